This is an optimization exercise on Yosys and OpenROAD, whose aim is small area, not a production implementation. The RTL was checked by simulation tests, not by an equivalence proof against the original design. Runs are listed by start time; runs that overlapped did not see each other's results, and the first one shown may already differ from the original design. The series may have gaps, and a smaller design here may also do less where the tests do not look.

**config.mk**
```make
export PLATFORM = sky130hd
export DESIGN_NAME = MorseEncoder
export DESIGN_NICKNAME = MorseEncoder
export VERILOG_FILES = /design/flow/design.v
export SDC_FILE = /design/flow/constraint.sdc
export NUM_CORES = 4
export LEC_CHECK = 0
export CAP_MARGIN = 20
export CORE_MARGIN = 2
export CORE_UTILIZATION = 40
export SLEW_MARGIN = 20
```
**constraint.sdc**
```tcl
create_clock -name core_clock -period 10.0 [get_ports {clk}]
set_input_delay 2.0000 -clock core_clock [delete_from_list [all_inputs] [get_ports {clk}]]
set_output_delay 2.0000 -clock core_clock [all_outputs]
set_load 0.01 [all_outputs]
```
**design.v**
```verilog
module MorseEncoder(	
	input logic clk, 		
	input logic rst_n,
	input logic [4:0] address,
	output logic [7:0] read_data,
	input logic write_enable,
	input logic [7:0] write_data,
	output logic [6:0] leds
	);
	integer i;
	logic [2:0] current_state;
	logic [2:0] next_state;
	logic [2:0] IDLE, QUEUE_LOAD, QUEUE_CHECK, DOT, DASH, SHORT_DELAY, LONG_DELAY, FINISH;
	assign IDLE = 3'd0;
	assign QUEUE_LOAD = 3'd1;
	assign QUEUE_CHECK = 3'd2;
	assign DOT = 3'd3;
	assign DASH = 3'd4;
	assign SHORT_DELAY = 3'd5;
	assign LONG_DELAY = 3'd6;
	assign FINISH = 3'd7;
	logic [7:0] register [31:0];		 
	logic [4:0] index;					 
	logic [2:0] queue [0:5];			 
	logic [31:0] counter1;	 
	logic [31:0] counter2; 	 
	logic [31:0] counter3; 	 
	logic [31:0] counter4;	 
	always_ff @ (negedge rst_n or posedge clk) begin
		if (!rst_n) begin 
			current_state <= IDLE;
			index <= 5'd1;
			for (i=0; i<32; i=i+1) register[i] <= 8'd0;
			for (i=0; i<6; i=i+1) queue[i] <= 3'd0;
			counter1 <= 0;
			counter2 <= 0;
			counter3 <= 0;
			counter4 <= 0;
		end
		else begin 
			current_state <= next_state;
			case (current_state) 
				IDLE:
					begin
						index <= 5'd1;				 
						if (write_enable) begin						 
							register[address] <= write_data;
						end
						else begin 
							for (i=0; i<32; i=i+1) register[i] <= register[i];
						end
						for (i=0; i<6; i=i+1) queue[i] <= queue[i];
						counter1 <= 0;
						counter2 <= 0;
						counter3 <= 0;
						counter4 <= 0;
					end
				QUEUE_LOAD:
					begin
						index <= index;
						for (i=0; i<32; i=i+1) register[i] <= register[i];
						case (register[index])
							"0": {queue[0],queue[1],queue[2],queue[3],queue[4],queue[5]} <= {DASH,DASH,DASH,DASH,DASH,LONG_DELAY}; 	
							"1": {queue[0],queue[1],queue[2],queue[3],queue[4],queue[5]} <= {DOT,DASH,DASH,DASH,DASH,LONG_DELAY}; 		
							"2": {queue[0],queue[1],queue[2],queue[3],queue[4],queue[5]} <= {DOT,DOT,DASH,DASH,DASH,LONG_DELAY}; 		
							"3": {queue[0],queue[1],queue[2],queue[3],queue[4],queue[5]} <= {DOT,DOT,DOT,DASH,DASH,LONG_DELAY}; 		
							"4": {queue[0],queue[1],queue[2],queue[3],queue[4],queue[5]} <= {DOT,DOT,DOT,DOT,DASH,LONG_DELAY}; 		
							"5": {queue[0],queue[1],queue[2],queue[3],queue[4],queue[5]} <= {DOT,DOT,DOT,DOT,DOT,LONG_DELAY}; 			
							"6": {queue[0],queue[1],queue[2],queue[3],queue[4],queue[5]} <= {DASH,DOT,DOT,DOT,DOT,LONG_DELAY}; 		
							"7": {queue[0],queue[1],queue[2],queue[3],queue[4],queue[5]} <= {DASH,DASH,DOT,DOT,DOT,LONG_DELAY}; 		
							"8": {queue[0],queue[1],queue[2],queue[3],queue[4],queue[5]} <= {DASH,DASH,DASH,DOT,DOT,LONG_DELAY}; 		
							"9": {queue[0],queue[1],queue[2],queue[3],queue[4],queue[5]} <= {DASH,DASH,DASH,DASH,DOT,LONG_DELAY}; 		
							"E": {queue[0],queue[1],queue[2],queue[3],queue[4],queue[5]} <= {DOT,LONG_DELAY,3'd0,3'd0,3'd0,3'd0};								
							"T": {queue[0],queue[1],queue[2],queue[3],queue[4],queue[5]} <= {DASH,LONG_DELAY,3'd0,3'd0,3'd0,3'd0};								
							"A": {queue[0],queue[1],queue[2],queue[3],queue[4],queue[5]} <= {DOT,DASH,LONG_DELAY,3'd0,3'd0,3'd0};							
							"I": {queue[0],queue[1],queue[2],queue[3],queue[4],queue[5]} <= {DOT,DOT,LONG_DELAY,3'd0,3'd0,3'd0};							
							"M": {queue[0],queue[1],queue[2],queue[3],queue[4],queue[5]} <= {DASH,DASH,LONG_DELAY,3'd0,3'd0,3'd0};						
							"N": {queue[0],queue[1],queue[2],queue[3],queue[4],queue[5]} <= {DASH,DOT,LONG_DELAY,3'd0,3'd0,3'd0};							
							"D": {queue[0],queue[1],queue[2],queue[3],queue[4],queue[5]} <= {DASH,DOT,DOT,LONG_DELAY,3'd0,3'd0};					
							"G": {queue[0],queue[1],queue[2],queue[3],queue[4],queue[5]} <= {DASH,DASH,DOT,LONG_DELAY,3'd0,3'd0};					
							"K": {queue[0],queue[1],queue[2],queue[3],queue[4],queue[5]} <= {DASH,DOT,DASH,LONG_DELAY,3'd0,3'd0};					
							"O": {queue[0],queue[1],queue[2],queue[3],queue[4],queue[5]} <= {DASH,DASH,DASH,LONG_DELAY,3'd0,3'd0};					
							"R": {queue[0],queue[1],queue[2],queue[3],queue[4],queue[5]} <= {DOT,DASH,DOT,LONG_DELAY,3'd0,3'd0};					
							"S": {queue[0],queue[1],queue[2],queue[3],queue[4],queue[5]} <= {DOT,DOT,DOT,LONG_DELAY,3'd0,3'd0};						
							"U": {queue[0],queue[1],queue[2],queue[3],queue[4],queue[5]} <= {DOT,DOT,DASH,LONG_DELAY,3'd0,3'd0};					
							"W": {queue[0],queue[1],queue[2],queue[3],queue[4],queue[5]} <= {DOT,DASH,DASH,LONG_DELAY,3'd0,3'd0};					
							"B": {queue[0],queue[1],queue[2],queue[3],queue[4],queue[5]} <= {DASH,DOT,DOT,DOT,LONG_DELAY,3'd0};				
							"C": {queue[0],queue[1],queue[2],queue[3],queue[4],queue[5]} <= {DASH,DOT,DASH,DOT,LONG_DELAY,3'd0};				
							"F": {queue[0],queue[1],queue[2],queue[3],queue[4],queue[5]} <= {DOT,DOT,DASH,DOT,LONG_DELAY,3'd0};				
							"H": {queue[0],queue[1],queue[2],queue[3],queue[4],queue[5]} <= {DOT,DOT,DOT,DOT,LONG_DELAY,3'd0}; 				
							"J": {queue[0],queue[1],queue[2],queue[3],queue[4],queue[5]} <= {DOT,DASH,DASH,DASH,LONG_DELAY,3'd0}; 			
							"L": {queue[0],queue[1],queue[2],queue[3],queue[4],queue[5]} <= {DOT,DASH,DOT,DOT,LONG_DELAY,3'd0};				
							"P": {queue[0],queue[1],queue[2],queue[3],queue[4],queue[5]} <= {DOT,DASH,DASH,DOT,LONG_DELAY,3'd0};				
							"Q": {queue[0],queue[1],queue[2],queue[3],queue[4],queue[5]} <= {DASH,DASH,DOT,DASH,LONG_DELAY,3'd0};			
							"V": {queue[0],queue[1],queue[2],queue[3],queue[4],queue[5]} <= {DOT,DOT,DOT,DASH,LONG_DELAY,3'd0};				
							"X": {queue[0],queue[1],queue[2],queue[3],queue[4],queue[5]} <= {DASH,DOT,DOT,DASH,LONG_DELAY,3'd0};				
							"Y": {queue[0],queue[1],queue[2],queue[3],queue[4],queue[5]} <= {DASH,DOT,DASH,DASH,LONG_DELAY,3'd0};			
							"Z": {queue[0],queue[1],queue[2],queue[3],queue[4],queue[5]} <= {DASH,DASH,DOT,DOT,LONG_DELAY,3'd0};
							default: {queue[0],queue[1],queue[2],queue[3],queue[4],queue[5]} <= {FINISH,3'd0,3'd0,3'd0,3'd0,3'd0};
						endcase
						counter1 <= counter1;
						counter2 <= counter2;
						counter3 <= counter3;
						counter4 <= counter4;
					end
				QUEUE_CHECK:
					begin
						index <= index;
						for (i=0; i<32; i=i+1) register[i] <= register[i];
						for (i=0; i<6; i=i+1) queue[i] <= queue[i];
						counter1 <= 0;
						counter2 <= 0;
						counter3 <= 0;
						counter4 <= 0;
					end
				DOT:
					begin
						index <= index;
						for (i=0; i<32; i=i+1) register[i] <= register[i];
						for (i=0; i<6; i=i+1) queue[i] <= queue[i];
						counter1 <= counter1 + 1;
						counter2 <= counter2;
						counter3 <= counter3;
						counter4 <= counter4;
					end
				DASH:
					begin
						index <= index;
						for (i=0; i<32; i=i+1) register[i] <= register[i];
						for (i=0; i<6; i=i+1) queue[i] <= queue[i];
						counter1 <= counter1;
						counter2 <= counter2 + 1;
						counter3 <= counter3;
						counter4 <= counter4;
					end
				SHORT_DELAY:
					begin
						index <= index;
						for (i=0; i<32; i=i+1) register[i] <= register[i];
						if (counter3 == 0) begin 
							{queue[0],queue[1],queue[2],queue[3],queue[4],queue[5]} <= {queue[1],queue[2],queue[3],queue[4],queue[5],3'd0};
						end
						else begin 
							{queue[0],queue[1],queue[2],queue[3],queue[4],queue[5]} <= {queue[0],queue[1],queue[2],queue[3],queue[4],queue[5]};
						end					
						counter1 <= counter1;
						counter2 <= counter2;
						counter3 <= counter3 + 1;
						counter4 <= counter4;
					end
				LONG_DELAY:
					begin
						if(counter4 == 0) begin
							index <= index + 5'd1;		 
						end
						else begin 
							index <= index;
						end
						for (i=0; i<32; i=i+1) register[i] <= register[i];
						for (i=0; i<6; i=i+1) queue[i] <= queue[i];
						counter1 <= counter1;
						counter2 <= counter2;
						counter3 <= counter3;
						counter4 <= counter4 + 1;
					end
				FINISH:
					begin
						index <= 5'd1;
						for (i=0; i<32; i=i+1) register[i] <= 8'd0;				 
						for (i=0; i<6; i=i+1) queue[i] <= 3'd0;					 
						counter1 <= 0;
						counter2 <= 0;
						counter3 <= 0;
						counter4 <= 0;
					end
				default:
					begin
						index <= 5'd1;
						for (i=0; i<32; i=i+1) register[i] <= 8'd0;				
						for (i=0; i<6; i=i+1) queue[i] <= 3'd0;					 
						counter1 <= 0;
						counter2 <= 0;
						counter3 <= 0;
						counter4 <= 0;
					end
			endcase
		end	 
	end	 
	assign read_data = register[address];
	always_comb begin 
		case (current_state)
			IDLE:
				begin
					if (register[0] == 8'd1) begin			 
						next_state = QUEUE_LOAD;
					end
					else begin
						next_state = IDLE;
					end
					leds = 7'b0000000;
				end
			QUEUE_LOAD:
				begin
					if (index == 5'd0)	begin						 
						next_state = FINISH;
					end
					else begin 
						next_state = QUEUE_CHECK;
					end
					leds = 7'b0000000;
				end
			QUEUE_CHECK:
				begin
					case (queue[0]) 
						DOT: next_state = DOT;
						DASH: next_state = DASH;
						LONG_DELAY: next_state = LONG_DELAY;
						FINISH: next_state = FINISH;
						default: next_state = FINISH;
					endcase
					leds = 7'b0000000;
				end
			DOT:
				begin
					if(counter1 < 125) begin 
						next_state = DOT;
					end
					else begin
						next_state = SHORT_DELAY;
					end
					leds = 7'b1111111;
				end
			DASH:
				begin
					if(counter2 < 375) begin			 
						next_state = DASH;
					end
					else begin
						next_state = SHORT_DELAY;
					end
					leds = 7'b1111111;
				end
			SHORT_DELAY:
				begin
					if(counter3 < 125) begin 		 
						next_state = SHORT_DELAY;
					end
					else begin
						next_state = QUEUE_CHECK;
					end
					leds = 7'b0000000;
				end
			LONG_DELAY:
				begin
					if(counter4 < 250) begin 		 
						next_state = LONG_DELAY;
					end
					else begin
						next_state = QUEUE_LOAD;
					end
					leds = 7'b0000000;
				end
			FINISH:
				begin
					next_state = IDLE;
					leds = 7'b0000000;
				end
			default:
				begin
					next_state = FINISH;
					leds = 7'b0000000;
				end
		endcase
	end
endmodule
```
**run.sh**
```bash
#!/bin/bash
# synth_recipe.tcl (not shown) runs the flow's synth.tcl, then flattens the netlist and writes it again
# the make line also repeats each setting of config.mk as NAME=value (left out here)
make -C /OpenROAD-flow-scripts/flow DESIGN_CONFIG=/design/flow/config.mk WORK_HOME=/design/flow/orfs CLKGATE_MAP_FILE= SYNTH_SCRIPT=/design/flow/synth_recipe.tcl finish
```
==> results of run 1 <==
==> final timing paths <==
| path | from | to | slack, ns | cells past startpoint |
|---|---|---|---|---|
| worst max-delay path | address[2] | read_data[4] | 2.41 | 9 |
| worst min-delay path | queue[5][1] | queue[5][1] | 0.47 | 2 |
| worst max register to register | index[4] | queue[3][2] | 4.25 | 12 |
| worst min register to register | queue[5][1] | queue[5][1] | 0.47 | 2 |
| max in group asynchronous | rst_n | register[19][5] | 6.55 | 3 |
| min in group asynchronous | rst_n | counter3[22] | 1.38 | 1 |
==> metal layers <==
layer / vias up / GRT usage, % / share of wire, %
li1: 9409 / - / -
met1: 10500 / 42.4 / 40
met2: 1114 / 53.1 / 44
met3: 391 / 7.38 / 7.8
met4: 0 / 25.0 / 8.3
met5: - / 0 / 0
==> worst max-delay path: stages <==
cell and delay (ns):
clkdlybuf4s50_1 0.64, or3b_2 0.55, nor2_1 0.93, a22o_1 0.28, a221oi_1 0.05, nand4_1 0.17
nor3_1 0.08, a21oi_1 0.26, clkdlybuf4s50_1 0.62
==> stage by stage <==
step,util [%],hold WS [ns],setup WS (ns),instances,area (um2)
after floorplan,-,0.439,4.30,2573,22400
after global placement,42.2,0.463,2.56,3229,23300
after detailed placement,42.3,0.460,2.57,3231,23400
after CTS,45.0,0.478,2.54,3312,24800
after global routing,45.1,0.510,2.41,3313,24900
final,45.1,0.473,2.41,3317,24900
==> area by class of cell <==
cell class / count / area, um2 / share of cell area [%]
multi-input combinational: 1952 / 11400 / 45.8
tap: 748 / 936 / 3.76
sequential: 408 / 10200 / 41.0
inverter: 32 / 120 / 0.482
timing repair buffer: 92 / 785 / 3.15
antenna: 4 / 10.0 / 0.0402
clock inverter: 12 / 101 / 0.407
clock buffer: 69 / 1340 / 5.38
==> cells in the final DEF, fill, tap and decap left out, types with 57 or more instances in the layout <==
cell and count:
a21oi_1 70, a22o_1 57, a22oi_1 81, buf_4 59
dfrtp_1 404, nand2_1 417, nand3_1 75, nand4_1 58
nor2_1 161, o21ai_0 432
==> state kept, by name (all words and copies together), names as in the netlist <==
name,cells
register,256
counter1,32
counter2,32
counter3,32
counter4,32
queue,16
index,5
current_state,3
==> cell families (layout without fill, tap and decap cells) <==
group	count (synthesis)	count (layout)	synth area share, %
buf+inv	213	205	4.28
simple gates	954	954	20.0
fa+ha+maj	15	15	0.828
other cells	0	4	0
xor+xnor	37	37	1.45
flops	408	408	45.7
mux	50	50	2.56
compound gates	896	896	25.2
==> metrics.md, run 1 <==
| Metric | Value |
|---|---|
| Gr ovfl total | `0` |
| Status | `timing/DRC/antenna clean` |
| Mapped Cells | `2,573` |
| Final Cycle Share | `75.9%` |
| CTS Sinks | `408` |
| Tmin final | `7.59 ns` |
| Async SR Flop Fraction | `100%` |
| Max Root-Sink Buffers | `3` |
| Final ANT Viol Nets | `0` |
| Synth top area cells | `dfrtp_1, o21ai_0, nand2_1` |
| First-pass GRT wire length | `142,000 um` |
| CTS Buf Count | `47` |
| Final Hold Viols | `0` |
| Max Cap Viol | `0` |
| CTS root buffer | `clkbuf_16` |
| I/O pin count | `31` |
| Worst Path Arrival | `5.59 ns` |
| Slew @ Worst Pin | `1.37 ns` |
| Hold-fix buffer count after cts | `0` |
| Row count | `86` |
| Fmax achieved | `132 MHz` |
| CTS tree | `yes` |
| Mapped Area | `22,400 um2` |
| Die W | `240 um` |
| Drt total wl | `99,400 um` |
| Vias in the first global route | `20,000` |
| Gr usage total | `34.3%` |
| Worst-Skew Late Latency | `0.61 ns` |
| Initial antenna violation count | `3` |
| Synth cell types | `90` |
| Initial DRC count | `2,476` |
| Worst relative slew slack | `8.52%` |
| Drt wl/cell | `30.0 um` |
| CP Class | `in -> out` |
| GP Congestion | `1.05` |
| Primary FF master, synth | `dfrtp_1` |
| Critical Path RT | `8.00 ns` |
| Top-count cell post-synth | `o21ai_0` |
| Sequential fraction of the synthesis area | `45.7%` |
| DR pass1 iterations | `8` |
| IO Port Bufs | `30` |
| Synthesis warning total | `3` |
| Initial Util | `40.5%` |
| Final Slew Violations | `0` |
| Final setup viols | `0` |
| Die area | `57,800 um2` |
| Dpl hpwl | `69,400 um` |
| Core Area | `55,200 um2` |
| Hold Crit Class | `reg -> reg` |
| Leading area contributor after synthesis | `dfrtp_1` |
| Post-CTS setup buffer count | `0` |
| Unrepaired setup endpoints after global routing | `no` |
| Vias/cell | `6.46` |
| CP Launch Type | `input port` |
| Fraction of layout cells with a size suffix above 1 | `8.81%` |
| Die Span Y | `240 um` |
| DR DRC count | `0` |
| Number of synthesized flops with an enable pin | `0` |
| Area delta synth->final | `11.4%` |
| Clock Skew | `0.0176 ns` |
| Worst setup EP type | `output pin` |
| Final nets | `2,563` |
| # fillers | `5,367` |
| Syn nets | `2,603` |
| Post-CTS sizing | `0` |
| Top post-synthesis cells by count | `o21ai_0, nand2_1, dfrtp_1` |
| Syn Area/Cell | `8.69 um2` |
| Fin Setup TNS | `0 ns` |
| Via count | `21,400` |
| Synth top area share | `45.6%` |
| Largest net degree at the start of global routing | `146` |
| H-tree Lvls | `2` |
| Clock Pin Slew Worst Setup and Hold Paths | `0.05 ns` |
| Flops & latches, synth | `408` |
| Crit-path max FO | `9` |
Power of run 1 is not shown: the default activity estimate is doubtful for this run.
==> inputs of run 2 (changes only) <==
==> design.v (replaced) <==
module MorseEncoder(
	input  logic       clk,
	input  logic       rst_n,
	input  logic [4:0] address,
	output logic [7:0] read_data,
	input  logic       write_enable,
	input  logic [7:0] write_data,
	output logic [6:0] leds
	);
	localparam logic [2:0] S_IDLE  = 3'd0;
	localparam logic [2:0] S_LOAD  = 3'd1;
	localparam logic [2:0] S_CHECK = 3'd2;
	localparam logic [2:0] S_ON    = 3'd3;
	localparam logic [2:0] S_SHORT = 3'd5;
	localparam logic [2:0] S_LONG  = 3'd6;
	localparam logic [2:0] S_FIN   = 3'd7;
	logic [7:0]  data [0:31];
	logic [31:0] valid;
	logic [2:0] state;
	logic [4:0] index;    
	logic [2:0] elem;     
	logic [8:0] tmr;      
	logic idle, wr;
	assign idle = (state == S_IDLE);
	assign wr = idle && write_enable;
	always_ff @(posedge clk) begin
		if (wr) data[address] <= write_data;
	end
	always_ff @(negedge rst_n or posedge clk) begin
		if (!rst_n) valid <= 32'd0;
		else if (state == S_FIN) valid <= 32'd0;
		else if (wr) valid[address] <= 1'b1;
	end
	logic [31:0] asel, isel;
	logic [7:0] ch;
	assign asel[0] = valid[0] && address == 5'd0;
	assign isel[0] = valid[0] && index == 5'd0;
	assign asel[1] = valid[1] && address == 5'd1;
	assign isel[1] = valid[1] && index == 5'd1;
	assign asel[2] = valid[2] && address == 5'd2;
	assign isel[2] = valid[2] && index == 5'd2;
	assign asel[3] = valid[3] && address == 5'd3;
	assign isel[3] = valid[3] && index == 5'd4;
	assign asel[4] = valid[4] && address == 5'd4;
	assign isel[4] = valid[4] && index == 5'd9;
	assign asel[5] = valid[5] && address == 5'd5;
	assign isel[5] = valid[5] && index == 5'd18;
	assign asel[6] = valid[6] && address == 5'd6;
	assign isel[6] = valid[6] && index == 5'd5;
	assign asel[7] = valid[7] && address == 5'd7;
	assign isel[7] = valid[7] && index == 5'd11;
	assign asel[8] = valid[8] && address == 5'd8;
	assign isel[8] = valid[8] && index == 5'd22;
	assign asel[9] = valid[9] && address == 5'd9;
	assign isel[9] = valid[9] && index == 5'd12;
	assign asel[10] = valid[10] && address == 5'd10;
	assign isel[10] = valid[10] && index == 5'd25;
	assign asel[11] = valid[11] && address == 5'd11;
	assign isel[11] = valid[11] && index == 5'd19;
	assign asel[12] = valid[12] && address == 5'd12;
	assign isel[12] = valid[12] && index == 5'd7;
	assign asel[13] = valid[13] && address == 5'd13;
	assign isel[13] = valid[13] && index == 5'd15;
	assign asel[14] = valid[14] && address == 5'd14;
	assign isel[14] = valid[14] && index == 5'd31;
	assign asel[15] = valid[15] && address == 5'd15;
	assign isel[15] = valid[15] && index == 5'd30;
	assign asel[16] = valid[16] && address == 5'd16;
	assign isel[16] = valid[16] && index == 5'd28;
	assign asel[17] = valid[17] && address == 5'd17;
	assign isel[17] = valid[17] && index == 5'd24;
	assign asel[18] = valid[18] && address == 5'd18;
	assign isel[18] = valid[18] && index == 5'd17;
	assign asel[19] = valid[19] && address == 5'd19;
	assign isel[19] = valid[19] && index == 5'd3;
	assign asel[20] = valid[20] && address == 5'd20;
	assign isel[20] = valid[20] && index == 5'd6;
	assign asel[21] = valid[21] && address == 5'd21;
	assign isel[21] = valid[21] && index == 5'd13;
	assign asel[22] = valid[22] && address == 5'd22;
	assign isel[22] = valid[22] && index == 5'd27;
	assign asel[23] = valid[23] && address == 5'd23;
	assign isel[23] = valid[23] && index == 5'd23;
	assign asel[24] = valid[24] && address == 5'd24;
	assign isel[24] = valid[24] && index == 5'd14;
	assign asel[25] = valid[25] && address == 5'd25;
	assign isel[25] = valid[25] && index == 5'd29;
	assign asel[26] = valid[26] && address == 5'd26;
	assign isel[26] = valid[26] && index == 5'd26;
	assign asel[27] = valid[27] && address == 5'd27;
	assign isel[27] = valid[27] && index == 5'd21;
	assign asel[28] = valid[28] && address == 5'd28;
	assign isel[28] = valid[28] && index == 5'd10;
	assign asel[29] = valid[29] && address == 5'd29;
	assign isel[29] = valid[29] && index == 5'd20;
	assign asel[30] = valid[30] && address == 5'd30;
	assign isel[30] = valid[30] && index == 5'd8;
	assign asel[31] = valid[31] && address == 5'd31;
	assign isel[31] = valid[31] && index == 5'd16;
	always_comb begin
		read_data = 8'd0;
		ch = 8'd0;
		for (int i = 0; i < 32; i++) begin
			read_data = read_data | ({8{asel[i]}} & data[i]);
			ch = ch | ({8{isel[i]}} & data[i]);
		end
	end
	logic       ok;
	logic [5:0] len;
	logic [4:0] code;
	always_comb begin
		ok = 1'b1;
		len = 6'd0;
		code = 5'b00000;
		case (ch)
			"0": begin len = 6'b100000; code = 5'b11111; end
			"1": begin len = 6'b100000; code = 5'b11110; end
			"2": begin len = 6'b100000; code = 5'b11100; end
			"3": begin len = 6'b100000; code = 5'b11000; end
			"4": begin len = 6'b100000; code = 5'b10000; end
			"5": begin len = 6'b100000; code = 5'b00000; end
			"6": begin len = 6'b100000; code = 5'b00001; end
			"7": begin len = 6'b100000; code = 5'b00011; end
			"8": begin len = 6'b100000; code = 5'b00111; end
			"9": begin len = 6'b100000; code = 5'b01111; end
			"A": begin len = 6'b000100; code = 5'b00010; end
			"B": begin len = 6'b010000; code = 5'b00001; end
			"C": begin len = 6'b010000; code = 5'b00101; end
			"D": begin len = 6'b001000; code = 5'b00001; end
			"E": begin len = 6'b000010; code = 5'b00000; end
			"F": begin len = 6'b010000; code = 5'b00100; end
			"G": begin len = 6'b001000; code = 5'b00011; end
			"H": begin len = 6'b010000; code = 5'b00000; end
			"I": begin len = 6'b000100; code = 5'b00000; end
			"J": begin len = 6'b010000; code = 5'b01110; end
			"K": begin len = 6'b001000; code = 5'b00101; end
			"L": begin len = 6'b010000; code = 5'b00010; end
			"M": begin len = 6'b000100; code = 5'b00011; end
			"N": begin len = 6'b000100; code = 5'b00001; end
			"O": begin len = 6'b001000; code = 5'b00111; end
			"P": begin len = 6'b010000; code = 5'b00110; end
			"Q": begin len = 6'b010000; code = 5'b01011; end
			"R": begin len = 6'b001000; code = 5'b00010; end
			"S": begin len = 6'b001000; code = 5'b00000; end
			"T": begin len = 6'b000010; code = 5'b00001; end
			"U": begin len = 6'b001000; code = 5'b00100; end
			"V": begin len = 6'b010000; code = 5'b01000; end
			"W": begin len = 6'b001000; code = 5'b00110; end
			"X": begin len = 6'b010000; code = 5'b01001; end
			"Y": begin len = 6'b010000; code = 5'b01101; end
			"Z": begin len = 6'b010000; code = 5'b00011; end
			default: ok = 1'b0;
		endcase
	end
	logic [5:0] eoh;
	assign eoh[0] = ~elem[2] & ~elem[0];
	assign eoh[1] = ~elem[1] &  elem[0];
	assign eoh[2] = ~elem[2] &  elem[1];
	assign eoh[3] =  elem[2] &  elem[0];
	assign eoh[4] =  elem[1] & ~elem[0];
	assign eoh[5] =  elem[2] & ~elem[1];
	logic last, dash;
	assign last = |(len & eoh);
	assign dash = |(code & eoh[4:0]);
	logic on_end, short_end, long_end;
	assign on_end = dash ? (tmr == 9'd130) : (tmr == 9'd239);
	assign short_end = (tmr == 9'd239);
	assign long_end = (tmr == 9'd358);
	always_ff @(posedge clk) begin
		if (state == S_ON ? on_end : (state != S_SHORT && state != S_LONG))
			tmr <= 9'd0;
		else
			tmr <= {tmr[7:0], ~(tmr[8] ^ tmr[4])};
	end
	always_ff @(posedge clk) begin
		if (state == S_LOAD) elem <= 3'd0;
		else if (state == S_SHORT && short_end) elem <= {elem[1:0], ~elem[2]};
	end
	always_ff @(posedge clk) begin
		if (idle) index <= 5'd1;
		else if (state == S_LONG && long_end)
			index <= {index[3:0], index[4] ^ index[2] ^ (index[3:0] == 4'd0)};
	end
	always_ff @(negedge rst_n or posedge clk) begin
		if (!rst_n) state <= S_IDLE;
		else begin
			case (state)
				S_IDLE:  if (valid[0] && data[0] == 8'd1) state <= S_LOAD;
				S_LOAD:  state <= (index == 5'd0) ? S_FIN : S_CHECK;
				S_CHECK: state <= !ok ? S_FIN : last ? S_LONG : S_ON;
				S_ON:    if (on_end) state <= S_SHORT;
				S_SHORT: if (short_end) state <= S_CHECK;
				S_LONG:  if (long_end) state <= S_LOAD;
				default: state <= S_IDLE;
			endcase
		end
	end
	assign leds = {7{state == S_ON}};
endmodule
==> metrics.md, run 2 <==
| Metric | Value |
|---|---|
| Hold Crit Class | `reg -> reg` |
| Max reg flops | `256` |
| Max Root-Sink Buffers | `3` |
| Initial Util | `40.4%` |
| CP Class | `in -> out` |
| Synthesis warning total | `1` |
| Worst Path Arrival | `5.65 ns` |
| Hold-fix buffer count after cts | `0` |
| Fin Setup TNS | `0 ns` |
| Met2 WL | `35,300 um` |
| Drt wl/cell | `44.6 um` |
| CTS Sinks | `308` |
| DR DRC count | `0` |
| Post-CTS setup buffer count | `0` |
| Final Hold Viols | `0` |
| Dpl hpwl | `59,600 um` |
| Hold slack | `0.477 ns` |
| Clock Pin Slew Worst Setup and Hold Paths | `0.05 ns` |
| Leading area contributor after synthesis | `edfxtp_1` |
| Via count | `13,900` |
| Hold Path Origin | `tmr[1]` |
| Status | `timing/DRC/antenna clean` |
| Syn Area/Cell | `11.5 um2` |
| H-tree Lvls | `2` |
| Biggest regs | `data: 256 flops, valid: 32 flops, tmr: 9 flops` |
| Crit path max-delay cell type | `clkdlybuf4s50_1` |
| Worst setup EP type | `output pin` |
| Max Cap Viol | `0` |
| Worst setup margin | `2.35 ns` |
| Tmin final | `7.65 ns` |
| Synth top area cells | `edfxtp_1, a22oi_1, dfrtp_1` |
| Gr usage total | `42.9%` |
| Flops & latches, synth | `308` |
| Commonest non-fill, non-tap cells in the layout | `edfxtp_1, a22oi_1, nand2_1` |
| Drt total wl | `83,800 um` |
| IO Port Bufs | `30` |
| Die area | `39,500 um2` |
| Final nets | `1,369` |
| Initial DRC count | `2,380` |
| Die Span Y | `199 um` |
| Critical Path RT | `8.00 ns` |
| Async SR Flop Fraction | `11.4%` |
| Mapped Cells | `1,318` |
| Synth cell types | `76` |
| Number of synthesized flops with an enable pin | `256` |
| Largest net degree at the start of global routing | `36` |
| DR pass1 iterations | `11` |
| Area delta synth->final | `13.3%` |
| Final ANT Viol Nets | `0` |
| CTS Buf Count | `35` |
| Fmax achieved | `131 MHz` |
| Vias in the first global route | `13,200` |
| Largest stage delay, worst path | `0.72 ns` |
| WL met3 | `10,500 um` |
| Core Area | `37,500 um2` |
| CTS root buffer | `clkbuf_16` |
| Sequential fraction of the synthesis area | `58.8%` |
| WL met1 | `30,000 um` |
| I/O pin count | `31` |
| Crit-path max FO | `11` |
| Vias/cell | `7.42` |
| Unrepaired setup endpoints after global routing | `no` |
| CTS tree | `yes` |
| First-pass GRT wire length | `112,000 um` |
| Mapped Area | `15,200 um2` |
| Row count | `71` |
| Final Cycle Share | `76.5%` |
| Cells along the critical path | `clkdlybuf4s50_1 -> clkinv_1 -> and2_1 -> and3_1 -> a222oi_1 -> nand3_1 -> or4_1 -> clkdlybuf4s50_1` |
| Fraction of layout cells with a size suffix above 1 | `10.2%` |
| Die W | `199 um` |
| Gr ovfl total | `0` |
| Primary FF master, synth | `edfxtp_1` |
| Worst relative slew slack | `21.3%` |
| Post-CTS sizing | `0` |
| Initial antenna violation count | `5` |
| Slew @ Worst Pin | `1.15 ns` |
| Top-count cell post-synth | `edfxtp_1` |
| Dpl cells | `1,813` |
| GP Congestion | `1.07` |
| Synth top area share | `50.7%` |
| Syn nets | `1,347` |
| Biggest register | `data` |
| CP Launch Type | `input port` |
| Post-route insts no fill | `1,881` |
| Critical Path Start | `address[4]` |
| Pre-CTS setup slack | `2.46 ns` |
| Top sig layer | `met5` |
| Top post-synthesis cells by count | `edfxtp_1, a22oi_1, nor2_1` |
| Most common cell on crit path | `clkdlybuf4s50_1` |
| Reg2reg start | `index[0]` |
| Final setup viols | `0` |
| Commonest non-fill, non-tap cell in the layout | `edfxtp_1` |
| Worst-Skew Late Latency | `0.60 ns` |
| Clock Skew | `0.0176 ns` |
| Final Slew Violations | `0` |
==> run 2: changes by cell type after synthesis, sizes merged, moves of 38 or more <==
cell and change:
a22o -41, clkbuf -71, nand3 -42, nand2 -318, a22oi +38, nor3 +40
dfrtp -372, nor2 -67, o21ai -447, and4 +43, edfxtp +256
==> run 2: cell type report <==
class | instances | area [um2]
sequential | 308 | 8900
clock buffer | 41 | 898
fill | 3580 | 20300
inverter | 17 | 63.8
timing repair buffer | 88 | 726
clock inverter | 22 | 191
multi-input combinational | 890 | 5740
tap | 511 | 639
antenna | 4 | 10.0
==> run 2: worst max-delay path, delay by kind of cell <==
family	cells	cell delay, ns
AO/OA/AOI/OAI	1	0.68
buffers and inverters	3	1.59
AND/OR/NAND/NOR	4	1.38
==> run 2: cell families (layout without fill, tap and decap cells) <==
logic type / after synthesis / after routing / synth area share [%]
buffers and inverters: 120 / 168 / 3.63
xor gates and xnor gates: 2 / 2 / 0.116
other: 0 / 4 / 0
adders and majority gates: 13 / 13 / 1.07
DFF: 308 / 308 / 58.8
and+or+nand+nor: 557 / 557 / 20.1
muxes: 15 / 15 / 1.07
AOI/OAI and AO/OA: 303 / 303 / 15.3
==> run 2: final timing paths <==
path,endpoint,slack (ns),depth (start not counted)
setup / recovery,read_data[0],2.35,8
hold / removal,tmr[2],0.48,1
setup reg to reg,state[2],3.75,14
hold reg to reg,tmr[2],0.48,1
max in group asynchronous,valid[1],7.97,1
min in group asynchronous,valid[8],1.51,1
==> run 2: stage by stage <==
stage          util (%)  cell area (um2)
2_1_floorplan         -            15200
3_3_place_gp       42.8            16000
3_5_place_dp       42.8            16100
4_1_cts            45.7            17100
5_1_grt            45.8            17200
6_report           45.8            17200
==> run 2: routing by layer <==
layer  global-route usage, %  vias to the layer above
li1                        -                     5303
met1                    52.3                     6924
met2                    62.9                     1321
met3                    14.3                      398
met4                    32.4                        2
met5                       0                        -
Power of run 2 is not shown: the default activity estimate is doubtful for this run.
==> inputs of run 3 (changes only) <==
--- a/design.v
+++ b/design.v
@@ -23,79 +23,83 @@
 	logic idle, wr;
 	assign idle = (state == S_IDLE);
 	assign wr = idle && write_enable;
-	always_ff @(posedge clk) begin
-		if (wr) data[address] <= write_data;
+	logic [31:0] adec;
+	always_comb for (int i = 0; i < 32; i++) adec[i] = (address == i);
+	always_ff @(posedge clk) begin
+		for (int i = 0; i < 32; i++)
+			if (wr && adec[i]) data[i] <= write_data;
 	end
 	always_ff @(negedge rst_n or posedge clk) begin
 		if (!rst_n) valid <= 32'd0;
 		else if (state == S_FIN) valid <= 32'd0;
-		else if (wr) valid[address] <= 1'b1;
+		else for (int i = 0; i < 32; i++)
+			if (wr && adec[i]) valid[i] <= 1'b1;
 	end
 	logic [31:0] asel, isel;
 	logic [7:0] ch;
-	assign asel[0] = valid[0] && address == 5'd0;
+	assign asel[0] = valid[0] && adec[0];
 	assign isel[0] = valid[0] && index == 5'd0;
-	assign asel[1] = valid[1] && address == 5'd1;
+	assign asel[1] = valid[1] && adec[1];
 	assign isel[1] = valid[1] && index == 5'd1;
-	assign asel[2] = valid[2] && address == 5'd2;
+	assign asel[2] = valid[2] && adec[2];
 	assign isel[2] = valid[2] && index == 5'd2;
-	assign asel[3] = valid[3] && address == 5'd3;
+	assign asel[3] = valid[3] && adec[3];
 	assign isel[3] = valid[3] && index == 5'd4;
-	assign asel[4] = valid[4] && address == 5'd4;
+	assign asel[4] = valid[4] && adec[4];
 	assign isel[4] = valid[4] && index == 5'd9;
-	assign asel[5] = valid[5] && address == 5'd5;
+	assign asel[5] = valid[5] && adec[5];
 	assign isel[5] = valid[5] && index == 5'd18;
-	assign asel[6] = valid[6] && address == 5'd6;
+	assign asel[6] = valid[6] && adec[6];
 	assign isel[6] = valid[6] && index == 5'd5;
-	assign asel[7] = valid[7] && address == 5'd7;
+	assign asel[7] = valid[7] && adec[7];
 	assign isel[7] = valid[7] && index == 5'd11;
-	assign asel[8] = valid[8] && address == 5'd8;
+	assign asel[8] = valid[8] && adec[8];
 	assign isel[8] = valid[8] && index == 5'd22;
-	assign asel[9] = valid[9] && address == 5'd9;
+	assign asel[9] = valid[9] && adec[9];
 	assign isel[9] = valid[9] && index == 5'd12;
-	assign asel[10] = valid[10] && address == 5'd10;
+	assign asel[10] = valid[10] && adec[10];
 	assign isel[10] = valid[10] && index == 5'd25;
-	assign asel[11] = valid[11] && address == 5'd11;
+	assign asel[11] = valid[11] && adec[11];
 	assign isel[11] = valid[11] && index == 5'd19;
-	assign asel[12] = valid[12] && address == 5'd12;
+	assign asel[12] = valid[12] && adec[12];
 	assign isel[12] = valid[12] && index == 5'd7;
-	assign asel[13] = valid[13] && address == 5'd13;
+	assign asel[13] = valid[13] && adec[13];
 	assign isel[13] = valid[13] && index == 5'd15;
-	assign asel[14] = valid[14] && address == 5'd14;
+	assign asel[14] = valid[14] && adec[14];
 	assign isel[14] = valid[14] && index == 5'd31;
-	assign asel[15] = valid[15] && address == 5'd15;
+	assign asel[15] = valid[15] && adec[15];
 	assign isel[15] = valid[15] && index == 5'd30;
-	assign asel[16] = valid[16] && address == 5'd16;
+	assign asel[16] = valid[16] && adec[16];
 	assign isel[16] = valid[16] && index == 5'd28;
-	assign asel[17] = valid[17] && address == 5'd17;
+	assign asel[17] = valid[17] && adec[17];
 	assign isel[17] = valid[17] && index == 5'd24;
-	assign asel[18] = valid[18] && address == 5'd18;
+	assign asel[18] = valid[18] && adec[18];
 	assign isel[18] = valid[18] && index == 5'd17;
-	assign asel[19] = valid[19] && address == 5'd19;
+	assign asel[19] = valid[19] && adec[19];
 	assign isel[19] = valid[19] && index == 5'd3;
-	assign asel[20] = valid[20] && address == 5'd20;
+	assign asel[20] = valid[20] && adec[20];
 	assign isel[20] = valid[20] && index == 5'd6;
-	assign asel[21] = valid[21] && address == 5'd21;
+	assign asel[21] = valid[21] && adec[21];
 	assign isel[21] = valid[21] && index == 5'd13;
-	assign asel[22] = valid[22] && address == 5'd22;
+	assign asel[22] = valid[22] && adec[22];
 	assign isel[22] = valid[22] && index == 5'd27;
-	assign asel[23] = valid[23] && address == 5'd23;
+	assign asel[23] = valid[23] && adec[23];
 	assign isel[23] = valid[23] && index == 5'd23;
-	assign asel[24] = valid[24] && address == 5'd24;
+	assign asel[24] = valid[24] && adec[24];
 	assign isel[24] = valid[24] && index == 5'd14;
-	assign asel[25] = valid[25] && address == 5'd25;
+	assign asel[25] = valid[25] && adec[25];
 	assign isel[25] = valid[25] && index == 5'd29;
-	assign asel[26] = valid[26] && address == 5'd26;
+	assign asel[26] = valid[26] && adec[26];
 	assign isel[26] = valid[26] && index == 5'd26;
-	assign asel[27] = valid[27] && address == 5'd27;
+	assign asel[27] = valid[27] && adec[27];
 	assign isel[27] = valid[27] && index == 5'd21;
-	assign asel[28] = valid[28] && address == 5'd28;
+	assign asel[28] = valid[28] && adec[28];
 	assign isel[28] = valid[28] && index == 5'd10;
-	assign asel[29] = valid[29] && address == 5'd29;
+	assign asel[29] = valid[29] && adec[29];
 	assign isel[29] = valid[29] && index == 5'd20;
-	assign asel[30] = valid[30] && address == 5'd30;
+	assign asel[30] = valid[30] && adec[30];
 	assign isel[30] = valid[30] && index == 5'd8;
-	assign asel[31] = valid[31] && address == 5'd31;
+	assign asel[31] = valid[31] && adec[31];
 	assign isel[31] = valid[31] && index == 5'd16;
 	always_comb begin
 		read_data = 8'd0;
==> flow/run.sh (new file) <==
#!/bin/bash
set -e
bash standard.sh > standard.log 2>&1
==> standard.sh (new file) <==
#!/bin/bash
# synth_recipe.tcl (not shown) runs the flow's synth.tcl, then flattens the netlist and writes it again
# the make line also repeats each setting of config.mk as NAME=value (left out here)
make -C /OpenROAD-flow-scripts/flow DESIGN_CONFIG=/design/flow/config.mk WORK_HOME=/design/flow/orfs CLKGATE_MAP_FILE= SYNTH_SCRIPT=/design/flow/synth_recipe.tcl "${@:-finish}"
removed: run.sh
==> metrics.md, run 3 <==
| Metric | Value |
|---|---|
| Status | `timing/DRC/antenna clean` |
| Synth top area share | `50.9%` |
| Worst setup EP type | `output pin` |
| First-pass GRT wire length | `118,000 um` |
| R2R Setup Slk | `4.03 ns` |
| Initial Util | `40.4%` |
| Fin Setup TNS | `0 ns` |
| Crit-path max FO | `12` |
| CTS Sinks | `308` |
| Worst-Skew Late Latency | `0.57 ns` |
| Max reg flops | `256` |
| Flops & latches, synth | `308` |
| Final Slew Violations | `0` |
| Most common cell on crit path | `clkdlybuf4s50_1` |
| Synthesis warning total | `2` |
| Pre-CTS setup slack | `2.51 ns` |
| # fillers | `3,429` |
| Dpl hpwl | `65,900 um` |
| Final setup viols | `0` |
| Finished Core Util | `45.8%` |
| Final ANT Viol Nets | `0` |
| Final nets | `1,348` |
| Sequential fraction of the synthesis area | `58.9%` |
| CTS Buf Count | `34` |
| DR pass1 iterations | `9` |
| GP Congestion | `1.14` |
| Mapped Area | `15,100 um2` |
| Max Root-Sink Buffers | `3` |
| Via count | `14,000` |
| Critical Path RT | `8.00 ns` |
| Biggest register | `data` |
| Async SR Flop Fraction | `11.4%` |
| Post-CTS sizing | `0` |
| Gr usage total | `46.5%` |
| H-tree Lvls | `2` |
| Tmin final | `7.61 ns` |
| Commonest non-fill, non-tap cell in the layout | `edfxtp_1` |
| Row count | `71` |
| Unrepaired setup endpoints after global routing | `no` |
| Fmax achieved | `131 MHz` |
| DR DRC count | `0` |
| Worst Path Arrival | `5.61 ns` |
| Vias in the first global route | `12,800` |
| Area delta synth->final | `13.4%` |
| Worst setup margin | `2.39 ns` |
| Leading area contributor after synthesis | `edfxtp_1` |
| Drt total wl | `91,200 um` |
| Largest stage delay, worst path | `0.73 ns` |
| Core Area | `37,400 um2` |
| Synth top area cells | `edfxtp_1, dfrtp_1, a22oi_1` |
| Met2 WL | `37,000 um` |
| Fraction of layout cells with a size suffix above 1 | `11.3%` |
| Cells along the critical path | `clkdlybuf4s50_1 -> nor2_1 -> and2_1 -> and3_1 -> a22o_1 -> a221oi_1 -> nand4_1 -> or3_1 -> clkdlybuf4s50_1` |
| Top sig layer | `met5` |
| Initial DRC count | `2,635` |
| Slew @ Worst Pin | `1.23 ns` |
| Syn nets | `1,321` |
| Drt wl/cell | `48.8 um` |
| Primary FF master, synth | `edfxtp_1` |
| Biggest regs | `data: 256 flops, valid: 32 flops, tmr: 9 flops` |
| Largest net degree at the start of global routing | `36` |
| WL met1 | `33,300 um` |
| Crit path max-delay cell type | `clkdlybuf4s50_1` |
| Vias/cell | `7.50` |
| Number of synthesized flops with an enable pin | `256` |
| Clock Skew | `0.0186 ns` |
| Top post-synthesis cells by count | `edfxtp_1, nand2_1, nor3_1` |
| Max Cap Viol | `0` |
| Mapped Cells | `1,298` |
| CTS tree | `yes` |
| Gr ovfl total | `0` |
| CP Launch Type | `input port` |
| WL met3 | `12,600 um` |
| Final Hold Viols | `0` |
| Synth cell types | `83` |
| Post-CTS setup buffer count | `0` |
| Hold-fix buffer count after cts | `0` |
| Final Cycle Share | `76.1%` |
| Syn Area/Cell | `11.6 um2` |
| I/O pin count | `31` |
| Clock Pin Slew Worst Setup and Hold Paths | `0.06 ns` |
| Die area | `39,300 um2` |
| Commonest non-fill, non-tap cells in the layout | `edfxtp_1, nand2_1, nor3_1` |
| Top-count cell post-synth | `edfxtp_1` |
| Die W | `198 um` |
| CTS root buffer | `clkbuf_16` |
| Hold Crit Class | `reg -> reg` |
| Worst relative slew slack | `15.7%` |
| Initial antenna violation count | `14` |
| CP Class | `in -> out` |
| IO Port Bufs | `30` |
| Die Span Y | `198 um` |
run 3: cell types whose count changed after synthesis, sizes merged, moves of 6 or more:
cell / previous run / this run
buf: 40 / 47
and4: 53 / 3
inv: 16 / 9
nand2: 104 / 155
o21a: 1 / 32
a22o: 16 / 29
nor3: 77 / 123
a21oi: 42 / 14
clkbuf: 63 / 49
a222oi: 18 / 2
a221oi: 14 / 32
nor2: 108 / 58
ha: 13 / 7
run 3: through the flow:
| stage | cells | instance area (um2) | hold slack (ns) |
|---|---|---|---|
| 2_1_floorplan | 1298 | 15100 | 0.458 |
| 3_3_place_gp | 1798 | 15900 | 0.464 |
| 3_5_place_dp | 1798 | 15900 | 0.472 |
| 4_1_cts | 1860 | 17100 | 0.486 |
| 5_1_grt | 1862 | 17100 | 0.501 |
| 6_report | 1870 | 17100 | 0.484 |
run 3: worst paths after layout:
path                            startpoint           end  depth (start not counted)
worst min-delay path                tmr[1]        tmr[2]                          1
worst min register to register      tmr[1]        tmr[2]                          1
min in group asynchronous            rst_n     valid[19]                          2
max in group asynchronous            rst_n     valid[13]                          2
worst max register to register    index[0]      state[0]                         11
worst max-delay path            address[2]  read_data[7]                          9
run 3: cells by family after synthesis:
group	count (synthesis)	synth area share (%)
simple gates	561	19.5
flops	308	58.9
compound gates	305	16.3
buf+inv	105	3.88
mux	10	0.712
fa+ha+maj	7	0.580
xor+xnor	2	0.116
run 3: critical path, delay by kind of cell:
family	cells	cell delay, ns
AND/OR/NAND/NOR	5	1.50
buffers and inverters	2	1.23
AO/OA/AOI/OAI	2	0.86
run 3: routing by layer:
layer  up-vias  global-route usage, %
li1       5188                      -
met1      6995                   58.4
met2      1442                   65.7
met3       386                   17.0
met4         6                   33.8
met5         -                      0
run 3: area by class of cell:
cell class / count / area (um2) / area share (%)
Clock buffer: 49 / 991 / 5.78
Sequential cell: 308 / 8900 / 52.0
Antenna cell: 8 / 20.0 / 0.117
Tap cell: 511 / 639 / 3.73
Multi-Input combinational cell: 885 / 5660 / 33.0
Inverter: 9 / 33.8 / 0.197
Timing Repair Buffer: 87 / 727 / 4.24
Clock inverter: 13 / 159 / 0.927
Power of run 3 is not shown: the default activity estimate is doubtful for this run.
==> inputs of run 4 (changes only) <==
==> run.sh (new file) <==
#!/bin/bash
# synth_recipe.tcl (not shown) runs the flow's synth.tcl, then flattens the netlist and writes it again
# the make line also repeats each setting of config.mk as NAME=value (left out here)
make -C /OpenROAD-flow-scripts/flow DESIGN_CONFIG=/design/flow/config.mk WORK_HOME=/design/flow/orfs CLKGATE_MAP_FILE= SYNTH_SCRIPT=/design/flow/synth_recipe.tcl finish
--- a/config.mk
+++ b/config.mk
@@ -5,7 +5,10 @@
 export SDC_FILE = /design/flow/constraint.sdc
 export NUM_CORES = 4
 export LEC_CHECK = 0
-export CAP_MARGIN = 20
+export CAP_MARGIN = 0
 export CORE_MARGIN = 2
 export CORE_UTILIZATION = 40
-export SLEW_MARGIN = 20
+export CTS_BUF_LIST = sky130_fd_sc_hd__clkbuf_8
+export CTS_CLUSTER_SIZE = 30
+export GPL_TIMING_DRIVEN = 0
+export SLEW_MARGIN = 0
removed: flow/run.sh
removed: standard.sh
==> metrics.md, run 4 <==
| Metric | Value |
|---|---|
| Status | `timing/DRC/antenna clean` |
| Async SR Flop Fraction | `11.4%` |
| Drt total wl | `80,500 um` |
| Number of synthesized flops with an enable pin | `256` |
| Syn nets | `1,321` |
| CTS Sinks | `308` |
| GP Congestion | `1.06` |
| CP Launch Type | `input port` |
| Synthesis warning total | `2` |
| Drt wl/cell | `41.0 um` |
| First-pass GRT wire length | `107,000 um` |
| Sequential fraction of the synthesis area | `58.9%` |
| Fmax achieved | `124 MHz` |
| Flops & latches, synth | `308` |
| I/O pin count | `31` |
| Crit-path max FO | `10` |
| Hold-fix buffer count after cts | `0` |
| CTS Buf Count | `54` |
| Commonest non-fill, non-tap cell in the layout | `edfxtp_1` |
| Final setup viols | `0` |
| Synth top area share | `50.9%` |
| Primary FF master, synth | `edfxtp_1` |
| Mapped Area | `15,100 um2` |
| Multi-input gate area | `5700 um2` |
| Biggest regs | `data: 256 flops, valid: 32 flops, tmr: 9 flops` |
| Max Root-Sink Buffers | `3` |
| Max reg flops | `256` |
| Critical Path RT | `8.00 ns` |
| Unrepaired setup endpoints after global routing | `no` |
| CTS tree | `yes` |
| Row count | `71` |
| Initial antenna violation count | `2` |
| Post-CTS sizing | `0` |
| Vias in the first global route | `13,100` |
| Worst setup EP type | `output pin` |
| Tmin final | `8.06 ns` |
| Synth top area cells | `edfxtp_1, dfrtp_1, a22oi_1` |
| Mapped Cells | `1,298` |
| Post-CTS setup buffer count | `0` |
| Met2 WL | `32,500 um` |
| Biggest register | `data` |
| R2R Setup Slk | `4.32 ns` |
| Hold Crit Class | `reg -> reg` |
| Worst-Skew Late Latency | `0.70 ns` |
| Initial Util | `40.4%` |
| Core Area | `37,400 um2` |
| Top post-synthesis cells by count | `edfxtp_1, nand2_1, nor3_1` |
| Die W | `198 um` |
| Final ANT Viol Nets | `0` |
| Final Cycle Share | `80.6%` |
| Top-count cell post-synth | `edfxtp_1` |
| H-tree Lvls | `2` |
| Reg area | `8900 um2` |
| Area delta synth->final | `16.3%` |
| Synth cell types | `83` |
| Leading area contributor after synthesis | `edfxtp_1` |
| Gr ovfl total | `0` |
| DR pass1 iterations | `7` |
| CTS root buffer | `clkbuf_8` |
| WL met3 | `11,500 um` |
| Via count | `13,900` |
| CP Class | `in -> out` |
| Clock Pin Slew Worst Setup and Hold Paths | `0.06 ns` |
| Slew @ Worst Pin | `1.41 ns` |
| Die area | `39,300 um2` |
| Fraction of layout cells with a size suffix above 1 | `14.4%` |
| Dpl hpwl | `55,200 um` |
| Vias/cell | `7.07` |
| Max Cap Viol | `0` |
| Initial DRC count | `2,447` |
| IO Port Bufs | `29` |
| Gr usage total | `41.3%` |
| DR DRC count | `0` |
| WL met1 | `29,000 um` |
| Worst relative slew slack | `5.90%` |
| Die Span Y | `198 um` |
| Final Slew Violations | `0` |
| Top sig layer | `met5` |
| # fillers | `3,457` |
| Final nets | `1,429` |
| Fin Setup TNS | `0 ns` |
| Largest net degree at the start of global routing | `33` |
| Clock Skew | `0.0286 ns` |
| Syn Area/Cell | `11.6 um2` |
| Commonest non-fill, non-tap cells in the layout | `edfxtp_1, nand2_1, nor3_1` |
| Worst Path Arrival | `6.06 ns` |
| Final Hold Viols | `0` |
[run 4: final cells by class]
class / instances / share of cell area, %
sequential: 308 / 50.7
multi-input combinational: 885 / 32.5
clock buffer: 60 / 4.70
tap: 511 / 3.64
timing repair buffer: 52 / 3.38
buffer: 96 / 3.15
clock inverter: 39 / 1.75
inverter: 9 / 0.192
antenna: 4 / 0.0570
[run 4: metal layers]
| metal | up-vias | GRT usage (%) |
|---|---|---|
| met5 | - | 1.02 |
| met4 | 4 | 31.1 |
| met3 | 392 | 15.5 |
| met2 | 1378 | 58.1 |
| met1 | 6758 | 51.5 |
| li1 | 5354 | - |
[run 4: critical path, cell delays in order]
cell and delay, ns:
clkdlybuf4s50_1 0.58, clkbuf_1 0.49, nor2_1 0.25, and2_1 0.26, and3_1 0.17, clkbuf_1 0.53, a22o_1 0.42, a221oi_1 0.26
nand4_1 0.16, or3_1 0.43, clkdlybuf4s50_1 0.50
[run 4: path summary, 6_finish.rpt]
kind / from / endpoint / depth (start not counted)
setup / recovery: address[3] / read_data[0] / 11
setup reg to reg: index[1] / tmr[0] / 15
max in group asynchronous: rst_n / valid[8] / 2
hold reg to reg: tmr[7] / tmr[8] / 1
min in group asynchronous: rst_n / state[0] / 1
hold / removal: tmr[7] / tmr[8] / 1
[run 4: cells by family after synthesis]
| logic type | Yosys count | share of synthesized area (%) |
|---|---|---|
| fa+ha+maj | 7 | 0.580 |
| simple gates | 561 | 19.5 |
| flops | 308 | 58.9 |
| compound gates | 305 | 16.3 |
| buf+inv | 105 | 3.88 |
| mux | 10 | 0.712 |
| xor+xnor | 2 | 0.116 |
[run 4: through the flow]
| step | setup WS [ns] | utilization, % | instances | hold slack [ns] | cell area [um2] |
|---|---|---|---|---|---|
| after floorplan | 4.12 | - | 1298 | 0.458 | 15100 |
| after global placement | 2.25 | 42.9 | 1838 | 0.469 | 16000 |
| after detailed placement | 2.17 | 43.9 | 1860 | 0.476 | 16400 |
| after CTS | 2.19 | 46.9 | 1959 | 0.485 | 17600 |
| after global routing | 1.92 | 46.9 | 1960 | 0.501 | 17600 |
| final | 1.94 | 47.0 | 1964 | 0.487 | 17600 |
Power of run 4 is not shown: the default activity estimate is doubtful for this run.
==> inputs of run 5 (changes only) <==
==> flow/run.sh (new file) <==
#!/bin/bash
# Standard ORFS layout, with an area-oriented ABC script in the (otherwise
# standard) synthesis, small port buffers and a lighter clock tree.
set -euo pipefail
HERE=$PWD
ABC_SCRIPT=$HERE/flow/area.abc
sed "s#log_cmd abc {\*}\$abc_args#log_cmd abc {*}[lreplace \$abc_args 1 1 $ABC_SCRIPT]#" \
  "$FLOW_HOME/scripts/synth.tcl" > synth_area.tcl
grep -q "$ABC_SCRIPT" synth_area.tcl
sed "s#source \$::env(SCRIPTS_DIR)/synth.tcl#source $HERE/synth_area.tcl#" synth_recipe.tcl > synth_recipe_area.tcl
grep -q "synth_area.tcl" synth_recipe_area.tcl
CTS="-sink_clustering_enable -repair_clock_nets -dont_use_dummy_load -buf_list sky130_fd_sc_hd__clkbuf_8 -sink_clustering_size 16 -sink_clustering_max_diameter 80"
bash standard.sh SYNTH_SCRIPT="$HERE/synth_recipe_area.tcl" \
  BUFFER_PORTS_ARGS="-buffer_cell sky130_fd_sc_hd__buf_1" \
  CTS_ARGS="$CTS" finish > standard.log 2>&1
==> flow/area.abc (new file) <==
strash
&get -n
&fraig -x
&put
dc2
strash
&get -n
&dch -f
&nf -a -R 1000 -C 32 -p
&put
topo
stime -c
==> standard.sh (new file) <==
#!/bin/bash
# synth_recipe.tcl (not shown) runs the flow's synth.tcl, then flattens the netlist and writes it again
# the make line also repeats each setting of config.mk as NAME=value (left out here)
make -C /OpenROAD-flow-scripts/flow DESIGN_CONFIG=/design/flow/config.mk WORK_HOME=/design/flow/orfs CLKGATE_MAP_FILE= SYNTH_SCRIPT=/design/flow/synth_recipe.tcl "${@:-finish}"
==> config.mk (replaced) <==
export PLATFORM = sky130hd
export DESIGN_NAME = MorseEncoder
export DESIGN_NICKNAME = MorseEncoder
export VERILOG_FILES = /design/flow/design.v
export SDC_FILE = /design/flow/constraint.sdc
export NUM_CORES = 4
export LEC_CHECK = 0
export CAP_MARGIN = 20
export CORE_MARGIN = 2
export CORE_UTILIZATION = 60
export SLEW_MARGIN = 20
removed: run.sh
==> metrics.md, run 5 <==
| Metric | Value |
|---|---|
| Flops & latches, synth | `308` |
| Final nets | `1,076` |
| Area delta synth->final | `9.51%` |
| Status | `timing/DRC/antenna clean` |
| DR DRC count | `0` |
| Max Root-Sink Buffers | `3` |
| Hold-fix buffer count after cts | `0` |
| Fin Setup TNS | `0 ns` |
| CTS root buffer | `clkbuf_8` |
| Final setup viols | `0` |
| H-tree Lvls | `1` |
| Die W | `153 um` |
| Worst setup EP type | `output pin` |
| Final Cycle Share | `73.0%` |
| Max reg flops | `256` |
| R2r worst-path depth | `21` |
| Worst relative slew slack | `5.76%` |
| First-pass GRT wire length | `76,000 um` |
| Syn nets | `984` |
| Mapped Cells | `961` |
| CP Launch Type | `input port` |
| IO Port Bufs | `30` |
| Initial Util | `61.0%` |
| Gr ovfl total | `0` |
| Dpl hpwl | `36,800 um` |
| Top post-synthesis cells by count | `edfxtp_1, a222oi_1, nor2_1` |
| Leading area contributor after synthesis | `edfxtp_1` |
| Commonest non-fill, non-tap cell in the layout | `edfxtp_1` |
| Vias in the first global route | `11,300` |
| Worst-Skew Late Latency | `0.60 ns` |
| GP Congestion | `1.09` |
| Row count | `54` |
| Worst Path Arrival | `5.30 ns` |
| Hold Path Origin | `tmr[0]` |
| DR pass1 iterations | `14` |
| CTS tree | `yes` |
| Die Span Y | `153 um` |
| Worst Hold End | `tmr[1]` |
| Capturing point of the worst reg2reg path | `state[1]` |
| Fraction of layout cells with a size suffix above 1 | `9.04%` |
| Biggest regs | `data: 256 flops, valid: 32 flops, tmr: 9 flops` |
| Hold Path Stages | `1` |
| Post-route insts no fill | `1,331` |
| Synth cell types | `49` |
| Max Cap Viol | `0` |
| Dpl cells | `1,304` |
| Clock Pin Slew Worst Setup and Hold Paths | `0.10 ns` |
| Biggest register | `data` |
| Commonest non-fill, non-tap cells in the layout | `edfxtp_1, a222oi_1, nor2_1` |
| Syn Area/Cell | `13.8 um2` |
| Gr usage total | `45.3%` |
| Final Slew Violations | `0` |
| Top-count cell post-synth | `edfxtp_1` |
| Via count | `11,500` |
| Post-CTS sizing | `0` |
| Drt wl/cell | `40.3 um` |
| Synthesis warning total | `2` |
| Design Area, Final | `14,600 um2` |
| Crit-path max FO | `8` |
| Largest net degree at the start of global routing | `54` |
| Sequential fraction of the synthesis area | `66.9%` |
| Reg2reg start | `index[3]` |
| Primary FF master, synth | `edfxtp_1` |
| Post-CTS setup buffer count | `0` |
| Tmin final | `7.30 ns` |
| Number of synthesized flops with an enable pin | `256` |
| Grt peak-use layer | `met2` |
| Slew @ Worst Pin | `1.41 ns` |
| Core Area | `21,800 um2` |
| Vias/cell | `8.63` |
| Fmax achieved | `137 MHz` |
| Met3 usage | `17.0%` |
| Die area | `23,400 um2` |
| Clock Skew | `0.0573 ns` |
| Placed standard-cell area | `14,200 um2` |
| Met1 GRT Util | `57.2%` |
| Async SR Flop Fraction | `11.4%` |
| Final ANT Viol Nets | `0` |
| CTS Buf Count | `23` |
| CTS Sinks | `308` |
| # diodes | `0` |
| Synth top area share | `57.8%` |
| I/O pin count | `31` |
| Drt total wl | `53,700 um` |
| Hold Crit Class | `reg -> reg` |
| Initial DRC count | `3,348` |
| Initial antenna violation count | `0` |
| CP Class | `in -> out` |
| Synth top area cells | `edfxtp_1, a222oi_1, dfrtp_1` |
| R2R Setup Slk | `3.38 ns` |
| Critical Path RT | `8.00 ns` |
| Final Hold Viols | `0` |
| Met2 GRT Util | `66.6%` |
| Mapped Area | `13,300 um2` |
| Unrepaired setup endpoints after global routing | `no` |
## run 5: cell families after synthesis
logic type | count (synthesis) | share of synthesized area [%]
simple gates | 337 | 13.4
xor+xnor | 2 | 0.132
flops | 308 | 66.9
buf+inv | 16 | 0.620
fa+ha+maj | 7 | 0.658
mux | 6 | 0.461
compound gates | 285 | 17.9
## run 5: metrics by stage
stage / worst slack (ns) / utilization, % / hold slack, ns
finish: 2.70 / 66.8 / 0.493
CTS: 3.39 / 66.4 / 0.490
global route: 2.91 / 66.8 / 0.507
floorplan: 4.35 / - / 0.452
detailed placement: 3.40 / 64.9 / 0.475
global placement: 3.41 / 64.8 / 0.459
## run 5: worst max path at each step
stage          startpoint           end  depth (start not counted)
2_1_floorplan  address[0]  read_data[6]                          7
3_3_place_gp   address[4]  read_data[2]                          7
3_5_place_dp   address[4]  read_data[2]                          7
4_1_cts        address[4]  read_data[2]                          7
5_1_grt        address[0]  read_data[3]                          8
6_report       address[0]  read_data[3]                          8
## run 5: area by class of cell
class | count | area, um2
Clock buffer | 23 | 317
Fill cell | 1579 | 7250
Tap cell | 280 | 350
Inverter | 10 | 37.5
Timing Repair Buffer | 73 | 457
Sequential cell | 308 | 8900
Multi-Input combinational cell | 637 | 4510
## run 5: worst max-delay path: stages
cell	delay, ns
buf_1	0.20
nand2b_1	0.53
nor2_1	0.13
and3_1	0.42
a222oi_1	1.15
nand4_1	0.18
or4_1	0.50
buf_1	0.17
## run 5: metal layers
layer,up-vias,wire (um)
met5,-,0
met3,415,9370
met2,1428,22700
met1,5334,16800
met4,0,4800
li1,4306,-
Power of run 5 is not shown: the default activity estimate is doubtful for this run.
==> inputs of run 6 (changes only) <==
==> flow/run.sh (replaced) <==
#!/bin/bash
# Standard ORFS layout (standard.sh) with these changes:
#  - ports buffered with buf_1, a lighter clock tree (clkbuf_8 clusters, no
#    dummy loads), and power recovery (downsizing) after global routing.
# Each tool's output goes to the ORFS logs under orfs/logs; make's own output
# goes to standard.log here.
set -euo pipefail
HERE=$PWD
ABC_SCRIPT=$HERE/flow/area.abc
sed -e "s#log_cmd abc {\*}\$abc_args#log_cmd abc {*}[lreplace \$abc_args 1 1 $ABC_SCRIPT]#" \
    -e "s#^  extract_fa .*#  \# extract_fa skipped#" \
  "$FLOW_HOME/scripts/synth.tcl" > synth_area.tcl
grep -q "$ABC_SCRIPT" synth_area.tcl
grep -q "extract_fa skipped" synth_area.tcl
sed "s#source \$::env(SCRIPTS_DIR)/synth.tcl#source $HERE/synth_area.tcl#" synth_recipe.tcl > synth_recipe_area.tcl
grep -q "synth_area.tcl" synth_recipe_area.tcl
CTS="-sink_clustering_enable -repair_clock_nets -dont_use_dummy_load -buf_list sky130_fd_sc_hd__clkbuf_8 -sink_clustering_size 16 -sink_clustering_max_diameter 80"
bash standard.sh SYNTH_SCRIPT="$HERE/synth_recipe_area.tcl" \
  BUFFER_PORTS_ARGS="-buffer_cell sky130_fd_sc_hd__buf_1" \
  CTS_ARGS="$CTS" RECOVER_POWER=100 finish > standard.log 2>&1
--- a/config.mk
+++ b/config.mk
@@ -5,7 +5,8 @@
 export SDC_FILE = /design/flow/constraint.sdc
 export NUM_CORES = 4
 export LEC_CHECK = 0
-export CAP_MARGIN = 20
+export CAP_MARGIN = 0
 export CORE_MARGIN = 2
-export CORE_UTILIZATION = 60
-export SLEW_MARGIN = 20
+export CORE_UTILIZATION = 45
+export GPL_TIMING_DRIVEN = 0
+export SLEW_MARGIN = 0
==> metrics.md, run 6 <==
| Metric | Value |
|---|---|
| Status | `complete, but fails checks` |
| SO Faults | `max-capacitance violations, max-slew violations` |
| Final setup viols | `0` |
| Tmin final | `7.38 ns` |
| Commonest non-fill, non-tap cells in the layout | `edfxtp_1, a222oi_1, nor2_1` |
| DR pass1 iterations | `15` |
| First-pass GRT wire length | `74,100 um` |
| Initial antenna violation count | `0` |
| DR DRC count | `0` |
| Vias in the first global route | `10,000` |
| CTS tree | `yes` |
| Core Area | `28,900 um2` |
| H-tree Lvls | `1` |
| Fmax achieved | `136 MHz` |
| Drt wl/cell | `37.7 um` |
| Dpl hpwl | `37,500 um` |
| Sequential fraction of the synthesis area | `67.2%` |
| WL met3 | `9040 um` |
| Final Slew Violations | `317` |
| Drt total wl | `53,600 um` |
| Largest net degree at the start of global routing | `40` |
| Gr usage total | `34.2%` |
| Unrepaired setup endpoints after global routing | `no` |
| Synth cell types | `48` |
| Max Root-Sink Buffers | `3` |
| Syn nets | `973` |
| Area delta synth->final | `8.85%` |
| Hold-fix buffer count after cts | `0` |
| Synthesis warning total | `2` |
| Top-count cell post-synth | `edfxtp_1` |
| Capturing point of the worst reg2reg path | `state[1]` |
| Biggest register | `data` |
| Largest stage delay, worst path | `1.29 ns` |
| Final Hold Viols | `0` |
| CTS Sinks | `308` |
| Crit path max-delay family | `simple AND/OR/NAND/NOR gates` |
| Initial DRC count | `3,140` |
| Leading area contributor after synthesis | `edfxtp_1` |
| Crit-path max FO | `9` |
| Commonest non-fill, non-tap cell in the layout | `edfxtp_1` |
| Top post-synthesis cells by count | `edfxtp_1, a222oi_1, nor2_1` |
| Hold Path Stages | `1` |
| Worst-Skew Late Latency | `0.57 ns` |
| Max Cap Viol | `15` |
| Vias/cell | `7.66` |
| Hold Crit Class | `reg -> reg` |
| Die Span Y | `176 um` |
| Via count | `10,900` |
| IO Port Bufs | `30` |
| Mapped Cells | `957` |
| Max reg flops | `256` |
| Number of synthesized flops with an enable pin | `256` |
| Pre-CTS setup slack | `2.86 ns` |
| Crit path max-delay cell type | `nor3b_1` |
| Primary FF master, synth | `edfxtp_1` |
| R2r worst-path depth | `19` |
| Top sig layer | `met4` |
| Synth top area share | `58.0%` |
| R2R Setup Slk | `3.78 ns` |
| WL met1 | `19,400 um` |
| Reg2reg start | `index[3]` |
| Die W | `176 um` |
| Clock Skew | `0.0350 ns` |
| Final ANT Viol Nets | `0` |
| CP Class | `in -> out` |
| Clock Pin Slew Worst Setup and Hold Paths | `0.10 ns` |
| I/O pin count | `31` |
| Finished Core Util | `50.0%` |
| CTS Buf Count | `23` |
| Worst setup margin | `2.62 ns` |
| Hold Path Origin | `tmr[1]` |
| Die area | `30,800 um2` |
| # fillers | `2,547` |
| Final Cycle Share | `73.8%` |
| Row count | `62` |
| Flops & latches, synth | `308` |
| Worst setup EP type | `output pin` |
| GP Congestion | `1.09` |
| Post-CTS setup buffer count | `0` |
| Fin Setup TNS | `0 ns` |
| Mapped Area | `13,300 um2` |
| Worst Hold End | `tmr[2]` |
| Critical Path RT | `8.00 ns` |
| Post-CTS sizing | `0` |
| Synth top area cells | `edfxtp_1, a222oi_1, dfrtp_1` |
| Fraction of layout cells with a size suffix above 1 | `5.51%` |
| CP Launch Type | `input port` |
| Worst Path Arrival | `5.38 ns` |
| CP bufs+invs | `2` |
| Worst relative slew slack | `-46.4%` |
| Biggest regs | `data: 256 flops, valid: 32 flops, tmr: 9 flops` |
| Initial Util | `45.9%` |
| Final nets | `1,053` |
| Cells along the critical path | `clkbuf_1 -> nor2_1 -> nand2_1 -> nor3b_1 -> a222oi_1 -> nand4_1 -> or4_1 -> buf_1` |
| CTS root buffer | `clkbuf_8` |
| Syn Area/Cell | `13.8 um2` |
| Met2 WL | `21,600 um` |
| Async SR Flop Fraction | `11.4%` |
| Slew @ Worst Pin | `2.20 ns` |
| Gr ovfl total | `0` |
-- run 6: per-layer routing --
layer / global-route usage (%) / vias up
met5: 0 / -
met4: 16.9 / 0
met3: 11.5 / 239
met2: 47.9 / 1110
met1: 47.6 / 5257
li1: - / 4277
-- run 6: area by class of cell --
| type | count | area [um2] | share of cell area (%) |
|---|---|---|---|
| sequential | 308 | 8900 | 61.7 |
| multi-input combinational | 642 | 4400 | 30.5 |
| tap | 384 | 480 | 3.33 |
| clock buffer | 23 | 317 | 2.19 |
| timing repair buffer | 55 | 273 | 1.89 |
| buffer | 6 | 45.0 | 0.312 |
| antenna | 2 | 5.00 | 0.0347 |
| inverter | 1 | 3.75 | 0.0260 |
-- run 6: kinds of logic (layout without fill, tap and decap cells) --
| family | count (synthesis) | count (layout) | synth area share, % |
|---|---|---|---|
| buf+inv | 7 | 85 | 0.368 |
| xor+xnor | 1 | 1 | 0.0661 |
| flops | 308 | 308 | 67.2 |
| other cells | 0 | 2 | 0 |
| compound gates | 277 | 277 | 17.5 |
| simple gates | 358 | 358 | 14.4 |
| mux | 6 | 6 | 0.463 |
-- run 6: stage by stage --
step / area [um2] / hold slack [ns] / instances
6_report: 14400 / 0.490 / 1421
5_1_grt: 14400 / 0.508 / 1419
4_1_cts: 14600 / 0.494 / 1419
3_5_place_dp: 14200 / 0.468 / 1396
3_3_place_gp: 13800 / 0.466 / 1371
2_1_floorplan: 13300 / 0.445 / 957
-- run 6: worst max-delay path by stage --
stage                from      endpoint  slack [ns]  depth (start not counted)
4_1_cts        address[0]  read_data[1]        2.86                          8
2_1_floorplan  address[0]  read_data[2]        4.43                          6
3_3_place_gp   address[4]  read_data[2]        1.55                          7
6_report       address[0]  read_data[1]        2.62                          8
3_5_place_dp   address[0]  read_data[1]        2.86                          8
5_1_grt        address[0]  read_data[2]        2.74                          9
-- run 6: worst register-to-register path, stage by stage, from the launching register on --
cell and delay [ns]:
dfxtp_1 0.41, nor4_1 1.03, nor2b_1 0.38, and2_0 0.76, a222oi_1 0.27, nand4_1 0.19, or3_1 0.47, nor2_1 0.21
nor2_1 0.24, or2_0 0.18, a21oi_1 0.08, o41ai_1 0.49, nand3_1 0.14, a41oi_1 0.24, a41o_1 0.19, nand4_1 0.10
o211ai_1 0.14, nand2_1 0.11, a21o_1 0.19, mux2_1 0.31
Power of run 6 is not shown: the default activity estimate is doubtful for this run.
==> inputs of run 7 (changes only) <==
==> flow/run.sh (replaced) <==
#!/bin/bash
# Standard ORFS layout (standard.sh) with these changes:
#  - ports buffered with buf_1 and a lighter clock tree (clkbuf_8 clusters, no
#    dummy loads).
# Each tool's output goes to the ORFS logs under orfs/logs; make's own output
# goes to standard.log here.
set -euo pipefail
HERE=$PWD
ABC_SCRIPT=$HERE/flow/area.abc
sed -e "s#log_cmd abc {\*}\$abc_args#log_cmd abc {*}[lreplace \$abc_args 1 1 $ABC_SCRIPT]#" \
    -e "s#^  extract_fa .*#  \# extract_fa skipped#" \
  "$FLOW_HOME/scripts/synth.tcl" > synth_area.tcl
grep -q "$ABC_SCRIPT" synth_area.tcl
grep -q "extract_fa skipped" synth_area.tcl
sed "s#source \$::env(SCRIPTS_DIR)/synth.tcl#source $HERE/synth_area.tcl#" synth_recipe.tcl > synth_recipe_area.tcl
grep -q "synth_area.tcl" synth_recipe_area.tcl
CTS="-sink_clustering_enable -repair_clock_nets -dont_use_dummy_load -buf_list sky130_fd_sc_hd__clkbuf_8 -sink_clustering_size 14 -sink_clustering_max_diameter 60"
bash standard.sh SYNTH_SCRIPT="$HERE/synth_recipe_area.tcl" \
  BUFFER_PORTS_ARGS="-buffer_cell sky130_fd_sc_hd__buf_1" \
  CTS_ARGS="$CTS" finish > standard.log 2>&1
--- a/config.mk
+++ b/config.mk
@@ -5,8 +5,7 @@
 export SDC_FILE = /design/flow/constraint.sdc
 export NUM_CORES = 4
 export LEC_CHECK = 0
-export CAP_MARGIN = 0
+export CAP_MARGIN = 20
 export CORE_MARGIN = 2
 export CORE_UTILIZATION = 45
-export GPL_TIMING_DRIVEN = 0
-export SLEW_MARGIN = 0
+export SLEW_MARGIN = 20
==> metrics.md, run 7 <==
| Metric | Value |
|---|---|
| Initial Util | `45.9%` |
| Dpl hpwl | `41,300 um` |
| Die Span Y | `176 um` |
| Core Area | `28,900 um2` |
| Clock Pin Slew Worst Setup and Hold Paths | `0.09 ns` |
| I/O pin count | `31` |
| CTS Sinks | `308` |
| Initial antenna violation count | `1` |
| Max reg flops | `256` |
| Hold-fix buffer count after cts | `0` |
| Final setup viols | `0` |
| Area delta synth->final | `11.0%` |
| Status | `timing/DRC/antenna clean` |
| Synth top area share | `58.0%` |
| # fillers | `2,543` |
| # diodes | `0` |
| Most common cell on crit path | `buf_1` |
| Synth cell types | `48` |
| Post-CTS setup buffer count | `0` |
| Final Hold Viols | `0` |
| Leading area contributor after synthesis | `edfxtp_1` |
| Largest stage delay, worst path | `0.92 ns` |
| Post-synthesis adder-cell area fraction | `0%` |
| Commonest non-fill, non-tap cell in the layout | `edfxtp_1` |
| Reg2reg start | `index[0]` |
| CP bufs+invs | `2` |
| Largest family of logic cells by synthesized area | `compound AO/OA/AOI/OAI gates` |
| Number of synthesized flops with an enable pin | `256` |
| Post-Synth Simple-Gate Area | `14.4%` |
| First-pass GRT wire length | `80,600 um` |
| Slew @ Worst Pin | `1.16 ns` |
| Die area | `30,800 um2` |
| Via count | `11,100` |
| Final ANT Viol Nets | `0` |
| IO Port Bufs | `30` |
| Hold Crit Class | `reg -> reg` |
| GP Congestion | `1.01` |
| DR DRC count | `0` |
| CP Class | `in -> out` |
| R2r worst-path depth | `20` |
| Mapped Area | `13,300 um2` |
| Cells along the critical path | `buf_1 -> nor2_1 -> nand3_1 -> nor2b_1 -> a222oi_1 -> nand2_1 -> a221oi_1 -> nand4_1 -> buf_1` |
| Top-count cell post-synth | `edfxtp_1` |
| Drt wl/cell | `40.5 um` |
| Post-CTS sizing | `0` |
| Largest net degree at the start of global routing | `54` |
| Final nets | `1,075` |
| Crit path max-delay cell type | `nor2b_1` |
| Final Cycle Share | `68.4%` |
| Max Cap Viol | `0` |
| Critical Path Start | `address[0]` |
| Vias in the first global route | `10,300` |
| Worst relative slew slack | `22.2%` |
| Initial DRC count | `3,291` |
| Top post-synthesis cells by count | `edfxtp_1, a222oi_1, nor2_1` |
| Fmax achieved | `146 MHz` |
| CTS Buf Count | `28` |
| Worst Path Arrival | `4.84 ns` |
| Clock Skew | `0.0342 ns` |
| Crit-path max FO | `9` |
| Flops & latches, synth | `308` |
| Hold Path Stages | `1` |
| Syn Area/Cell | `13.8 um2` |
| Gr usage total | `37.6%` |
| Worst setup EP type | `output pin` |
| CTS tree | `yes` |
| Mapped Cells | `957` |
| Drt total wl | `58,400 um` |
| Primary FF master, synth | `edfxtp_1` |
| H-tree Lvls | `1` |
| Mux cell area share after synthesis | `0.463%` |
| Row count | `62` |
| Multi-input gate area | `4460 um2` |
| Final Slew Violations | `0` |
| Synthesis warning total | `2` |
| Sequential fraction of the synthesis area | `67.2%` |
| Levels on crit path | `9` |
| Biggest regs | `data: 256 flops, valid: 32 flops, tmr: 9 flops` |
| Vias/cell | `7.68` |
| Synth top area cells | `edfxtp_1, a222oi_1, dfrtp_1` |
| Complex-gate fraction of the synthesized area | `17.5%` |
| Biggest register | `data` |
| Max Root-Sink Buffers | `3` |
| XOR/XNOR share of the synthesized area | `0.0661%` |
| Reg area | `8900 um2` |
| Gr ovfl total | `0` |
| Worst-Skew Late Latency | `0.62 ns` |
| Unrepaired setup endpoints after global routing | `no` |
| CTS root buffer | `clkbuf_8` |
| Die W | `176 um` |
| Crit path max-delay family | `simple AND/OR/NAND/NOR gates` |
| Critical Path RT | `8.00 ns` |
| Tmin final | `6.84 ns` |
| DR pass1 iterations | `11` |
| Syn nets | `973` |
| Fraction of layout cells with a size suffix above 1 | `9.56%` |
| Fin Setup TNS | `0 ns` |
| CP Launch Type | `input port` |
| Async SR Flop Fraction | `11.4%` |
| Hold Path Origin | `tmr[0]` |
| Commonest non-fill, non-tap cells in the layout | `edfxtp_1, a222oi_1, nor2_1` |
run 7: cell types whose count changed in the layout (fill, tap and decap cells not counted), sizes merged:
| cell | delta |
|---|---|
| buf | +40 |
| clkbuf | -18 |
| diode | -2 |
run 7: per-layer routing:
| metal | up-vias | wire length (um) | track usage [%] |
|---|---|---|---|
| met5 | - | 0 | 0 |
| met1 | 5391 | 22600 | 55.7 |
| met2 | 1154 | 23100 | 51.5 |
| met3 | 220 | 9540 | 11.3 |
| met4 | 0 | 3030 | 15.1 |
| li1 | 4306 | - | - |
run 7: metrics by stage:
step           cell area, um2  cells  util, %  hold slack [ns]  worst slack (ns)
6_report                14700   1441     51.0            0.489              3.16
5_1_grt                 14700   1441     51.0            0.519              3.22
3_5_place_dp            14300   1413     49.6            0.474              3.42
3_3_place_gp            14300   1413     49.6            0.469              3.36
4_1_cts                 14700   1441     50.9            0.493              3.41
2_1_floorplan           13300    957        -            0.445              4.43
run 7: cells by family (layout without fill, tap and decap cells):
group                     after synthesis  count (layout)
buffers and inverters                   7             107
xor gates and xnor gates                1               1
muxes                                   6               6
DFF                                   308             308
and+or+nand+nor                       358             358
AOI/OAI and AO/OA                     277             277
run 7: layout make-up:
| cell class | count | area share, % |
|---|---|---|
| sequential | 308 | 60.6 |
| multi-input combinational | 642 | 30.3 |
| timing repair buffer | 78 | 3.23 |
| clock buffer | 28 | 2.62 |
| inverter | 1 | 0.0255 |
| tap | 384 | 3.27 |
run 7: final timing paths:
| check | end | slack [ns] |
|---|---|---|
| setup reg to reg | state[1] | 3.99 |
| hold / removal | tmr[1] | 0.49 |
| min in group asynchronous | valid[28] | 1.51 |
| hold reg to reg | tmr[1] | 0.49 |
| setup / recovery | read_data[2] | 3.16 |
| max in group asynchronous | valid[4] | 7.88 |
Power of run 7 is not shown: the default activity estimate is doubtful for this run.
==> inputs of run 8 (changes only) <==
--- a/design.v
+++ b/design.v
@@ -15,97 +15,64 @@
 	localparam logic [2:0] S_LONG  = 3'd6;
 	localparam logic [2:0] S_FIN   = 3'd7;
 	logic [7:0]  data [0:31];
-	logic [31:0] valid;
 	logic [2:0] state;
 	logic [4:0] index;    
 	logic [2:0] elem;     
 	logic [8:0] tmr;      
-	logic idle, wr;
+	logic idle, wr, fin;
 	assign idle = (state == S_IDLE);
 	assign wr = idle && write_enable;
+	assign fin = (state == S_FIN);
 	logic [31:0] adec;
 	always_comb for (int i = 0; i < 32; i++) adec[i] = (address == i);
-	always_ff @(posedge clk) begin
-		for (int i = 0; i < 32; i++)
-			if (wr && adec[i]) data[i] <= write_data;
+	always_ff @(negedge rst_n or posedge clk) begin
+		if (!rst_n) begin
+			for (int i = 0; i < 32; i++) data[i] <= 8'd0;
+		end else begin
+			for (int i = 0; i < 32; i++)
+				if (fin) data[i] <= 8'd0;
+				else if (wr && adec[i]) data[i] <= write_data;
+		end
 	end
-	always_ff @(negedge rst_n or posedge clk) begin
-		if (!rst_n) valid <= 32'd0;
-		else if (state == S_FIN) valid <= 32'd0;
-		else for (int i = 0; i < 32; i++)
-			if (wr && adec[i]) valid[i] <= 1'b1;
-	end
-	logic [31:0] asel, isel;
+	logic [31:0] isel;
 	logic [7:0] ch;
-	assign asel[0] = valid[0] && adec[0];
-	assign isel[0] = valid[0] && index == 5'd0;
-	assign asel[1] = valid[1] && adec[1];
-	assign isel[1] = valid[1] && index == 5'd1;
-	assign asel[2] = valid[2] && adec[2];
-	assign isel[2] = valid[2] && index == 5'd2;
-	assign asel[3] = valid[3] && adec[3];
-	assign isel[3] = valid[3] && index == 5'd4;
-	assign asel[4] = valid[4] && adec[4];
-	assign isel[4] = valid[4] && index == 5'd9;
-	assign asel[5] = valid[5] && adec[5];
-	assign isel[5] = valid[5] && index == 5'd18;
-	assign asel[6] = valid[6] && adec[6];
-	assign isel[6] = valid[6] && index == 5'd5;
-	assign asel[7] = valid[7] && adec[7];
-	assign isel[7] = valid[7] && index == 5'd11;
-	assign asel[8] = valid[8] && adec[8];
-	assign isel[8] = valid[8] && index == 5'd22;
-	assign asel[9] = valid[9] && adec[9];
-	assign isel[9] = valid[9] && index == 5'd12;
-	assign asel[10] = valid[10] && adec[10];
-	assign isel[10] = valid[10] && index == 5'd25;
-	assign asel[11] = valid[11] && adec[11];
-	assign isel[11] = valid[11] && index == 5'd19;
-	assign asel[12] = valid[12] && adec[12];
-	assign isel[12] = valid[12] && index == 5'd7;
-	assign asel[13] = valid[13] && adec[13];
-	assign isel[13] = valid[13] && index == 5'd15;
-	assign asel[14] = valid[14] && adec[14];
-	assign isel[14] = valid[14] && index == 5'd31;
-	assign asel[15] = valid[15] && adec[15];
-	assign isel[15] = valid[15] && index == 5'd30;
-	assign asel[16] = valid[16] && adec[16];
-	assign isel[16] = valid[16] && index == 5'd28;
-	assign asel[17] = valid[17] && adec[17];
-	assign isel[17] = valid[17] && index == 5'd24;
-	assign asel[18] = valid[18] && adec[18];
-	assign isel[18] = valid[18] && index == 5'd17;
-	assign asel[19] = valid[19] && adec[19];
-	assign isel[19] = valid[19] && index == 5'd3;
-	assign asel[20] = valid[20] && adec[20];
-	assign isel[20] = valid[20] && index == 5'd6;
-	assign asel[21] = valid[21] && adec[21];
-	assign isel[21] = valid[21] && index == 5'd13;
-	assign asel[22] = valid[22] && adec[22];
-	assign isel[22] = valid[22] && index == 5'd27;
-	assign asel[23] = valid[23] && adec[23];
-	assign isel[23] = valid[23] && index == 5'd23;
-	assign asel[24] = valid[24] && adec[24];
-	assign isel[24] = valid[24] && index == 5'd14;
-	assign asel[25] = valid[25] && adec[25];
-	assign isel[25] = valid[25] && index == 5'd29;
-	assign asel[26] = valid[26] && adec[26];
-	assign isel[26] = valid[26] && index == 5'd26;
-	assign asel[27] = valid[27] && adec[27];
-	assign isel[27] = valid[27] && index == 5'd21;
-	assign asel[28] = valid[28] && adec[28];
-	assign isel[28] = valid[28] && index == 5'd10;
-	assign asel[29] = valid[29] && adec[29];
-	assign isel[29] = valid[29] && index == 5'd20;
-	assign asel[30] = valid[30] && adec[30];
-	assign isel[30] = valid[30] && index == 5'd8;
-	assign asel[31] = valid[31] && adec[31];
-	assign isel[31] = valid[31] && index == 5'd16;
+	assign isel[0] = index == 5'd0;
+	assign isel[1] = index == 5'd1;
+	assign isel[2] = index == 5'd2;
+	assign isel[3] = index == 5'd4;
+	assign isel[4] = index == 5'd9;
+	assign isel[5] = index == 5'd18;
+	assign isel[6] = index == 5'd5;
+	assign isel[7] = index == 5'd11;
+	assign isel[8] = index == 5'd22;
+	assign isel[9] = index == 5'd12;
+	assign isel[10] = index == 5'd25;
+	assign isel[11] = index == 5'd19;
+	assign isel[12] = index == 5'd7;
+	assign isel[13] = index == 5'd15;
+	assign isel[14] = index == 5'd31;
+	assign isel[15] = index == 5'd30;
+	assign isel[16] = index == 5'd28;
+	assign isel[17] = index == 5'd24;
+	assign isel[18] = index == 5'd17;
+	assign isel[19] = index == 5'd3;
+	assign isel[20] = index == 5'd6;
+	assign isel[21] = index == 5'd13;
+	assign isel[22] = index == 5'd27;
+	assign isel[23] = index == 5'd23;
+	assign isel[24] = index == 5'd14;
+	assign isel[25] = index == 5'd29;
+	assign isel[26] = index == 5'd26;
+	assign isel[27] = index == 5'd21;
+	assign isel[28] = index == 5'd10;
+	assign isel[29] = index == 5'd20;
+	assign isel[30] = index == 5'd8;
+	assign isel[31] = index == 5'd16;
 	always_comb begin
 		read_data = 8'd0;
 		ch = 8'd0;
 		for (int i = 0; i < 32; i++) begin
-			read_data = read_data | ({8{asel[i]}} & data[i]);
+			read_data = read_data | ({8{adec[i]}} & data[i]);
 			ch = ch | ({8{isel[i]}} & data[i]);
 		end
 	end
@@ -189,7 +156,7 @@
 		if (!rst_n) state <= S_IDLE;
 		else begin
 			case (state)
-				S_IDLE:  if (valid[0] && data[0] == 8'd1) state <= S_LOAD;
+				S_IDLE:  if (data[0] == 8'd1) state <= S_LOAD;
 				S_LOAD:  state <= (index == 5'd0) ? S_FIN : S_CHECK;
 				S_CHECK: state <= !ok ? S_FIN : last ? S_LONG : S_ON;
 				S_ON:    if (on_end) state <= S_SHORT;
--- a/flow/run.sh
+++ b/flow/run.sh
@@ -7,7 +7,12 @@
 set -euo pipefail
 HERE=$PWD
 ABC_SCRIPT=$HERE/flow/area.abc
-sed -e "s#log_cmd abc {\*}\$abc_args#log_cmd abc {*}[lreplace \$abc_args 1 1 $ABC_SCRIPT]#" \
+# cells kept out of ABC's mapping: weak NOR-type cells that the later
+# repair otherwise has to buffer or upsize
+DONT="nor4_1 nor4b_1 nor4bb_1 nor3b_1 nor3_1 nor2_1 a2111oi_0"
+EXTRA=""
+for c in $DONT; do EXTRA="$EXTRA -dont_use sky130_fd_sc_hd__$c"; done
+sed -e "s#log_cmd abc {\*}\$abc_args#log_cmd abc {*}[concat [lreplace \$abc_args 1 1 $ABC_SCRIPT] {$EXTRA}]#" \
     -e "s#^  extract_fa .*#  \# extract_fa skipped#" \
   "$FLOW_HOME/scripts/synth.tcl" > synth_area.tcl
 grep -q "$ABC_SCRIPT" synth_area.tcl
==> metrics.md, run 8 <==
| Metric | Value |
|---|---|
| Crit path max-delay cell type | `buf_1` |
| Async SR Flop Fraction | `93.8%` |
| Final setup viols | `0` |
| Largest stage delay, worst path | `0.64 ns` |
| Worst setup EP type | `output pin` |
| Via count | `13,800` |
| Placed standard-cell area | `13,800 um2` |
| Post-synthesis adder-cell area fraction | `0%` |
| Mux cell area share after synthesis | `0.0857%` |
| # fillers | `2,687` |
| Max reg flops | `256` |
| Initial antenna violation count | `6` |
| Die area | `30,600 um2` |
| Hold-fix buffer count after cts | `0` |
| Commonest non-fill, non-tap cells in the layout | `nand2_1, o21ai_0, dfrtp_1` |
| Number of synthesized flops with an enable pin | `0` |
| Crit-path max FO | `32` |
| Core Area | `28,700 um2` |
| DR DRC count | `0` |
| Unrepaired setup endpoints after global routing | `no` |
| Final nets | `1,474` |
| Hold Crit Class | `reg -> reg` |
| Design Area, Final | `14,200 um2` |
| Vias/cell | `7.46` |
| Leading area contributor after synthesis | `dfrtp_1` |
| CTS tree | `yes` |
| Top-count cell post-synth | `nand2_1` |
| H-tree Lvls | `1` |
| Critical Path Start | `address[4]` |
| Status | `timing/DRC/antenna clean` |
| Fin Setup TNS | `0 ns` |
| IO Port Bufs | `30` |
| Post-CTS setup buffer count | `0` |
| Largest family of logic cells by synthesized area | `compound AO/OA/AOI/OAI gates` |
| Die Span Y | `175 um` |
| Syn nets | `1,407` |
| Hold Path Origin | `tmr[3]` |
| Worst setup margin | `3.42 ns` |
| Gr usage total | `44.6%` |
| Clock Pin Slew Worst Setup and Hold Paths | `0.05 ns` |
| DR pass1 iterations | `13` |
| Syn Area/Cell | `9.45 um2` |
| Max Root-Sink Buffers | `3` |
| GP Congestion | `1.06` |
| Biggest regs | `data: 256 flops, tmr: 9 flops, index: 5 flops` |
| Final Cycle Share | `65.8%` |
| Flops & latches, synth | `276` |
| Area delta synth->final | `8.15%` |
| Sequential fraction of the synthesis area | `51.9%` |
| Biggest register | `data` |
| Top post-synthesis cells by count | `nand2_1, o21ai_0, dfrtp_1` |
| Mapped Area | `13,100 um2` |
| CP Launch Type | `input port` |
| Gr ovfl total | `0` |
| Most common cell on crit path | `buf_1` |
| Post-Synth Simple-Gate Area | `20.0%` |
| Tmin final | `6.58 ns` |
| Fraction of layout cells with a size suffix above 1 | `3.71%` |
| Max Cap Viol | `0` |
| Slew @ Worst Pin | `1.13 ns` |
| Clock Skew | `0.0661 ns` |
| I/O pin count | `31` |
| First-pass GRT wire length | `97,600 um` |
| Dpl hpwl | `49,400 um` |
| Final Hold Viols | `0` |
| Drt wl/cell | `36.9 um` |
| Row count | `62` |
| XOR/XNOR share of the synthesized area | `0.0666%` |
| Primary FF master, synth | `dfrtp_1` |
| CTS root buffer | `clkbuf_8` |
| Final Slew Violations | `0` |
| Initial DRC count | `3,228` |
| Pre-CTS setup slack | `3.48 ns` |
| Initial Util | `45.8%` |
| CTS Buf Count | `29` |
| Critical Path RT | `8.00 ns` |
| Worst-Skew Late Latency | `0.62 ns` |
| Post-CTS sizing | `0` |
| Worst Path Arrival | `4.58 ns` |
| Worst relative slew slack | `24.8%` |
| CP Class | `in -> out` |
| Reg2reg start | `index[4]` |
| Cells along the critical path | `buf_1 -> and3b_1 -> a222oi_1 -> nand4_1 -> or4_1 -> buf_1` |
| Synth top area cells | `dfrtp_1, o21ai_0, nand2_1` |
| Vias in the first global route | `12,800` |
| Final ANT Viol Nets | `0` |
| Fmax achieved | `152 MHz` |
| Die W | `175 um` |
| Synth cell types | `48` |
| Largest net degree at the start of global routing | `78` |
| Hold slack | `0.476 ns` |
| Synth top area share | `49.3%` |
| CTS Sinks | `276` |
| Commonest non-fill, non-tap cell in the layout | `nand2_1` |
| Mapped Cells | `1,391` |
| Synthesis warning total | `2` |
| Complex-gate fraction of the synthesized area | `27.3%` |
| Drt total wl | `68,100 um` |
## run 8: cell types whose count changed in the layout (fill, tap and decap cells not counted), moves of 35 or more
cell	previous run	this run
a21o_1	36	1
buf_4	48	12
dfrtp_1	35	259
nand2_1	67	337
a21oi_1	15	53
o21ai_0	7	272
nor2_1	68	0
edfxtp_1	256	0
## run 8: final timing paths
kind / endpoint / slack [ns] / depth (start not counted)
min: tmr[4] / 0.48 / 1
min in group asynchronous: data[27][2] / 1.46 / 1
max: read_data[0] / 3.42 / 6
max reg2reg: state[1] / 3.58 / 16
min reg2reg: tmr[4] / 0.48 / 1
max in group asynchronous: data[5][5] / 6.32 / 3
## run 8: per-stage QoR
| step | utilization [%] | instances |
|---|---|---|
| 6_report | 49.5 | 1847 |
| 5_1_grt | 49.5 | 1841 |
| 4_1_cts | 49.5 | 1840 |
| 3_5_place_dp | 48.1 | 1811 |
| 3_3_place_gp | 48.1 | 1811 |
| 2_1_floorplan | - | 1391 |
## run 8: logic make-up (layout without fill, tap and decap cells)
kind of cell / Yosys count / count (layout)
xor+xnor: 1 / 1
other cells: 0 / 7
compound gates: 546 / 546
mux: 1 / 1
flops: 276 / 276
buf+inv: 16 / 81
simple gates: 551 / 551
## run 8: metal layers
metal / wire [um] / vias up / part of all wire [%] / GRT usage (%)
met3: 8740 / 304 / 13 / 13.4
met5: 0 / - / 0 / 0
met2: 29000 / 1128 / 43 / 66.6
met4: 4660 / 0 / 6.8 / 22.5
met1: 25700 / 6804 / 38 / 59.1
li1: - / 5538 / - / -
## run 8: final cells by class
| cell class | count | area (um2) | share of cell area (%) |
|---|---|---|---|
| flip-flops and latches | 276 | 6820 | 48.0 |
| well taps | 384 | 480 | 3.38 |
| multi-input cells | 1099 | 6250 | 44.0 |
| inverters | 10 | 37.5 | 0.264 |
| diodes | 7 | 17.5 | 0.123 |
| clock buffers | 29 | 399 | 2.81 |
| repair buffers | 42 | 206 | 1.45 |
## run 8: worst max-delay path: cells and delay by family
kind / cells / cell delay, ns
AND/OR/NAND/NOR: 3 / 1.35
buffers and inverters: 2 / 0.81
AO/OA/AOI/OAI: 1 / 0.40
Power of run 8 is not shown: the default activity estimate is doubtful for this run.
==> inputs of run 9 (changes only) <==
--- a/flow/run.sh
+++ b/flow/run.sh
@@ -1,6 +1,6 @@
 #!/bin/bash
 # Standard ORFS layout (standard.sh) with these changes:
-#  - ports buffered with buf_1 and a lighter clock tree (clkbuf_8 clusters, no
+#  - ports buffered with buf_1 and a lighter clock tree (clkbuf_4 clusters, no
 #    dummy loads).
 # Each tool's output goes to the ORFS logs under orfs/logs; make's own output
 # goes to standard.log here.
@@ -19,7 +19,7 @@
 grep -q "extract_fa skipped" synth_area.tcl
 sed "s#source \$::env(SCRIPTS_DIR)/synth.tcl#source $HERE/synth_area.tcl#" synth_recipe.tcl > synth_recipe_area.tcl
 grep -q "synth_area.tcl" synth_recipe_area.tcl
-CTS="-sink_clustering_enable -repair_clock_nets -dont_use_dummy_load -buf_list sky130_fd_sc_hd__clkbuf_8 -sink_clustering_size 14 -sink_clustering_max_diameter 60"
+CTS="-sink_clustering_enable -repair_clock_nets -dont_use_dummy_load -buf_list sky130_fd_sc_hd__clkbuf_4 -sink_clustering_size 9 -sink_clustering_max_diameter 40"
 bash standard.sh SYNTH_SCRIPT="$HERE/synth_recipe_area.tcl" \
   BUFFER_PORTS_ARGS="-buffer_cell sky130_fd_sc_hd__buf_1" \
   CTS_ARGS="$CTS" finish > standard.log 2>&1
==> metrics.md, run 9 <==
| Metric | Value |
|---|---|
| Status | `timing/DRC/antenna clean` |
| IO Port Bufs | `30` |
| Hold-fix buffer count after cts | `0` |
| R2r worst-path depth | `16` |
| Tmin final | `6.63 ns` |
| Number of synthesized flops with an enable pin | `0` |
| Largest stage delay, worst path | `0.64 ns` |
| Vias in the first global route | `12,800` |
| Gr ovfl total | `0` |
| Cells along the critical path | `buf_1 -> and3b_1 -> a222oi_1 -> nand3_1 -> or4_1 -> buf_1` |
| Worst Path Arrival | `4.63 ns` |
| Unrepaired setup endpoints after global routing | `no` |
| Slew @ Worst Pin | `1.20 ns` |
| Synth cell types | `48` |
| Final nets | `1,488` |
| Post-CTS sizing | `0` |
| I/O pin count | `31` |
| First-pass GRT wire length | `97,800 um` |
| Initial antenna violation count | `6` |
| Hold Path Stages | `1` |
| Worst-Skew Late Latency | `0.73 ns` |
| Max reg flops | `256` |
| Post-CTS setup buffer count | `0` |
| Fmax achieved | `151 MHz` |
| Final Slew Violations | `0` |
| Die W | `175 um` |
| CTS root buffer | `clkbuf_4` |
| Sequential fraction of the synthesis area | `51.9%` |
| Top-count cell post-synth | `nand2_1` |
| Post-route insts no fill | `1,857` |
| Mapped Area | `13,100 um2` |
| Mapped Cells | `1,391` |
| Clock Skew | `0.0583 ns` |
| Clock Pin Slew Worst Setup and Hold Paths | `0.09 ns` |
| DR DRC count | `0` |
| Area delta synth->final | `7.49%` |
| Worst relative slew slack | `20.3%` |
| Placed standard-cell area | `13,800 um2` |
| Synth top area cells | `dfrtp_1, o21ai_0, nand2_1` |
| Most common cell on crit path | `buf_1` |
| Drt total wl | `68,400 um` |
| CTS tree | `yes` |
| Largest net degree at the start of global routing | `78` |
| Final Hold Viols | `0` |
| Via count | `13,900` |
| Dpl cells | `1,811` |
| DR pass1 iterations | `31` |
| H-tree Lvls | `2` |
| Commonest non-fill, non-tap cell in the layout | `nand2_1` |
| Final Cycle Share | `66.3%` |
| Async SR Flop Fraction | `93.8%` |
| GP Congestion | `1.06` |
| Initial Util | `45.8%` |
| Drt wl/cell | `36.9 um` |
| Final ANT Viol Nets | `0` |
| Die area | `30,600 um2` |
| Design Area, Final | `14,100 um2` |
| Fin Setup TNS | `0 ns` |
| Core Area | `28,700 um2` |
| Max Cap Viol | `0` |
| Commonest non-fill, non-tap cells in the layout | `nand2_1, o21ai_0, dfrtp_1` |
| CP Class | `in -> out` |
| Dpl hpwl | `49,400 um` |
| Vias/cell | `7.49` |
| Initial DRC count | `3,271` |
| Crit path max-delay cell type | `buf_1` |
| Top post-synthesis cells by count | `nand2_1, o21ai_0, dfrtp_1` |
| CTS Buf Count | `43` |
| Fraction of layout cells with a size suffix above 1 | `4.63%` |
| Crit-path max FO | `32` |
| Hold slack | `0.482 ns` |
| Worst setup EP type | `output pin` |
| CTS Sinks | `276` |
| Primary FF master, synth | `dfrtp_1` |
| Row count | `62` |
| Biggest regs | `data: 256 flops, tmr: 9 flops, index: 5 flops` |
| # fillers | `2,708` |
| Critical Path RT | `8.00 ns` |
| Max Root-Sink Buffers | `3` |
| CP Launch Type | `input port` |
| Final setup viols | `0` |
| Hold Crit Class | `reg -> reg` |
| Gr usage total | `44.9%` |
| Synth top area share | `49.3%` |
| Biggest register | `data` |
| Flops & latches, synth | `276` |
| Syn nets | `1,407` |
| Syn Area/Cell | `9.45 um2` |
| Synthesis warning total | `2` |
| Die Span Y | `175 um` |
| Leading area contributor after synthesis | `dfrtp_1` |
-- run 9: cell types whose count changed in the layout (fill, tap and decap cells not counted), sizes merged --
| cell | delta |
|---|---|
| diode | -4 |
| clkbuf | +14 |
-- run 9: per-layer routing --
metal | track usage [%] | up-vias | wire length (um)
met2 | 66.9 | 1221 | 29100
met5 | 0 | - | 24
met4 | 21.1 | 4 | 4490
met1 | 59.8 | 6817 | 25600
li1 | - | 5572 | -
met3 | 13.9 | 302 | 9260
-- run 9: worst max-delay path, delay by kind of cell --
family                 cells  cell delay, ns
AND/OR/NAND/NOR            3            1.32
buffers and inverters      2            0.81
AO/OA/AOI/OAI              1            0.48
-- run 9: cell families after synthesis --
kind of cell	Yosys count	synth area share, %
and+or+nand+nor	551	20.0
AOI/OAI and AO/OA	546	27.3
DFF	276	51.9
buffers and inverters	16	0.628
xor gates and xnor gates	1	0.0667
muxes	1	0.0857
-- run 9: area by class of cell --
type / instances / area, um2 / area share (%)
timing repair buffer: 42 / 206 / 1.46
clock buffer: 43 / 323 / 2.29
antenna: 3 / 7.51 / 0.0531
multi-input combinational: 1099 / 6250 / 44.2
sequential: 276 / 6820 / 48.3
inverter: 10 / 37.5 / 0.266
tap: 384 / 480 / 3.40
-- run 9: stage by stage --
step | util [%] | worst slack, ns
5_1_grt | 49.2 | 3.14
6_report | 49.2 | 3.37
2_1_floorplan | - | 4.50
3_5_place_dp | 48.1 | 3.48
3_3_place_gp | 48.1 | 3.48
4_1_cts | 49.2 | 3.46
-- run 9: final timing paths --
kind,from,end,slack (ns)
setup / recovery,address[4],read_data[7],3.37
hold / removal,tmr[3],tmr[4],0.48
setup reg to reg,index[4],state[1],3.54
hold reg to reg,tmr[3],tmr[4],0.48
max in group asynchronous,rst_n,data[7][5],6.37
min in group asynchronous,rst_n,data[27][2],1.37
Power of run 9 is not shown: the default activity estimate is doubtful for this run.
==> inputs of run 10 (changes only) <==
--- a/design.v
+++ b/design.v
@@ -25,14 +25,20 @@
 	assign fin = (state == S_FIN);
 	logic [31:0] adec;
 	always_comb for (int i = 0; i < 32; i++) adec[i] = (address == i);
+	logic ready, clr;
 	always_ff @(negedge rst_n or posedge clk) begin
-		if (!rst_n) begin
-			for (int i = 0; i < 32; i++) data[i] <= 8'd0;
-		end else begin
-			for (int i = 0; i < 32; i++)
-				if (fin) data[i] <= 8'd0;
-				else if (wr && adec[i]) data[i] <= write_data;
-		end
+		if (!rst_n) ready <= 1'b0;
+		else ready <= 1'b1;
+	end
+	assign clr = fin || !ready;
+	logic [31:0] we, hold;
+	always_comb for (int i = 0; i < 32; i++) begin
+		we[i] = wr && adec[i];
+		hold[i] = !we[i] && !clr;
+	end
+	always_ff @(posedge clk) begin
+		for (int i = 0; i < 32; i++)
+			data[i] <= ({8{we[i]}} & write_data) | ({8{hold[i]}} & data[i]);
 	end
 	logic [31:0] isel;
 	logic [7:0] ch;
@@ -72,7 +78,7 @@
 		read_data = 8'd0;
 		ch = 8'd0;
 		for (int i = 0; i < 32; i++) begin
-			read_data = read_data | ({8{adec[i]}} & data[i]);
+			read_data = read_data | ({8{adec[i] && ready}} & data[i]);
 			ch = ch | ({8{isel[i]}} & data[i]);
 		end
 	end
@@ -156,7 +162,7 @@
 		if (!rst_n) state <= S_IDLE;
 		else begin
 			case (state)
-				S_IDLE:  if (data[0] == 8'd1) state <= S_LOAD;
+				S_IDLE:  if (ready && data[0] == 8'd1) state <= S_LOAD;
 				S_LOAD:  state <= (index == 5'd0) ? S_FIN : S_CHECK;
 				S_CHECK: state <= !ok ? S_FIN : last ? S_LONG : S_ON;
 				S_ON:    if (on_end) state <= S_SHORT;
==> metrics.md, run 10 <==
| Metric | Value |
|---|---|
| Synth top area cells | `dfxtp_1, a22o_1, a222oi_1` |
| Async SR Flop Fraction | `1.44%` |
| Worst-Skew Late Latency | `0.71 ns` |
| Mapped Cells | `1,159` |
| Clock Skew | `0.0626 ns` |
| Crit-path max FO | `9` |
| Initial antenna violation count | `4` |
| Via count | `12,900` |
| Max reg flops | `256` |
| Worst relative slew slack | `15.8%` |
| R2r worst-path depth | `16` |
| Post-CTS setup buffer count | `0` |
| Finished Core Util | `48.7%` |
| Vias in the first global route | `11,600` |
| R2R Setup Slk | `3.82 ns` |
| CTS Sinks | `277` |
| Final Cycle Share | `73.3%` |
| Largest net degree at the start of global routing | `35` |
| Hold Crit Class | `reg -> reg` |
| Sequential fraction of the synthesis area | `45.8%` |
| CTS root buffer | `clkbuf_4` |
| CP Class | `in -> out` |
| Final setup viols | `0` |
| Mapped Area | `12,200 um2` |
| Core Area | `26,700 um2` |
| Leading area contributor after synthesis | `dfxtp_1` |
| Synth cell types | `44` |
| Commonest non-fill, non-tap cell in the layout | `dfxtp_1` |
| DR pass1 iterations | `10` |
| Die Span Y | `168 um` |
| Top post-synthesis cells by count | `dfxtp_1, a22o_1, a222oi_1` |
| Hold Path Stages | `1` |
| CTS Buf Count | `40` |
| Max Cap Viol | `0` |
| Final nets | `1,248` |
| IO Port Bufs | `30` |
| Fraction of layout cells with a size suffix above 1 | `9.92%` |
| Biggest regs | `data: 256 flops, tmr: 9 flops, index: 5 flops` |
| Syn nets | `1,175` |
| CP Launch Type | `input port` |
| Final Slew Violations | `0` |
| Synthesis warning total | `2` |
| Fmax achieved | `136 MHz` |
| Hold-fix buffer count after cts | `0` |
| Biggest register | `data` |
| Top-count cell post-synth | `dfxtp_1` |
| I/O pin count | `31` |
| First-pass GRT wire length | `91,600 um` |
| Cells along the critical path | `buf_1 -> nor2b_1 -> or3b_1 -> nor2b_1 -> a222oi_1 -> nand4_1 -> or4_1 -> buf_1` |
| Flops & latches, synth | `277` |
| Slew @ Worst Pin | `1.26 ns` |
| Primary FF master, synth | `dfxtp_1` |
| Gr ovfl total | `0` |
| Commonest non-fill, non-tap cells in the layout | `dfxtp_1, a22o_1, a222oi_1` |
| Worst Hold End | `tmr[6]` |
| Max Root-Sink Buffers | `3` |
| Worst Path Arrival | `5.33 ns` |
| Worst setup EP type | `output pin` |
| H-tree Lvls | `2` |
| Post-CTS sizing | `0` |
| Final Hold Viols | `0` |
| Synth top area share | `45.0%` |
| Final ANT Viol Nets | `0` |
| Gr usage total | `45.7%` |
| Fin Setup TNS | `0 ns` |
| Critical Path RT | `8.00 ns` |
| Number of synthesized flops with an enable pin | `0` |
| GP Congestion | `1.08` |
| Initial DRC count | `3,188` |
| Clock Pin Slew Worst Setup and Hold Paths | `0.10 ns` |
| Tmin final | `7.33 ns` |
| DR DRC count | `0` |
| Status | `timing/DRC/antenna clean` |
| Vias/cell | `8.21` |
| Unrepaired setup endpoints after global routing | `no` |
| Capturing point of the worst reg2reg path | `tmr[7]` |
| CTS tree | `yes` |
| Row count | `60` |
| Reg2reg start | `index[4]` |
| Crit path max-delay cell type | `nor2b_1` |
| Drt wl/cell | `42.2 um` |
| Initial Util | `45.5%` |
| Largest stage delay, worst path | `0.84 ns` |
| Die area | `28,300 um2` |
| Die W | `168 um` |
| Hold Path Origin | `tmr[5]` |
| Drt total wl | `66,500 um` |
| Dpl hpwl | `49,100 um` |
| Area delta synth->final | `7.20%` |
| Syn Area/Cell | `10.5 um2` |
run 10: cell types whose count changed after synthesis, sizes merged, moves of 56 or more:
cell and change:
nor2 +56, o21ai -257, nand2 -289, dfxtp +256
dfrtp -255, a22o +260
run 10: worst max-delay path by stage:
stage / from / to / depth (start not counted)
after floorplan: address[2] / read_data[7] / 7
after global placement: address[0] / read_data[0] / 8
after detailed placement: address[0] / read_data[0] / 8
after CTS: address[0] / read_data[0] / 8
after global routing: address[0] / read_data[0] / 8
final: address[0] / read_data[0] / 8
run 10: through the flow:
step / area (um2) / setup slack, ns / cells / hold slack (ns)
2_1_floorplan: 12200 / 4.47 / 1159 / 0.405
3_3_place_gp: 12700 / 2.85 / 1531 / 0.431
5_1_grt: 13000 / 2.77 / 1572 / 0.423
6_report: 13000 / 2.67 / 1576 / 0.402
4_1_cts: 13000 / 2.90 / 1571 / 0.414
3_5_place_dp: 12700 / 2.90 / 1531 / 0.429
run 10: layer usage:
metal | vias up | part of all wire, % | global-route usage (%)
met4 | 0 | 7.3 | 25.7
met1 | 6275 | 39 | 61.8
met5 | - | 0 | 0
li1 | 5124 | - | -
met3 | 300 | 15 | 15.4
met2 | 1237 | 39 | 63.4
run 10: layout make-up:
cell class / count / area, um2
Fill cell: 2476 / 13700
Multi-Input combinational cell: 865 / 6510
Sequential cell: 277 / 5570
Tap cell: 341 / 427
Clock buffer: 40 / 300
Timing Repair Buffer: 37 / 175
Inverter: 11 / 41.3
Antenna cell: 5 / 12.5
run 10: worst max-delay path, delay by kind of cell:
kind / cells / cell delay, ns
AND/OR/NAND/NOR: 5 / 2.48
buffers and inverters: 2 / 0.51
AO/OA/AOI/OAI: 1 / 0.33
run 10: cells by family (layout without fill, tap and decap cells):
group | after synthesis | after routing | synth area share (%)
buffers and inverters | 17 | 88 | 0.710
XOR/XNOR | 1 | 1 | 0.0721
flip-flops | 277 | 277 | 45.8
AO/OA/AOI/OAI | 508 | 508 | 35.9
other | 1 | 6 | 0.0309
AND/OR/NAND/NOR | 355 | 355 | 17.5
Power of run 10 is not shown: the default activity estimate is doubtful for this run.
==> inputs of run 11 (changes only) <==
--- a/flow/run.sh
+++ b/flow/run.sh
@@ -9,7 +9,7 @@
 ABC_SCRIPT=$HERE/flow/area.abc
 # cells kept out of ABC's mapping: weak NOR-type cells that the later
 # repair otherwise has to buffer or upsize
-DONT="nor4_1 nor4b_1 nor4bb_1 nor3b_1 nor3_1 nor2_1 a2111oi_0"
+DONT="nor4_1 nor4b_1 nor4bb_1 nor3b_1 nor3_1"
 EXTRA=""
 for c in $DONT; do EXTRA="$EXTRA -dont_use sky130_fd_sc_hd__$c"; done
 sed -e "s#log_cmd abc {\*}\$abc_args#log_cmd abc {*}[concat [lreplace \$abc_args 1 1 $ABC_SCRIPT] {$EXTRA}]#" \
==> metrics.md, run 11 <==
| Metric | Value |
|---|---|
| Top-count cell post-synth | `dfxtp_1` |
| Gr usage total | `43.9%` |
| Biggest register | `data` |
| Final Slew Violations | `0` |
| Status | `timing/DRC/antenna clean` |
| Final Cycle Share | `72.1%` |
| Hold-fix buffer count after cts | `0` |
| Synth top area share | `45.6%` |
| CTS root buffer | `clkbuf_4` |
| Post-CTS setup buffer count | `0` |
| Largest net degree at the start of global routing | `35` |
| Drt total wl | `62,900 um` |
| Post-CTS sizing | `0` |
| Flops & latches, synth | `277` |
| Biggest regs | `data: 256 flops, tmr: 9 flops, index: 5 flops` |
| Die W | `167 um` |
| Leading area contributor after synthesis | `dfxtp_1` |
| Synthesis warning total | `2` |
| Number of synthesized flops with an enable pin | `0` |
| Die area | `27,900 um2` |
| DR DRC count | `0` |
| Initial antenna violation count | `4` |
| Core Area | `26,100 um2` |
| DR pass1 iterations | `13` |
| CTS Buf Count | `38` |
| Max Root-Sink Buffers | `3` |
| Synth cell types | `45` |
| Final setup viols | `0` |
| Initial DRC count | `3,697` |
| Mapped Area | `12,000 um2` |
| I/O pin count | `31` |
| Fraction of layout cells with a size suffix above 1 | `5.03%` |
| Hold Path Stages | `1` |
| Clock Pin Slew Worst Setup and Hold Paths | `0.09 ns` |
| Dpl hpwl | `45,800 um` |
| Initial Util | `45.9%` |
| Fmax achieved | `139 MHz` |
| Max Cap Viol | `0` |
| Row count | `59` |
| CTS tree | `yes` |
| CTS Sinks | `277` |
| Async SR Flop Fraction | `1.44%` |
| Mapped Cells | `1,176` |
| Final nets | `1,271` |
| Primary FF master, synth | `dfxtp_1` |
| Gr ovfl total | `0` |
| Tmin final | `7.21 ns` |
| Worst-Skew Late Latency | `0.64 ns` |
| Die Span Y | `167 um` |
| First-pass GRT wire length | `88,600 um` |
| Worst setup EP type | `output pin` |
| Slew @ Worst Pin | `1.15 ns` |
| H-tree Lvls | `2` |
| Crit-path max FO | `8` |
| Vias/cell | `8.12` |
| Top post-synthesis cells by count | `dfxtp_1, a22o_1, nor2_1` |
| Final Hold Viols | `0` |
| Worst Path Arrival | `5.21 ns` |
| Sequential fraction of the synthesis area | `46.5%` |
| Max reg flops | `256` |
| IO Port Bufs | `30` |
| Drt wl/cell | `39.5 um` |
| Syn nets | `1,192` |
| Unrepaired setup endpoints after global routing | `no` |
| GP Congestion | `1.16` |
| CP Launch Type | `input port` |
| Via count | `12,900` |
| Clock Skew | `0.0353 ns` |
| Final ANT Viol Nets | `0` |
| Area delta synth->final | `7.55%` |
| Worst relative slew slack | `23.1%` |
| R2r worst-path depth | `18` |
| Vias in the first global route | `11,600` |
| Critical Path RT | `8.00 ns` |
| Synth top area cells | `dfxtp_1, a22o_1, a222oi_1` |
| Fin Setup TNS | `0 ns` |
| Commonest non-fill, non-tap cell in the layout | `dfxtp_1` |
| Syn Area/Cell | `10.2 um2` |
| Hold Crit Class | `reg -> reg` |
| Commonest non-fill, non-tap cells in the layout | `dfxtp_1, a22o_1, nor2_1` |
| CP Class | `in -> out` |
## run 11: changes by cell type after synthesis, moves of 9 or more
cell	previous run	this run
nor2b_1	56	47
and3_1	36	21
nand2_1	50	72
nor2_2	65	0
nor2_1	0	111
nand3_1	53	37
and4b_1	12	1
## run 11: critical path, cell delays in order
cell and delay [ns]:
buf_1 0.24, nor2b_1 0.56, nand3b_1 0.37, nor2b_1 0.85, a222oi_1 0.39, a21boi_0 0.27
nand4_1 0.17, nor2_1 0.05, nand4_1 0.14, buf_1 0.17
## run 11: final timing paths
kind                       startpoint            to  slack, ns
min reg2reg                    tmr[0]        tmr[1]       0.48
max in group asynchronous       rst_n      state[2]       8.66
min                            tmr[0]        tmr[1]       0.48
min in group asynchronous       rst_n      state[0]       1.16
max reg2reg                  index[4]        tmr[6]       3.81
max                        address[1]  read_data[7]       2.79
## run 11: cell families after synthesis
kind of cell              count (synthesis)  share of synthesized area, %
buffers and inverters                    10                         0.502
xor gates and xnor gates                  1                        0.0732
muxes                                     6                         0.502
DFF                                     277                          46.5
and+or+nand+nor                         387                          16.6
other                                     1                        0.0313
AOI/OAI and AO/OA                       494                          35.8
## run 11: layer usage
layer | part of all wire [%] | track usage (%)
met4 | 8.0 | 24.7
met1 | 39 | 60.0
met5 | 0 | 0.696
met3 | 15 | 15.6
met2 | 38 | 59.6
## run 11: metrics by stage
stage	instances	utilization [%]	setup WS [ns]	instance area, um2	hold slack (ns)
after floorplan	1176	-	4.47	12000	0.437
after global placement	1550	48.3	3.09	12600	0.459
after detailed placement	1550	48.3	3.09	12600	0.466
after CTS	1588	49.4	3.08	12900	0.491
after global routing	1589	49.4	2.81	12900	0.517
final	1590	49.4	2.79	12900	0.485
## run 11: area by class of cell
type | instances | area (um2)
multi-input cells | 889 | 6350
repair buffers | 45 | 235
well taps | 335 | 419
inverters | 4 | 15.0
diodes | 2 | 5.00
clock buffers | 38 | 285
flip-flops and latches | 277 | 5570
fillers | 2467 | 13200
Power of run 11 is not shown: the default activity estimate is doubtful for this run.

==> static timing again, ports no longer ideal <==
In the flow no input, the clock included, has a driving cell. The finished layouts below were timed again as built, in two steps. Step 1 (the two cells are an assumption about what drives the block):
set clk [get_ports {clk}]
set_driving_cell -lib_cell sky130_fd_sc_hd__clkbuf_16 $clk
set_driving_cell -lib_cell sky130_fd_sc_hd__buf_2 [delete_from_list [all_inputs] $clk]
Step 2 times the ports against the registers' clock, not the clock port: input delays grow and output delays shrink by t, the midpoint of the rising clock arrivals with the driver on. Slacks: ideal ports / drivers / drivers and shift; pairs: ideal ports / drivers.
run	shift t [ns]	setup WS [ns]	max-slew violations	cell pins on the clock port's net
run 1	0.665	2.412 / 2.322 / 2.322	0 / 0	1
run 2	0.643	2.347 / 2.305 / 2.305	0 / 0	1
run 3	0.609	2.390 / 2.367 / 2.367	0 / 0	1
run 4	0.736	1.941 / 1.913 / 1.913	0 / 0	1
run 5	0.614	2.701 / 2.673 / 2.673	0 / 0	1
run 6	0.619	2.624 / 2.603 / 2.603	317 / 318	1
run 7	0.651	3.157 / 3.132 / 3.132	0 / 0	1
run 8	0.647	3.415 / 3.390 / 3.390	0 / 0	1
run 9	0.716	3.370 / 3.345 / 3.345	0 / 0	1
run 10	0.726	2.670 / 2.642 / 2.642	0 / 0	1
run 11	0.684	2.787 / 2.747 / 2.747	0 / 0	1
The drivers bring new slew violations in run 6. For run 1, which loses most, drivers alone change the setup slack by -0.090 ns; drivers and shift together by -0.090 ns.
